Context: an optimization exercise on an open-source flow, tuned for small area and a short achievable clock period. The choices shown serve that exercise and are no tape-out recipe.
Where RTL was checked, it was by simulation tests only, not by an equivalence proof against the original.
Runs are listed by start time; runs that overlapped did not see each other's results, and the first one shown may already differ from the original design.
The series may have gaps, and a smaller design here may also do less where the tests do not look.
Only the layout flow was run in runs 4 and 5; the RTL was not checked for function there.
Power figures rest on the tool's default switching activity, not on a simulated workload.

**design/flow/design.v**
```verilog
module processor ( 
		  input         CLK, RESET,
                  output [31:0] PCcurrent, 
                  input  [31:0] instruction, 
                  output        WEmem, 
                  output [31:0] Adres_mem, 
                  output [31:0] WriteData, 
                  input  [31:0] ReadData 
                );
	wire [3:0]  ALUControl; 
   	wire       Destination   ;
   	wire       AluIMMe    ;
    	wire       WEreg;
    	wire       PCSrcJal ;
    	wire       PCSrcJr   ;
	wire	   PCSrcBQ;
	wire MemToReg;
    controller controller_inst (
			instruction,
			ALUControl,
			Destination, 
			AluIMMe, 
			WEmem, 
			MemToReg, 
			WEreg,
			PCSrcJal, 
			PCSrcJr,
			PCSrcBQ
    );
	datapath compliting_instr (
			instruction,
			CLK,
			RESET,
			ReadData,
			ALUControl,
			Destination, 
			AluIMMe, 
			WEmem, 
			MemToReg, 
			WEreg,
			PCSrcJal, 
			PCSrcJr,
			PCSrcBQ,
			PCcurrent,
			Adres_mem,
			WriteData
    );
endmodule
module datapath (
	input [31:0]instruction,
	input CLK,
	input RESET,
	input [31:0]ReadData,
	input [3:0]ALUControl,
	input Destination, 
	input AluIMMe, 
	input WEmem, 
	input MemToReg, 
	input WEreg,
	input PCSrcJal, 
	input PCSrcJr,
	input PCSrcBQ,
	output [31:0]PCcurrent,
	output [31:0]Adres_mem,
	output [31:0]WriteData
);
wire [31:0] PCnext;
wire [31:0] PCjal;
wire [31:0] extimm;
wire [31:0] PCbeq;
wire [31:0] SrcA;
wire [31:0] SrcBtoAlu;
wire [31:0] PCSrcPC;
wire [31:0] ReadDataToReg;
wire [31:0] toWriteReg;
wire [4:0] CurrentRegD;
wire [4:0] defiRegD;
wire Zero;
wire PCSrcBeq;
PCAdder incCouter ( PCcurrent, PCnext);
jaladresmaker makeJaladres ( PCnext, instruction[25:0], PCjal);
signext extention ( instruction[15:0], extimm );
PCbranc makeBQadr ( extimm, PCnext, CLK, PCbeq );
mux2x1_5_dest choose_dest ( instruction[20:16], instruction[15:11], Destination, defiRegD );
mux2x1_JALdest Jal_dest (defiRegD, PCSrcJal, CurrentRegD);
mux2x1_32_ALUBSrc choose_ALUsrc( WriteData, extimm, AluIMMe, SrcBtoAlu); 
Registers redfile( instruction[25:21], instruction[20:16], CurrentRegD, ReadDataToReg, WEreg, CLK, SrcA, WriteData );
ALU32Bit Alu( ALUControl, SrcA, SrcBtoAlu, Adres_mem, Zero );
andbeq detectedBEQflag( Zero, PCSrcBeq);
mux_4to1_32toPC choose_new_PC( PCnext, PCjal, SrcA, PCbeq, PCSrcBeq, PCSrcBQ, PCSrcJr, PCSrcJal, PCSrcPC);
programcounter PC( PCSrcPC, RESET, CLK, PCcurrent );
mux2x1_32tomem choose_SRC_to_reg( Adres_mem, ReadData, MemToReg, toWriteReg);
mux_2x1_32jalwrite choose_normaly_or_JAL_reg( toWriteReg, PCnext, PCSrcJal, ReadDataToReg);
endmodule
module controller(
	input  [31:0] instruction,
	output  [3:0]  ALUControl, 
	output  Destination,
	output  AluIMMe,
	output  WEmem,
	output  MemToReg,
	output  WEreg,
	output  PCSrcJal,
	output  PCSrcJr,
	output  PCSrcBQ
);
decoder decod_inst (
			instruction,
			Destination, 
			AluIMMe, 
			WEmem, 
			MemToReg, 
			WEreg,
			PCSrcJal, 
			PCSrcJr,
			PCSrcBQ
    );
alu_dec alu_comand(
			instruction,
			ALUControl
   );	
endmodule
module alu_dec (
	input  [31:0] instruction     ,
	output reg [ 3:0] ALUControl
);
	always @(*) begin
		casex ({instruction[31:26], instruction[10:0]})
			17'b00000000000100000  : ALUControl = 4'b0010;
			17'b00000000000100010  : ALUControl = 4'b0110;
			17'b00000000000100100  : ALUControl = 4'b0000;
			17'b00000000000100101  : ALUControl = 4'b0001;
			17'b00000000000101010  : ALUControl = 4'b0111;
			17'b001000xxxxxxxxxxx  : ALUControl = 4'b0010; 
			17'b100011xxxxxxxxxxx  : ALUControl = 4'b0010; 
			17'b101011xxxxxxxxxxx  : ALUControl = 4'b0010; 
			17'b000100xxxxxxxxxxx  : ALUControl = 4'b0110;
			17'b01111100000010000  : ALUControl = 4'b1000;
			17'b01111100100010000  : ALUControl = 4'b1001;
			17'b000000xxxxx000100  : ALUControl = 4'b1010;
			17'b00000000000000110  : ALUControl = 4'b1011;
			17'b00000000000000111  : ALUControl = 4'b1100;
			default          : ALUControl = 4'b0010;
		endcase
	end
endmodule
module decoder(
	input  [31:0] instruction, 
	output  Destination,
	output  AluIMMe,
	output  WEmem,
	output  MemToReg,
	output  WEreg,
	output  PCSrcJal,
	output  PCSrcJr,
	output  PCSrcBQ
);
	wire [5:0] opcode;
	assign opcode = instruction[31:26];
	wire [5:0] func;
	assign func = instruction[5:0];
	wire [4:0] sramt;
	assign sramt = instruction[10:6];
	wire is_add = ((opcode == 6'h00) & (func == 6'h20));
	wire is_sub = ((opcode == 6'h00) & (func == 6'h22));
	wire is_and = ((opcode == 6'h00) & (func == 6'h24));
	wire is_or  = ((opcode == 6'h00) & (func == 6'h25));
	wire is_slt = ((opcode == 6'h00) & (func == 6'h2A));
	wire is_sllv = ((opcode == 6'h00) & (func == 6'h04));
	wire is_srlv = ((opcode == 6'h00) & (func == 6'h06));
	wire is_srav = ((opcode == 6'h00) & (func == 6'h07));
	wire is_addu_s = (( opcode == 6'h1f ) & (sramt == 5'h04));			
	wire is_addu = (( opcode == 6'h1f ) & (sramt == 5'h00));
	wire is_lw = (opcode == 6'h23);
	wire is_sw = (opcode == 6'h2B);
	wire is_beq  = (opcode == 6'h04);
	wire is_addi = (opcode == 6'h08);
	wire is_jr    = ( opcode == 6'h07 );
	wire is_jal   = ( opcode == 6'h03 );
	assign PCSrcBQ    = is_beq;
	assign PCSrcJr    = is_jr;
	assign PCSrcJal   = is_jal;
	assign MemToReg = is_lw;
	assign WEmem  = is_sw ;
	assign Destination    = is_add | is_sub | is_and | is_or | is_slt | is_sllv | is_srlv | is_srav | is_addu_s | is_addu;
	assign WEreg  = is_add | is_sub | is_and | is_or | is_slt | is_sllv | is_srlv | is_srav | is_addu_s | is_addu | is_lw  | is_addi | is_jal;
	assign AluIMMe    = is_addi | is_lw | is_sw;
endmodule	
module ALU32Bit(
	input   [3:0]   ALUControl,   
	input   [31:0]  SrcA, SrcB,	    
	output  reg [31:0]  ALUResult,	
	output  reg     Zero
	);	   
    always @(*)	
    begin
		case (ALUControl)
			4'b0000:  
				ALUResult = SrcA & SrcB;				
			4'b0001:  
				ALUResult = SrcA | SrcB;
			4'b0010:  
				begin					
					ALUResult = SrcA + SrcB;
				end
			4'b0011:  
				ALUResult = SrcA ^ SrcB;
			4'b0110:  
					begin
						ALUResult = SrcA - SrcB;
					end
			4'b0111:   
				begin 
						if (SrcA < SrcB)
						begin
							ALUResult = 1 ;
						end
						else
						begin
							ALUResult = 0 ;
						end
				end
			4'b1000:  
				begin
					ALUResult[7:0] = SrcA[6:0] + SrcB[6:0];
					ALUResult[7] = ALUResult[7] ^  (SrcA[7] ^ SrcB[7]);
					ALUResult[15:8] = SrcA[14:8] + SrcB[14:8];
					ALUResult[15] = ALUResult[15] ^  (SrcA[15] ^ SrcB[15]);
					ALUResult[23:16] = SrcA[22:16] + SrcB[22:16];
					ALUResult[23] = ALUResult[23] ^  (SrcA[23] ^ SrcB[23]);
					ALUResult[31:24] = SrcA[30:24] + SrcB[30:24];
					ALUResult[31] = ALUResult[31] ^  (SrcA[31] ^ SrcB[31]);			
				end
			4'b1001: 
				begin
					ALUResult[7:0] = SrcA[6:0] + SrcB[6:0];
					ALUResult[7] = ALUResult[7] ^  (SrcA[7] ^ SrcB[7]);
						if (SrcB[7:0] > ALUResult[7:0] || SrcA[7:0] > ALUResult[7:0])
						begin
						ALUResult[7:0]=8'hff;
						end
					ALUResult[15:8] = SrcA[14:8] + SrcB[14:8];
					ALUResult[15] = ALUResult[15] ^  (SrcA[15] ^ SrcB[15]);
						if (SrcB[15:8] > ALUResult[15:8] || SrcA[15:8] > ALUResult[15:8])
						begin
						ALUResult[15:8]=8'hff;
						end
					ALUResult[23:16] = SrcA[22:16] + SrcB[22:16];
					ALUResult[23] = ALUResult[23] ^  (SrcA[23] ^ SrcB[23]);
						if (SrcB[23:16] > ALUResult[23:16] || SrcA[23:16] > ALUResult[23:16])
						begin
						ALUResult[23:16]=8'hff;
						end
					ALUResult[31:24] = SrcA[30:24] + SrcB[30:24];
					ALUResult[31] = ALUResult[31] ^  (SrcA[31] ^ SrcB[31]);		
						if (SrcB[31:24] > ALUResult[31:24] || SrcA[31:24] > ALUResult[31:24])
						begin
						ALUResult[31:24]=8'hff;
						end
				end
			4'b1010:  
				begin
					ALUResult = SrcB << (SrcA[4:0]);
				end
			4'b1011:  
				begin
					ALUResult = SrcB >> (SrcA[4:0]);
				end
			4'b1100:  
				begin
					case (SrcA[4:0])
					5'b00000: ALUResult = SrcB;
					5'b00001: ALUResult =  { SrcB[31] , SrcB[31:1] };
					5'b00010: ALUResult =  { {2{SrcB[31]}} , SrcB[31:2] };
					5'b00011: ALUResult =  { {3{SrcB[31]}} , SrcB[31:3] };
					5'b00100: ALUResult =  { {4{SrcB[31]}} , SrcB[31:4] };
					5'b00101: ALUResult =  { {5{SrcB[31]}} , SrcB[31:5] };
					5'b00110: ALUResult =  { {6{SrcB[31]}} , SrcB[31:6] };
					5'b00111: ALUResult =  { {7{SrcB[31]}} , SrcB[31:7] };
					5'b01000: ALUResult =  { {8{SrcB[31]}} , SrcB[31:8] };
					5'b01001: ALUResult =  { {9{SrcB[31]}} , SrcB[31:9] };
					5'b01010: ALUResult =  { {10{SrcB[31]}} , SrcB[31:10] };
					5'b01011: ALUResult =  { {11{SrcB[31]}} , SrcB[31:11] };
					5'b01100: ALUResult =  { {12{SrcB[31]}} , SrcB[31:12] };
					5'b01101: ALUResult =  { {13{SrcB[31]}} , SrcB[31:13] };
					5'b01110: ALUResult =  { {14{SrcB[31]}} , SrcB[31:14] };
					5'b01111: ALUResult =  { {15{SrcB[31]}} , SrcB[31:15] };
					5'b10000: ALUResult =  { {16{SrcB[31]}} , SrcB[31:16] };
					5'b10001: ALUResult =  { {17{SrcB[31]}} , SrcB[31:17] };
					5'b10010: ALUResult =  { {18{SrcB[31]}} , SrcB[31:18] };
					5'b10011: ALUResult =  { {19{SrcB[31]}} , SrcB[31:19] };
					5'b10100: ALUResult =  { {20{SrcB[31]}} , SrcB[31:20] };
					5'b10101: ALUResult =  { {21{SrcB[31]}} , SrcB[31:21] };
					5'b10110: ALUResult =  { {22{SrcB[31]}} , SrcB[31:22] };
					5'b10111: ALUResult =  { {23{SrcB[31]}} , SrcB[31:23] };
					5'b11000: ALUResult =  { {24{SrcB[31]}} , SrcB[31:24] };
					5'b11001: ALUResult =  { {25{SrcB[31]}} , SrcB[31:25] };
					5'b11010: ALUResult =  { {26{SrcB[31]}} , SrcB[31:26] };
					5'b11011: ALUResult =  { {27{SrcB[31]}} , SrcB[31:27] };
					5'b11100: ALUResult =  { {28{SrcB[31]}} , SrcB[31:28] };
					5'b11101: ALUResult =  { {29{SrcB[31]}} , SrcB[31:29] };
					5'b11110: ALUResult =  { {30{SrcB[31]}} , SrcB[31:30] };
					5'b11111: ALUResult =  { {31{SrcB[31]}} , SrcB[31] };
					endcase
				end
			default:
				ALUResult = 32'h00000000;
			endcase
	end
        always @(ALUResult) 
		begin
		if (ALUResult == 0 )  
		begin
			Zero = 1;
		end else 
		begin
			Zero = 0;
		end
		end
endmodule
module andbeq(
    input   Zero,
    output reg PCSrcBeq
	); 
always@ ( Zero)
	begin
	PCSrcBeq = Zero & 1'b1;
	end
endmodule
module jaladresmaker (
	input [31:0] PCnext,
	input [25:0] JalAdres,
	output reg [31:0] PCjal
	);
always @(JalAdres,PCnext)
	begin	
	PCjal = {PCnext[31:28], JalAdres[25:0], 2'b00 };
	end
endmodule
module mux2x1_32tomem(
    input   [31:0] ALUResult,
    input   [31:0] RD,
    input          MemToReg,
    output reg [31:0] toWriteReg
	);
	 always@(ALUResult,RD,MemToReg)
	 begin
  		  if (MemToReg == 1)
	 		begin
	  		toWriteReg = RD;
			end
	 	  else 
			begin
     			toWriteReg = ALUResult;
	 	        end
	 end
endmodule
module mux2x1_5_dest(
    input   [4:0] regT,
    input   [4:0] regD,
    input          Destination,
    output reg [4:0] defiRegD
	);
	 always@(regT,regD,Destination)
	 begin
  		  if (Destination == 1)
	 		begin
	  		defiRegD = regD;
			end
	 	  else 
			begin
     			defiRegD = regT;
	 	        end
	 end
endmodule
module mux2x1_32_ALUBSrc(
    input   [31:0] SrcB,
    input   [31:0] extimm,
    input          AlluIMMe,
    output reg [31:0] SrcBtoAlu
	);
	 always@(SrcB,extimm,AlluIMMe)
	 begin
  		  if (AlluIMMe == 1)
	 		begin
	  		SrcBtoAlu = extimm;
			end
	 	  else 
			begin
     			SrcBtoAlu = SrcB;
	 	        end
	 end
endmodule
module mux_4to1_32toPC(
    input   [31:0] PCnext, PCjal, PCjr, PCbeq,
    input    PCSrcBeq, PCSrcBQ, PCSrcJr, PCSrcJal,
    output reg [31:0] PCcurrent
	); 
reg [2:0] key;
	 always@(*)
	 begin
	key=0;
	if(PCSrcBeq == 1 && PCSrcBQ == 1)
			begin	
			key = 1;
			end	
	else if ( PCSrcJr == 1 )
			begin	
			key = 2;
			end        
	else if (PCSrcJal == 1)
			begin
			key = 3;
			end	
		case (key) 
			0:
				PCcurrent = PCnext;
			1:
				PCcurrent = PCbeq;
			2:
				PCcurrent = PCjr;
			3:
				PCcurrent = PCjal;
			default:
				PCcurrent = PCnext;
		endcase
	 end
endmodule
module mux2x1_JALdest(
    input   [4:0] regD,
    input          PCSrcJal,
    output reg [4:0] CurrentRegD
	);
	 always@(regD,PCSrcJal)
	 begin
  		  if (PCSrcJal == 1)
	 		begin
	  		CurrentRegD = 5'b11111;
			end
	 	  else 
			begin
     			CurrentRegD = regD;
	 	        end
	 end
endmodule
module mux_2x1_32jalwrite(
    input   [31:0] toWriteReg, PCnext,
    input          PCSrcJal,
    output reg [31:0] WD3
	);
	 always@(PCnext,PCSrcJal,toWriteReg)
	 begin
  		  if (PCSrcJal == 1)
	 		begin
	  		WD3 = PCnext;
			end
	 	  else 
			begin
     			WD3 = toWriteReg;
	 	        end
	 end
endmodule
module programcounter(
	input       [31:0]  PCNext,
	input               RESET, CLK,
	output reg  [31:0]  PCcurrent
);
    always @(posedge CLK)
    begin
    	PCcurrent = PCNext;
	if (RESET == 1)
	    	begin
    		PCcurrent = 32'h00000000;
		end
    end
endmodule
module PCAdder(
    input   [31:0]  PCcurrent,
    output reg [31:0]  PCnext
);
    always @(PCcurrent)
    begin
    	PCnext = PCcurrent + 32'h00000004;
    end
endmodule
module PCbranc(
input [31:0] extimm, PCnext, 
input CLK,
output reg [31:0] PCbeq
		);
wire [31:0] temp;
assign temp = extimm<<2;
always@(*)
	 begin
	PCbeq = temp + PCnext;
	end
endmodule
module Registers(
	input [4:0] A1, A2, A3,
	input [31:0] WD3,
	input WEreg,CLK,
	output reg [31:0] SrcA,SrcB );
	reg [31:0] Registersmem [0:31];
	always  @(*)
		begin
	SrcA = (A1 == 5'd0) ? 32'h00000000 : Registersmem[A1];
	SrcB = (A2 == 5'd0) ? 32'h00000000 : Registersmem[A2];
		end
	always @(posedge CLK)
	begin
		if (WEreg == 1) 
		begin
			Registersmem[A3] = WD3;
		end
	end
endmodule
module signext(
      input   [15:0] imm,
      output reg [31:0] extimm
		);
        always@(imm)
	 begin
			extimm = {{16{imm[15]}}, imm};
	end
endmodule
```
**design/flow/config.mk**
```make
export PLATFORM = sky130hd
export DESIGN_NAME = processor
export DESIGN_NICKNAME = processor
export VERILOG_FILES = /design/flow/design.v
export SDC_FILE = /design/flow/constraint.sdc
export NUM_CORES = 4
export LEC_CHECK = 0
export CAP_MARGIN = 20
export CORE_MARGIN = 2
export CORE_UTILIZATION = 30
export SLEW_MARGIN = 20
```
**design/flow/constraint.sdc**
```tcl
create_clock -name core_clock -period 11.0 [get_ports {CLK}]
set_input_delay 2.2000 -clock core_clock [delete_from_list [all_inputs] [get_ports {CLK}]]
set_output_delay 2.2000 -clock core_clock [all_outputs]
set_load 0.01 [all_outputs]
```
**design/flow/run.sh**
```bash
#!/bin/bash
# synth_recipe.tcl (not shown) runs the flow's synth.tcl, then flattens the netlist and writes it again
# the make line also repeats each setting of config.mk as NAME=value (left out here)
make -C /OpenROAD-flow-scripts/flow DESIGN_CONFIG=/design/flow/config.mk WORK_HOME=/design/flow/orfs CLKGATE_MAP_FILE= SYNTH_SCRIPT=/design/flow/synth_recipe.tcl finish
```
==> notes.md, run 1 <==
* Outcome: finished clean
* Clock sinks at 1,056
* Hold buffer count at cts at 0
* Post-synth EDFFs at 1,024
* Post-layout min period at 10.84 ns
* Die height at 482 um
* Syn avg cell area at 12.0 um^2
* Syn Nets at 5,966
* Mapped Cells at 5,709
* Yosys cell types at 118
* Final instance area at 85,300 um^2
* Max-slew violations at 0
* Number of synthesis warnings at 15
* Crit path capture type: output port
* Skew-Pair Late Insertion Delay at 0.78 ns
* VDD IR max at 137 uV
* Final ANT Viol Nets at 0
* DP HPWL at 262 mm
* Cell Chain, Critical Path: clkdlybuf4s50_1 > buf_12 > nand3b_1 > buf_4 > buf_4 > o22ai_1 > a21o_1 > o41ai_2 > buf_4 > inv_1 > ha_1 > or3_1 > o41ai_2 > buf_4 > a221oi_2 > o31ai_2 > nand2_1 > a221oi_1 > a21oi_1 > nor4b_4 > buf_4 > inv_1 > clkdlybuf4s50_1
* Yosys reg bits at 1,056
* Final GP Congestion at 1.09
* Layout cell share with drive strength beyond 1 at 28.8%
* Pwr/cell area at 169 nW/um^2
* Worst-path clk slew at 0.07 ns
* Area grow syn2layout at 24.3%
* Global-route wire length before repair at 486 mm
* Worst setup SP type: input port
* Synthesized area at 68,700 um^2
* Most frequent cells in the layout: edfxtp_1 (1,024), buf_4 (952), mux2i_1 (444)
* Critical path fanouts, max at 14
* CTS H-tree depth at 3
* Final setup fails at 0
* Slew HR at 25.6%
* DRC viols at 0
* Top Ports at 163
* Internal at 9.17 mW
* Die area at 233,000 um^2
* Area after DPL at 80,700 um^2
* Layout net count at 6,812
* Vias in the first global route at 58,400
* Drt pass-1 iters at 9
* Final hold violations at 0
* Hold WS at 0.582 ns
* Pin count of the biggest net entering global routing at 112
* Sw Share at 36.4%
* Worst Tran Pin Value at 1.12 ns
* Number of port buffers at 162
* DRT iter0 DRCs at 10,200
* Clk pwr share at 27.3%
* Critical path's slowest cell: o41ai_2
* Setup TNS at 0 ns
* Max Fclk at 92.2 MHz
* Synth area leader: edfxtp_1
* Max cap viols at 0
* Leakage at 30.8 nW
* Most common cell after layout, fill and taps aside: edfxtp_1
* Sw Pwr at 5.25 mW
* Sequential element share of the synthesized area at 45.7%
* Fill cell count at 21,900
* CP arrival at 8.64 ns
* CTS Root Buffer Type: clkbuf_16
* Detailed Route WL at 360 mm
* CTS tree: done
* Combinational share of power at 38.4%
* Required time of the critical path at 8.80 ns
* Row cnt at 175
* Seq pwr share at 34.3%
* Post-synth top flop: edfxtp_1
* Post-synth top area share at 44.8%
* Initial antenna violation count at 15
* Initial Utilization at 30.2%
* Routed vias/inst at 6.39
* Post-synth ARST share at 0%
* Global route overflow at 0
* Final Cycle Share at 98.6%
* Die W at 482 um
* Clock Skew at 0.0559 ns
* Dominant cells by area after synthesis: edfxtp_1 (45%), mux4_2 (13%), mux2i_1 (6.5%)
* Worst Hold Class: reg2reg
* WL per Instance at 37.2 um
* Clock buffer count from CTS at 110
* Setup CP Type: in2out
* GRT Util Overall at 29.9%
* Max stage delay on crit path at 0.63 ns
* Core area at 227,000 um^2
* Clock Tree Buf Depth at 3
* Most used cell, CP: buf_4
* Vias at 61,700
* Tot Pwr at 14.4 mW
==> through the flow <==
step	utilization, %	std cells	setup slack [ns]
floorplan	-	5709	-0.0567
CTS	37.2	9636	0.000436
global placement	35.4	9425	-1.04
global route	37.5	9658	-0.0592
detailed placement	35.5	9427	-0.946
finish	37.5	9664	0.155
==> layer usage <==
metal | up-vias | share of wire [%] | wire length, um | GRT usage (%)
li1 | 24700 | - | - | -
met5 | - | 0.020 | 73 | 0
met1 | 31300 | 38 | 136000 | 39.0
met3 | 1090 | 12 | 42000 | 7.75
met2 | 4589 | 42 | 152000 | 43.5
met4 | 12 | 8.2 | 29500 | 20.1
==> state kept, by name, indices dropped and copies added (netlist names) <==
| signal | count |
|---|---|
| compliting_instr.PC.PCcurrent | 32 |
| compliting_instr.redfile.Registersmem | 1024 |
==> cell usage after synthesis, types with 40 or more instances <==
cell type / number
a221oi_1: 48
nand2b_1: 40
mux2_2: 47
edfxtp_1: 1024
buf_2: 100
a21oi_1: 346
a21o_1: 44
a31oi_1: 77
o21ai_0: 135
o221ai_1: 40
clkbuf_1: 234
ha_1: 185
buf_1: 50
nand2_1: 370
xnor2_1: 67
a211oi_1: 63
nand3_1: 141
nor3_1: 116
o22ai_1: 102
nand4_1: 58
mux2i_1: 444
inv_1: 128
o211ai_1: 70
mux4_2: 401
nor2_1: 377
a22oi_1: 178
==> cell families (layout without fill, tap and decap cells) <==
| group | after synthesis | after routing | synth area share, % |
|---|---|---|---|
| compound gates | 1524 | 1524 | 15.5 |
| xor+xnor | 93 | 93 | 1.19 |
| fa+ha+maj | 192 | 192 | 3.56 |
| buf+inv | 603 | 1543 | 4.17 |
| flops | 1056 | 1056 | 45.7 |
| mux | 893 | 893 | 20.4 |
| other cells | 0 | 6 | 0 |
| simple gates | 1348 | 1348 | 9.42 |
==> final timing paths <==
path	start	endpoint	slack, ns	cells after the start
max	instruction[20]	Adres_mem[25]	0.16	23
min	compliting_instr.PC.PCcurrent[0]	compliting_instr.PC.PCcurrent[0]	0.58	2
max reg2reg	compliting_instr.redfile.Registersmem[22][0]	compliting_instr.PC.PCcurrent[31]	2.95	32
min reg2reg	compliting_instr.PC.PCcurrent[0]	compliting_instr.PC.PCcurrent[0]	0.58	2
==> power by group through the flow <==
stage	registers, mW	logic (mW)	clock network, mW
floorplan	5.04	2.37	0
global placement	5.02	5.22	0
detailed placement	5.02	5.23	0
CTS	4.94	5.27	3.98
global route	4.94	5.70	4.13
finish	4.94	5.54	3.94
==> final cells by class <==
class                      instances  area [um^2]  area share, %
inverter                         142          547          0.641
antenna                            6         15.0         0.0176
clock buffer                     128         2820           3.30
tap                             3009         3760           4.41
multi-input combinational       4050        35400           41.5
clock inverter                    78          976           1.14
sequential                      1056        31400           36.8
timing repair buffer            1195        10400           12.2
==> critical path: cells and delay by family <==
kind	cells	cell delay, ns
AOI/OAI and AO/OA	8	2.23
adders and majority gates	1	0.42
and+or+nand+nor	4	1.24
buffers and inverters	10	2.52
==> timing repair <==
item,CTS,global route
buffers inserted,2,18
pin swaps,3,13
resized for setup,30,93
cloned,1,3
setup endpoints to repair,18,23
==> run 2: changes to the inputs <==
==> design/flow/design.v (replaced) <==
module processor (
    input         CLK, RESET,
    output [31:0] PCcurrent,
    input  [31:0] instruction,
    output        WEmem,
    output [31:0] Adres_mem,
    output [31:0] WriteData,
    input  [31:0] ReadData
);
    wire [5:0]  op  = instruction[31:26];
    wire [4:0]  rs  = instruction[25:21];
    wire [4:0]  rt  = instruction[20:16];
    wire [4:0]  rd  = instruction[15:11];
    wire [5:0]  fn  = instruction[5:0];
    wire [15:0] imm = instruction[15:0];
    wire is_r    = ~op[5] & ~op[3] & ~op[2] & ~op[1];    
    wire is_qb   = op[4];                                
    wire is_imm  = op[5] | (op[3] & ~op[4]);             
    wire is_lw   = op[5] & ~op[3];                       
    wire is_beq  = op[2] & ~op[1];                       
    wire is_jr   = op[2] & op[1] & ~op[4];               
    wire is_jal  = op[1] & op[0] & ~op[5] & ~op[2];      
    wire is_rd   = is_r | is_qb;
    wire we      = op[5] ? ~op[3] : ~(op[2] & ~op[4]);
    assign WEmem = (op == 6'h2B);
    wire f_shift = ~fn[5];
    wire f_logic = fn[2];
    wire f_slt   = fn[3];
    wire sub     = is_r & fn[1];
    wire sat     = is_qb & instruction[8];
    reg  [31:0] regs [1:31];
    wire [4:0]  wa = is_jal ? 5'd31 : (is_rd ? rd : rt);
    wire [31:0] wd;
    integer k;
    wire [31:0] a, b;
    wire [31:1] sel_a, sel_b;
    wire [32*31-1:0] rflat;
    genvar gi;
    generate for (gi = 1; gi < 32; gi = gi + 1) begin : rdec
        assign sel_a[gi] = (rs == gi);
        assign sel_b[gi] = (rt == gi);
        assign rflat[(gi-1)*32 +: 32] = regs[gi];
    end endgenerate
    rdmux rd_a (.sel(sel_a), .d(rflat), .y(a));
    rdmux rd_b (.sel(sel_b), .d(rflat), .y(b));
    always @(posedge CLK) begin
        if (we && wa != 5'd0)
            regs[wa] <= wd;
    end
    wire [31:0] bx = is_imm ? {{16{imm[15]}}, imm} : (b ^ {32{sub}});
    wire        ps = ~is_qb;    
    wire [34:0] a35 = {a[31:24], ps, a[23:16], ps, a[15:8], ps, a[7:0]};
    wire [34:0] b35 = {bx[31:24], 1'b0, bx[23:16], 1'b0, bx[15:8], 1'b0, bx[7:0]};
    wire [35:0] s36 = {1'b0, a35} + {1'b0, b35} + {35'd0, sub};
    wire [31:0] sum = {s36[34:27], s36[25:18], s36[16:9], s36[7:0]};
    wire [3:0]  bc  = {s36[35], s36[26], s36[17], s36[8]};
    wire [31:0] sum_sat = sum | {{8{sat & bc[3]}}, {8{sat & bc[2]}}, {8{sat & bc[1]}}, {8{sat & bc[0]}}};
    wire        ltu = ~s36[35];
    assign Adres_mem = sum;
    assign WriteData = b;
    wire        left = ~fn[1];
    wire        fill = fn[0] & b[31];
    reg  [31:0] brev, srev;
    always @(*) begin
        for (k = 0; k < 32; k = k + 1) brev[k] = b[31 - k];
    end
    wire [31:0] sx = left ? brev : b;
    wire [31:0] sh1 = a[0] ? {fill, sx[31:1]}          : sx;
    wire [31:0] sh2 = a[1] ? {{2{fill}}, sh1[31:2]}    : sh1;
    wire [31:0] sh4 = a[2] ? {{4{fill}}, sh2[31:4]}    : sh2;
    wire [31:0] sh8 = a[3] ? {{8{fill}}, sh4[31:8]}    : sh4;
    wire [31:0] sr  = a[4] ? {{16{fill}}, sh8[31:16]}  : sh8;
    always @(*) begin
        for (k = 0; k < 32; k = k + 1) srev[k] = sr[31 - k];
    end
    wire [31:0] shres = left ? srev : sr;
    wire [31:0] logic_r = fn[0] ? (a | b) : (a & b);
    wire [31:0] alu = ~is_r      ? sum_sat :
                      f_shift    ? shres :
                      f_logic    ? logic_r :
                      f_slt      ? {31'd0, ltu} : sum;
    wire [31:0] pc4 = {PCcurrent[31:2] + 30'd1, PCcurrent[1:0]};
    assign wd = is_lw ? ReadData : (is_jal ? pc4 : alu);
    reg  [31:0] pc;
    assign PCcurrent = pc;
    wire [31:0] pcbr = {pc4[31:2] + {{14{imm[15]}}, imm}, pc[1:0]};
    wire [31:0] pcj  = {pc4[31:28], instruction[25:0], 2'b00};
    wire        eq   = (a == b);
    wire [31:0] npc  = is_jr ? a : is_jal ? pcj : (is_beq & eq) ? pcbr : pc4;
    always @(posedge CLK) begin
        if (RESET) pc <= 32'd0;
        else       pc <= npc;
    end
endmodule
module rdmux (
    input      [31:1]        sel,
    input      [32*31-1:0]   d,
    output reg [31:0]        y
);
    integer k;
    always @(*) begin
        y = 32'd0;
        for (k = 1; k < 32; k = k + 1)
            y = y | ({32{sel[k]}} & d[(k-1)*32 +: 32]);
    end
endmodule
--- a/design/flow/config.mk
+++ b/design/flow/config.mk
@@ -7,5 +7,7 @@
 export LEC_CHECK = 0
 export CAP_MARGIN = 20
 export CORE_MARGIN = 2
-export CORE_UTILIZATION = 30
+export CORE_UTILIZATION = 45
 export SLEW_MARGIN = 20
+export SYNTH_HIERARCHICAL = 1
+export SYNTH_MINIMUM_KEEP_SIZE = 0
==> run 2 against run 1 <==
Against the previous run:
- final cell count fell by 37%
- clock-buffer cell count is 4 higher
- routed wire length fell by 39%
- area after synthesis is 22% lower
- sequential power shrank 2%
- flip-flop and latch count is 32 lower
- register-to-register slack improved by 1.9 ns
- synthesized cell count is 24% lower
- clock power fell by 6.3%
- worst setup slack improved by 0.029 ns
- via count down 30%
==> notes.md, run 2 <==
* Outcome: finished clean (unchanged)
* Post-synth top area share at 55.8% (was 44.8%)
* Post-synth top flop: edfxtp_1 (unchanged)
* Initial Utilization at 45.3% (was 30.2%)
* Setup CP Type: in2out (unchanged)
* Post-layout min period at 10.82 ns (was 10.84 ns)
* Dominant cells by area after synthesis: edfxtp_1 (56%), a22oi_1 (11%), ha_1 (2.9%) (was edfxtp_1 (45%), mux4_2 (13%), mux2i_1 (6.5%))
* Crit path from: instruction[24] (was instruction[20])
* Slew HR at 21.2% (was 25.6%)
* CTS Root Buffer Type: clkbuf_16 (unchanged)
* Synthesized area at 53,400 um^2 (was 68,700 um^2)
* Final Cycle Share at 98.3% (was 98.6%)
* Synth area leader: edfxtp_1 (unchanged)
* Max cap viols at 0 (unchanged)
* Required time of the critical path at 8.80 ns (about the same)
* Clock Tree Buf Depth at 3 (unchanged)
* Final ANT Viol Nets at 0 (unchanged)
* CTS H-tree depth at 3 (unchanged)
* Global route overflow at 0 (unchanged)
* R2R Path Start: regs[2][0] (was compliting_instr.redfile.Registersmem[22][0])
* Hold Startpoint: pc[1] (was compliting_instr.PC.PCcurrent[0])
* Clock sinks at 1,024 (was 1,056)
* Final setup fails at 0 (unchanged)
* Register Area at 30,400 um^2 (was 31,400 um^2)
* DRC viols at 0 (unchanged)
* Crit path capture type: output port (unchanged)
* Row cnt at 126 (was 175)
* CTS tree: done (unchanged)
* Detailed Route WL at 220 mm (was 360 mm)
* Clk pwr share at 32.3% (was 27.3%)
* Count leader, synth: edfxtp_1 (unchanged)
* Area grow syn2layout at 15.6% (was 24.3%)
* Skew-Pair Late Insertion Delay at 0.74 ns (was 0.78 ns)
* Post-synth ARST share at 0% (unchanged)
* Most common cell after layout, fill and taps aside: edfxtp_1 (unchanged)
* Number of port buffers at 162 (unchanged)
* Die height at 349 um (was 482 um)
* Global-route wire length before repair at 305 mm (was 486 mm)
* DRT iter0 DRCs at 7,169 (was 10,200)
* Sw Share at 31.4% (was 36.4%)
* Worst-path clk slew at 0.05 ns (was 0.07 ns)
* Footprint of the multi-input gates at 21,800 um^2 (was 35,400 um^2)
* Worst Tran Pin Value at 1.17 ns (was 1.12 ns)
* Sequential element share of the synthesized area at 57.0% (was 45.7%)
* Fill cell count at 9,978 (was 21,900)
* Core area at 118,000 um^2 (was 227,000 um^2)
* Most frequent cells in the layout: edfxtp_1 (992), a22oi_1 (777), buf_4 (227) (was edfxtp_1 (1,024), buf_4 (952), mux2i_1 (444))
* Die W at 349 um (was 482 um)
* Clock buffer count from CTS at 107 (was 110)
* Hold buffer count at cts at 0 (unchanged)
* Post-synth EDFFs at 992 (was 1,024)
* Clock Skew at 0.0358 ns (was 0.0559 ns)
* Max Fclk at 92.5 MHz (was 92.2 MHz)
* Worst Hold Class: reg2reg (unchanged)
* Combinational share of power at 25.2% (was 38.4%)
* Max FFs per register at 992 (was 1,024)
* Number of synthesis warnings at 8 (was 15)
* Syn Nets at 4,514 (was 5,966)
* Yosys reg bits at 1,024 (was 1,056)
* Drt pass-1 iters at 9 (unchanged)
* Tot Pwr at 11.4 mW (was 14.4 mW)
* Setup TNS at 0 ns (unchanged)
* Routed vias/inst at 7.12 (was 6.39)
* RSZ-0062 raised after global routing: no
* Pwr/cell area at 185 nW/um^2 (was 169 nW/um^2)
* Layout cell share with drive strength beyond 1 at 14.6% (was 28.8%)
* Final GP Congestion at 1.01 (was 1.09)
* Internal at 7.82 mW (was 9.17 mW)
* Leakage at 20.6 nW (was 30.8 nW)
* Vias at 43,500 (was 61,700)
* Fin worst setup slack at 0.184 ns (was 0.155 ns)
* GRT Util Overall at 35.3% (was 29.9%)
* Worst setup SP type: input port (unchanged)
* Pin count of the biggest net entering global routing at 77 (was 112)
* Vias in the first global route at 40,600 (was 58,400)
* Max-slew violations at 0 (unchanged)
* WL per Instance at 36.0 um (was 37.2 um)
* Layout net count at 4,683 (was 6,812)
* Seq pwr share at 42.5% (was 34.3%)
* Critical path fanouts, max at 31 (was 14)
* Initial antenna violation count at 17 (was 15)
* Setup WS pre-CTS at 0.0641 ns (was -0.946 ns)
* DP HPWL at 149 mm (was 262 mm)
* Syn avg cell area at 12.4 um^2 (was 12.0 um^2)
* VDD IR max at 157 uV (was 137 uV)
* Mapped Cells at 4,320 (was 5,709)
* Top Ports at 163 (unchanged)
* Final hold violations at 0 (unchanged)
* Die area at 121,000 um^2 (was 233,000 um^2)
* Most frequent cells after synthesis: edfxtp_1 (992), a22oi_1 (777), clkbuf_1 (277) (was edfxtp_1 (1,024), mux2i_1 (444), mux4_2 (401))
* CP arrival at 8.62 ns (was 8.64 ns)
* Sw Pwr at 3.58 mW (was 5.25 mW)
* Yosys cell types at 82 (was 118)
==> run 2: cell types whose count changed after synthesis, moves of 83 or more <==
cell     change
o22ai_1     -87
mux4_2     -345
buf_2       -83
mux2i_1    -380
a22oi_1    +599
nor2_1     -130
nand2_1    -213
a21oi_1    -168
==> run 2: power by group through the flow <==
stage / Combinational (mW) / Clock, mW / Sequential [mW]
global placement: 2.75 / 0 / 4.92
floorplan: 1.43 / 0 / 4.93
CTS: 2.78 / 3.71 / 4.84
detailed placement: 2.77 / 0 / 4.93
finish: 2.87 / 3.69 / 4.85
global route: 2.99 / 3.86 / 4.85
==> run 2: what timing repair did <==
action / 4_1_cts / 5_1_grt
resized for setup: 0 / 8
setup endpoints to repair: 0 / 6
setup buffers: 0 / 1
==> run 2: layer usage <==
layer  global-route usage (%)  up-vias  part of all wire [%]
li1                         -    18100                     -
met1                     47.0    21600                    38
met2                     52.4     3281                    43
met3                     10.7      527                    14
met4                     17.5        8                   5.7
met5                        0        -                 0.024
==> run 2: worst max-delay path, cell delays in order <==
cell	delay (ns)
clkdlybuf4s50_1	0.90
nand2b_1	0.28
buf_4	0.22
nor3_2	0.09
buf_4	0.41
a22oi_1	0.25
nand4_1	0.46
or4_1	0.80
ha_1	0.50
nand2_1	0.09
o31ai_1	0.26
a21oi_1	0.08
buf_4	0.16
nor3_1	0.19
o21ai_1	0.17
o21ai_1	0.26
nor4b_1	0.09
a311oi_1	0.54
clkdlybuf4s50_1	0.66
==> run 2: area by class of cell <==
class                           count  share of cell area [%]
Clock inverter                     62                    1.15
Clock buffer                      132                    4.56
Tap cell                         1536                    3.11
Antenna cell                        6                  0.0243
Inverter                          123                   0.748
Multi-Input combinational cell   2835                    35.4
Sequential cell                  1024                    49.3
Timing Repair Buffer              398                    5.72
==> run 2: per-module statistics from Yosys, one instance, submodules excluded <==
| module | flip-flops and latches | copies in the design | cells inside | cell area (um^2) |
|---|---|---|---|---|
| rdmux | 0 | 2 | 733 | 5340 |
| processor | 1024 | 1 | 2854 | 42700 |
==> run 2: path summary, 6_finish.rpt <==
path / slack (ns) / end / cells after the start
setup / recovery: 0.18 / Adres_mem[31] / 19
hold / removal: 0.55 / pc[1] / 2
setup reg to reg: 4.86 / regs[5][18] / 20
hold reg to reg: 0.55 / pc[1] / 2
==> run 2: cells by family after synthesis <==
logic type | Yosys count | share of synthesized area [%]
xor+xnor | 113 | 1.85
buf+inv | 461 | 3.61
simple gates | 930 | 8.76
flops | 1024 | 57.0
mux | 150 | 4.34
compound gates | 1514 | 21.4
fa+ha+maj | 128 | 3.04
==> run 2: per-stage QoR <==
stage	util [%]	area, um^2	instances	hold slack, ns
after floorplan	-	53400	4320	0.556
after global placement	49.2	58000	5910	0.534
after detailed placement	49.3	58200	5915	0.526
after CTS	52.3	61700	6109	0.542
after global routing	52.3	61700	6110	0.558
final	52.3	61700	6116	0.547
==> run 3: changes to the inputs <==
--- a/design/flow/config.mk
+++ b/design/flow/config.mk
@@ -8,6 +8,7 @@
 export CAP_MARGIN = 20
 export CORE_MARGIN = 2
 export CORE_UTILIZATION = 45
+export SETUP_SLACK_MARGIN = 3.0
 export SLEW_MARGIN = 20
 export SYNTH_HIERARCHICAL = 1
 export SYNTH_MINIMUM_KEEP_SIZE = 0
==> run 3 against run 2 <==
Against the previous run:
- routed wire length increased by 0.82%
- design area increased by 4.8%
- first-iteration DRC count increased by 0.93%
- largest power group unchanged
- worst setup slack improved by 1.8 ns
- hold slack improved by 0.0054 ns
- via count increased by 2.4%
- largest cell class unchanged
- register-to-register slack improved by 0.30 ns
==> notes.md, run 3 <==
* Pwr/cell area at 181 nW/um^2 (was 185 nW/um^2)
* Layout cell share with drive strength beyond 1 at 22.5% (was 14.6%)
* Vias in the first global route at 41,700 (was 40,600)
* Mapped Cells at 4,320 (unchanged)
* CP delay by family, top: simple AND/OR/NAND/NOR gates (was buffers and inverters)
* DRT iter0 DRCs at 7,236 (was 7,169)
* Hold Crit Depth at 2 (unchanged)
* Global route overflow at 0 (unchanged)
* Core area at 118,000 um^2 (unchanged)
* DP HPWL at 149 mm (about the same)
* CTS tree: done (unchanged)
* Post-synth top flop: edfxtp_1 (unchanged)
* WHS Endpoint: pc[1] (unchanged)
* Clock sinks at 1,024 (unchanged)
* Max-slew violations at 0 (unchanged)
* Die height at 349 um (unchanged)
* RSZ-0062 raised after global routing: yes (was no)
* GRT Util Overall at 35.5% (was 35.3%)
* Synth area leader: edfxtp_1 (unchanged)
* Outcome: finished clean (unchanged)
* Post-synth EDFFs at 992 (unchanged)
* Post-layout min period at 9.05 ns (was 10.82 ns)
* Post-synth ARST share at 0% (unchanged)
* Row cnt at 126 (unchanged)
* Layout net count at 4,840 (was 4,683)
* WL per Instance at 35.4 um (was 36.0 um)
* Syn avg cell area at 12.4 um^2 (unchanged)
* Most frequent cells in the layout: edfxtp_1 (992), a22oi_1 (766), buf_4 (328) (was edfxtp_1 (992), a22oi_1 (777), buf_4 (227))
* Worst setup SP type: input port (unchanged)
* Fin worst setup slack at 1.95 ns (was 0.184 ns)
* Die W at 349 um (unchanged)
* Cell Chain, Critical Path: buf_12 > buf_8 > nand3b_1 > buf_4 > buf_6 > nor2_4 > a22oi_2 > nand4_1 > or4_4 > xnor2_2 > a21oi_2 > fa_2 > fa_2 > a21o_1 > a221o_1 > a21oi_4 > nor3_2 > o21ai_1 > buf_4 > o21ai_4 > nor4b_4 > a311oi_4 > buf_2 (was clkdlybuf4s50_1 > nand2b_1 > buf_4 > nor3_2 > buf_4 > a22oi_1 > nand4_1 > or4_1 > ha_1 > nand2_1 > o31ai_1 > a21oi_1 > buf_4 > nor3_1 > o21ai_1 > o21ai_1 > nor4b_1 > a311oi_1 > clkdlybuf4s50_1)
* Detailed Route WL at 222 mm (was 220 mm)
* Yosys reg bits at 1,024 (unchanged)
* Number of synthesis warnings at 8 (unchanged)
* Reg2Reg Setup Slack at 5.16 ns (was 4.86 ns)
* R2r worst-path depth at 17 (was 20)
* CTS H-tree depth at 3 (unchanged)
* CP arrival at 6.85 ns (was 8.62 ns)
* Setup WS pre-CTS at 0.212 ns (was 0.0641 ns)
* Crit path capture type: output port (unchanged)
* R2R Path Start: regs[2][0] (unchanged)
* Synthesized area at 53,400 um^2 (unchanged)
* Initial antenna violation count at 8 (was 17)
* Hold Startpoint: pc[1] (unchanged)
* Pin count of the biggest net entering global routing at 68 (was 77)
* Initial Utilization at 45.3% (unchanged)
* Final design utilization at 54.9% (was 52.3%)
* Setup TNS at 0 ns (unchanged)
* Final Cycle Share at 82.3% (was 98.3%)
* Sequential element share of the synthesized area at 57.0% (unchanged)
* Max stage delay on crit path at 0.63 ns (was 0.90 ns)
* Required time of the critical path at 8.80 ns (about the same)
* Worst Tran Pin Value at 1.30 ns (was 1.17 ns)
* Final setup fails at 0 (unchanged)
* Yosys cell types at 82 (unchanged)
* Setup CP Type: in2out (unchanged)
* Top Ports at 163 (unchanged)
* Slew HR at 12.8% (was 21.2%)
* Fill cell count at 9,779 (was 9,978)
* Most frequent cells after synthesis: edfxtp_1 (992), a22oi_1 (777), clkbuf_1 (277) (unchanged)
* Routed vias/inst at 7.10 (was 7.12)
* Final ANT Viol Nets at 0 (unchanged)
* Final hold violations at 0 (unchanged)
* Die area at 121,000 um^2 (unchanged)
* Max FFs per register at 992 (unchanged)
* Dominant cells by area after synthesis: edfxtp_1 (56%), a22oi_1 (11%), ha_1 (2.9%) (unchanged)
* Max Fclk at 110 MHz (was 92.5 MHz)
* Leakage at 22.0 nW (was 20.6 nW)
* Clock buffer count from CTS at 107 (unchanged)
* Global-route wire length before repair at 310 mm (was 305 mm)
* R2R Path End: regs[20][18] (was regs[5][18])
* Final GP Congestion at 1.02 (was 1.01)
* Hold WS at 0.552 ns (was 0.547 ns)
* Clock Skew at 0.0628 ns (was 0.0358 ns)
* Critical path's slowest cell: or4_4 (was clkdlybuf4s50_1)
* Tot Pwr at 11.7 mW (was 11.4 mW)
* Syn Nets at 4,514 (unchanged)
* Worst Hold Class: reg2reg (unchanged)
* DRC viols at 0 (unchanged)
* VDD IR max at 127 uV (was 157 uV)
* Most common cell after layout, fill and taps aside: edfxtp_1 (unchanged)
* CTS Root Buffer Type: clkbuf_16 (unchanged)
* Count leader, synth: edfxtp_1 (unchanged)
* Buf+Inv Stages, Crit Path at 6 (was 5)
* Clock Tree Buf Depth at 3 (unchanged)
* Drt pass-1 iters at 9 (unchanged)
* Number of port buffers at 162 (unchanged)
* Area grow syn2layout at 21.2% (was 15.6%)
* Max cap viols at 0 (unchanged)
* Skew-Pair Late Insertion Delay at 0.74 ns (about the same)
* Post-synth top area share at 55.8% (unchanged)
* Critical path fanouts, max at 7 (was 31)
* Vias at 44,600 (was 43,500)
* Worst-path clk slew at 0.06 ns (was 0.05 ns)
run 3: timing repair:
action                      CTS  global route
cloned                        7             2
setup buffers               112            34
setup endpoints to repair  1069           152
resized for setup           361           107
pin swaps                   117            74
hold buffers                  0             0
run 3: per-module statistics from Yosys (local to each module, per instance):
module,cells,cell area [um^2]
processor,2854,42700
rdmux,733,5340
run 3: per-layer routing:
metal | GRT usage (%) | routed length (um) | up-vias
met5 | 0 | 43 | -
met4 | 18.4 | 13800 | 6
met3 | 9.27 | 29200 | 571
met2 | 54.2 | 97500 | 3554
met1 | 46.8 | 81700 | 22000
li1 | - | - | 18400
run 3: logic make-up (layout without fill, tap and decap cells):
logic type,Yosys count,count (layout),share of synthesized area (%)
compound gates,1514,1514,21.4
other cells,0,3,0
mux,150,150,4.34
fa+ha+maj,128,128,3.04
xor+xnor,113,113,1.85
flops,1024,1024,57.0
buf+inv,461,873,3.61
simple gates,930,932,8.76
run 3: cell type report:
type | count | area, um^2 | area share (%)
Antenna cell | 3 | 7.51 | 0.0116
Clock buffer | 127 | 2800 | 4.32
Clock inverter | 70 | 674 | 1.04
Inverter | 123 | 462 | 0.713
Multi-Input combinational cell | 2837 | 23300 | 36.0
Sequential cell | 1024 | 30400 | 47.0
Tap cell | 1536 | 1920 | 2.97
Timing Repair Buffer | 553 | 5120 | 7.92
run 3: metrics by stage:
step / instance area, um^2 / cells
finish: 64700 / 6273
global placement: 58400 / 5918
CTS: 64000 / 6234
global route: 64700 / 6270
detailed placement: 58400 / 5918
floorplan: 53900 / 4320
run 3: worst max-delay path by stage:
stage                          from            end  depth (start not counted)
floorplan           instruction[16]  Adres_mem[31]                         18
global placement    instruction[25]  Adres_mem[29]                         20
detailed placement  instruction[19]  Adres_mem[29]                         20
CTS                 instruction[20]  Adres_mem[22]                         21
global route        instruction[20]  Adres_mem[26]                         26
finish              instruction[20]  Adres_mem[31]                         23
run 3: power by group:
part	internal (mW)	total, mW	leakage [nW]	switching (mW)
Clock	2.05	3.63	1.70	1.58
Sequential	4.80	4.85	9.19	0.0504
Combinational	1.13	3.20	11.1	2.08
run 3: worst reg2reg max path: cells and delay by family, from the launching register on:
kind	cells	cell delay [ns]
buffers and inverters	3	0.81
flip-flops	1	0.41
multiplexers	1	0.37
AND/OR/NAND/NOR	5	1.14
AO/OA/AOI/OAI	8	2.77
==> run 4: changes to the inputs <==
--- a/design/flow/design.v
+++ b/design/flow/design.v
@@ -26,7 +26,7 @@
     wire f_shift = ~fn[5];
     wire f_logic = fn[2];
     wire f_slt   = fn[3];
-    wire sub     = is_r & fn[1];
+    wire sub     = (is_r & fn[1]) | is_beq;    
     wire sat     = is_qb & instruction[8];
     reg  [31:0] regs [1:31];
     wire [4:0]  wa = is_jal ? 5'd31 : (is_rd ? rd : rt);
@@ -51,12 +51,13 @@
     wire        ps = ~is_qb;    
     wire [34:0] a35 = {a[31:24], ps, a[23:16], ps, a[15:8], ps, a[7:0]};
     wire [34:0] b35 = {bx[31:24], 1'b0, bx[23:16], 1'b0, bx[15:8], 1'b0, bx[7:0]};
-    wire [35:0] s36 = {1'b0, a35} + {1'b0, b35} + {35'd0, sub};
+    wire [36:0] s37 = {1'b0, a35, 1'b1} + {1'b0, b35, sub};
+    wire [35:0] s36 = s37[36:1];
     wire [31:0] sum = {s36[34:27], s36[25:18], s36[16:9], s36[7:0]};
     wire [3:0]  bc  = {s36[35], s36[26], s36[17], s36[8]};
     wire [31:0] sum_sat = sum | {{8{sat & bc[3]}}, {8{sat & bc[2]}}, {8{sat & bc[1]}}, {8{sat & bc[0]}}};
     wire        ltu = ~s36[35];
-    assign Adres_mem = sum;
+    assign Adres_mem = a + {{16{imm[15]}}, imm};
     assign WriteData = b;
     wire        left = ~fn[1];
     wire        fill = fn[0] & b[31];
@@ -85,7 +86,7 @@
     assign PCcurrent = pc;
     wire [31:0] pcbr = {pc4[31:2] + {{14{imm[15]}}, imm}, pc[1:0]};
     wire [31:0] pcj  = {pc4[31:28], instruction[25:0], 2'b00};
-    wire        eq   = (a == b);
+    wire        eq   = &(a ^ bx);    
     wire [31:0] npc  = is_jr ? a : is_jal ? pcj : (is_beq & eq) ? pcbr : pc4;
     always @(posedge CLK) begin
         if (RESET) pc <= 32'd0;
--- a/design/flow/config.mk
+++ b/design/flow/config.mk
@@ -7,8 +7,9 @@
 export LEC_CHECK = 0
 export CAP_MARGIN = 20
 export CORE_MARGIN = 2
-export CORE_UTILIZATION = 45
-export SETUP_SLACK_MARGIN = 3.0
+export CORE_UTILIZATION = 55
+export CTS_BUF_LIST = sky130_fd_sc_hd__clkbuf_8 sky130_fd_sc_hd__clkbuf_4
+export SETUP_SLACK_MARGIN = 3.5
 export SLEW_MARGIN = 20
 export SYNTH_HIERARCHICAL = 1
 export SYNTH_MINIMUM_KEEP_SIZE = 0
==> run 4 against run 3 <==
Against the previous run:
- global-route usage rose by 7.5 points
- critical endpoint is now Adres_mem[28]
- clock skew decreased by 0.0057 ns
- still clean on timing, DRC and antenna
- power down 2.5%
==> notes.md, run 4 <==
* Synthesized area at 53,200 um^2 (was 53,400 um^2)
* Most frequent cells after synthesis: edfxtp_1 (992), a22oi_1 (785), clkbuf_1 (244) (was edfxtp_1 (992), a22oi_1 (777), clkbuf_1 (277))
* Worst-path clk slew at 0.06 ns (about the same)
* Hold buffer count at cts at 0 (unchanged)
* Clock sinks at 1,024 (unchanged)
* Layout cell share with drive strength beyond 1 at 23.8% (was 22.5%)
* DRT iter0 DRCs at 7,921 (was 7,236)
* Initial antenna violation count at 9 (was 8)
* Post-synth top area share at 56.0% (was 55.8%)
* CP arrival at 6.54 ns (was 6.85 ns)
* CTS H-tree depth at 4 (was 3)
* Die height at 315 um (was 349 um)
* Pin count of the biggest net entering global routing at 52 (was 68)
* Core area at 96,300 um^2 (was 118,000 um^2)
* Count leader, synth: edfxtp_1 (unchanged)
* Clock Tree Buf Depth at 3 (unchanged)
* Layout net count at 4,860 (was 4,840)
* Leakage at 21.5 nW (was 22.0 nW)
* Cell Chain, Critical Path: buf_12 > buf_8 > nand3b_1 > nor3_4 > buf_12 > buf_6 > a22oi_2 > nand4_1 > or4_4 > inv_2 > fa_2 > nor2b_1 > o21a_1 > o21a_1 > o211a_4 > o31ai_2 > buf_4 > a311oi_4 > o31ai_2 > buf_4 > o21bai_1 > a21oi_1 > xnor2_1 > buf_2 (was buf_12 > buf_8 > nand3b_1 > buf_4 > buf_6 > nor2_4 > a22oi_2 > nand4_1 > or4_4 > xnor2_2 > a21oi_2 > fa_2 > fa_2 > a21o_1 > a221o_1 > a21oi_4 > nor3_2 > o21ai_1 > buf_4 > o21ai_4 > nor4b_4 > a311oi_4 > buf_2)
* Skew-Pair Late Insertion Delay at 0.88 ns (was 0.74 ns)
* Syn avg cell area at 12.4 um^2 (about the same)
* Post-layout min period at 8.74 ns (was 9.05 ns)
* Top Ports at 163 (unchanged)
* Outcome: finished clean (unchanged)
* Global route overflow at 0 (unchanged)
* Post-Synth Adder-Cell Area at 2.86% (was 3.04%)
* Post-synth top flop: edfxtp_1 (unchanged)
* Hold WS at 0.486 ns (was 0.552 ns)
* Final Cycle Share at 79.4% (was 82.3%)
* Largest family of logic cells by synthesized area: compound AO/OA/AOI/OAI gates (unchanged)
* Post-synth EDFFs at 992 (unchanged)
* Clock Skew at 0.0571 ns (was 0.0628 ns)
* CTS tree: done (unchanged)
* Vias at 45,400 (was 44,600)
* Max layer used: met5 (unchanged)
* Yosys reg bits at 1,024 (unchanged)
* Most common cell after layout, fill and taps aside: edfxtp_1 (unchanged)
* Routed vias/inst at 7.43 (was 7.10)
* Worst setup SP type: input port (unchanged)
* Buf+Inv Stages, Crit Path at 8 (was 6)
* VDD IR max at 154 uV (was 127 uV)
* Vias in the first global route at 42,500 (was 41,700)
* Initial Utilization at 55.3% (was 45.3%)
* Dominant cells by area after synthesis: edfxtp_1 (56%), a22oi_1 (11%), mux4_2 (2.3%) (was edfxtp_1 (56%), a22oi_1 (11%), ha_1 (2.9%))
* RSZ-0062 raised after global routing: yes (unchanged)
* Simple-gate area share of the yosys netlist at 9.14% (was 8.76%)
* Mapped Cells at 4,300 (was 4,320)
* Routed length on met3 at 32.9 mm (was 29.2 mm)
* Max cap viols at 0 (unchanged)
* Worst Tran Pin Value at 1.27 ns (was 1.30 ns)
* Worst Hold Class: reg2reg (unchanged)
* Yosys cell types at 84 (was 82)
* Drt pass-1 iters at 10 (was 9)
* Clock buffer count from CTS at 168 (was 107)
* CP delay by family, top: compound AO/OA/AOI/OAI gates (was simple AND/OR/NAND/NOR gates)
* Met2 WL at 94.4 mm (was 97.5 mm)
* Final hold violations at 0 (unchanged)
* Die W at 315 um (was 349 um)
* GRT Util Overall at 43.1% (was 35.5%)
* Max stage delay on crit path at 0.69 ns (was 0.63 ns)
* Critical path's slowest cell: or4_4 (unchanged)
* WL per Instance at 35.9 um (was 35.4 um)
* Most frequent cells in the layout: edfxtp_1 (992), a22oi_1 (770), buf_4 (298) (was edfxtp_1 (992), a22oi_1 (766), buf_4 (328))
* CTS Root Buffer Type: clkbuf_8 (was clkbuf_16)
* Compound-cell area share of the yosys netlist at 22.2% (was 21.4%)
* Number of port buffers at 162 (unchanged)
* Final setup fails at 0 (unchanged)
* Detailed Route WL at 220 mm (was 222 mm)
* Max Fclk at 114 MHz (was 110 MHz)
* Syn Nets at 4,462 (was 4,514)
* Post-synth ARST share at 0% (unchanged)
* Row cnt at 114 (was 126)
* Synth area leader: edfxtp_1 (unchanged)
* Global-route wire length before repair at 304 mm (was 310 mm)
* Crit path capture type: output port (unchanged)
* Final ANT Viol Nets at 0 (unchanged)
* Sequential element share of the synthesized area at 57.2% (was 57.0%)
* DP HPWL at 144 mm (was 149 mm)
* Setup CP Type: in2out (unchanged)
* Pwr/cell area at 178 nW/um^2 (was 181 nW/um^2)
* Required time of the critical path at 8.80 ns (about the same)
* Die area at 99,300 um^2 (was 121,000 um^2)
* Area grow syn2layout at 20.3% (was 21.2%)
* DRC viols at 0 (unchanged)
* Final GP Congestion at 1.00 (was 1.02)
* Setup TNS at 0 ns (unchanged)
* Max FFs per register at 992 (unchanged)
* Met1 WL at 78.1 mm (was 81.7 mm)
* Multiplexer share of the synthesized area at 3.56% (was 4.34%)
* Max-slew violations at 0 (unchanged)
* Number of synthesis warnings at 8 (unchanged)
* Critical path fanouts, max at 7 (unchanged)
* XOR/XNOR Fraction of Synth Area at 2.19% (was 1.85%)
* Slew HR at 14.9% (was 12.8%)
## run 4: logic make-up (layout without fill, tap and decap cells)
kind of cell | after synthesis | count (layout)
muxes | 119 | 119
and+or+nand+nor | 970 | 971
buffers and inverters | 359 | 888
AOI/OAI and AO/OA | 1569 | 1569
xor gates and xnor gates | 133 | 133
other | 0 | 6
DFF | 1024 | 1024
adders and majority gates | 126 | 126
## run 4: worst register-to-register path, stage by stage, from the launching register on
cell and delay, ns:
edfxtp_1 0.40, a22oi_2 0.21, nand4_1 0.31, or4_4 0.69, inv_2 0.10, buf_4 0.11, buf_4 0.10, buf_4 0.09
buf_4 0.09, buf_4 0.09, buf_4 0.11, buf_4 0.10, buf_4 0.10, buf_4 0.10, buf_4 0.09, buf_4 0.10
buf_4 0.26, mux2i_1 0.28, a21oi_1 0.16, mux2i_1 0.20, nand2b_1 0.14, a311oi_1 1.07, a21oi_1 0.06, o21ai_0 0.15
o21ai_2 0.07, buf_4 0.26
## run 4: path summary, 6_finish.rpt
kind,startpoint,end,slack [ns],cells after the start
worst max-delay path,instruction[22],Adres_mem[28],2.26,24
worst min-delay path,pc[0],pc[0],0.49,2
worst max register to register,regs[3][1],regs[16][23],5.21,25
worst min register to register,pc[0],pc[0],0.49,2
## run 4: per-layer routing
layer / vias up / global-route usage, %
met3: 737 / 15.9
met5: - / 0
met2: 3756 / 62.6
li1: 18600 / -
met1: 22200 / 55.6
met4: 10 / 24.6
## run 4: through the flow
stage | utilization [%] | cell area [um^2] | power (mW) | instances | setup slack [ns]
after floorplan | - | 53500 | 6.46 | 4300 | 2.61
after global placement | 59.7 | 57500 | 7.67 | 5627 | 0.400
after detailed placement | 59.8 | 57500 | 7.68 | 5627 | 0.337
after CTS | 65.8 | 63300 | 11.2 | 6063 | 2.35
after global routing | 66.5 | 64000 | 11.7 | 6107 | 2.18
final | 66.5 | 64000 | 11.4 | 6112 | 2.26
## run 4: repair_timing
action / 4_1_cts / 5_1_grt
buffers inserted: 128 / 42
setup endpoints to repair: 1081 / 916
pin swaps: 97 / 69
gates cloned: 6 / 1
resized for setup: 430 / 92
## run 4: final cells by class
class / instances / area [um^2]
Clock buffer: 217 / 2710
Sequential cell: 1024 / 30400
Antenna cell: 6 / 15.0
Timing Repair Buffer: 542 / 5130
Inverter: 44 / 165
Fill cell: 7106 / 32200
Tap cell: 1276 / 1600
Multi-Input combinational cell: 2918 / 23300
Clock inverter: 85 / 647
## run 4: report_power, final
group / switching, mW / internal [mW]
clock network: 1.55 / 1.84
registers: 0.0517 / 4.81
logic: 2.08 / 1.06
## run 4: modules after synthesis, one instance, submodules excluded
module	times used	area, um^2
processor	1	42500
rdmux	2	5340
==> run 5: changes to the inputs <==
--- a/design/flow/config.mk
+++ b/design/flow/config.mk
@@ -7,8 +7,7 @@
 export LEC_CHECK = 0
 export CAP_MARGIN = 20
 export CORE_MARGIN = 2
-export CORE_UTILIZATION = 55
-export CTS_BUF_LIST = sky130_fd_sc_hd__clkbuf_8 sky130_fd_sc_hd__clkbuf_4
+export CORE_UTILIZATION = 45
 export SETUP_SLACK_MARGIN = 3.5
 export SLEW_MARGIN = 20
 export SYNTH_HIERARCHICAL = 1
==> run 5 against run 4 <==
Against the previous run:
- still clean on timing, DRC and antenna
- design area grew 0.75%
- utilization shrank 12 points
- clock-buffer cell count shrank 96
- critical path depth is the same
- routed wire length grew 1.1%
==> notes.md, run 5 <==
* Yosys cell types at 84 (unchanged)
* Worst-path clk slew at 0.07 ns (was 0.06 ns)
* Global-route wire length before repair at 308 mm (was 304 mm)
* CTS tree: done (unchanged)
* Final hold violations at 0 (unchanged)
* Post-synth ARST share at 0% (unchanged)
* Syn Nets at 4,462 (unchanged)
* Slew HR at 23.5% (was 14.9%)
* Most common cell after layout, fill and taps aside: edfxtp_1 (unchanged)
* Dominant cells by area after synthesis: edfxtp_1 (56%), a22oi_1 (11%), mux4_2 (2.3%) (unchanged)
* Critical path fanouts, max at 8 (was 7)
* Area grow syn2layout at 21.2% (was 20.3%)
* Synth area leader: edfxtp_1 (unchanged)
* Routed vias/inst at 7.16 (was 7.43)
* Count leader, synth: edfxtp_1 (unchanged)
* Syn avg cell area at 12.4 um^2 (unchanged)
* Outcome: finished clean (unchanged)
* WL per Instance at 35.3 um (was 35.9 um)
* Clock buffer count from CTS at 105 (was 168)
* Synthesized area at 53,200 um^2 (unchanged)
* Pwr/cell area at 178 nW/um^2 (about the same)
* Vias at 45,100 (was 45,400)
* Hold buffer count at cts at 0 (unchanged)
* Sequential element share of the synthesized area at 57.2% (unchanged)
* Post-synth top flop: edfxtp_1 (unchanged)
* Drt pass-1 iters at 14 (was 10)
* Number of synthesis warnings at 8 (unchanged)
* Final setup fails at 0 (unchanged)
* Clock Skew at 0.0433 ns (was 0.0571 ns)
* Post-synth EDFFs at 992 (unchanged)
* DRC viols at 0 (unchanged)
* Tot Pwr at 11.5 mW (was 11.4 mW)
* RSZ-0062 raised after global routing: yes (unchanged)
* Post-synth top area share at 56.0% (unchanged)
* Number of port buffers at 162 (unchanged)
* Most used cell, CP: buf_4
* DRT iter0 DRCs at 7,893 (was 7,921)
* Skew-Pair Late Insertion Delay at 0.73 ns (was 0.88 ns)
* Detailed Route WL at 222 mm (was 220 mm)
* Crit path capture type: output port (unchanged)
* Layout cell share with drive strength beyond 1 at 22.8% (was 23.8%)
* Vias in the first global route at 42,200 (was 42,500)
* Post-layout min period at 8.94 ns (was 8.74 ns)
* Leakage at 21.6 nW (was 21.5 nW)
* Worst Tran Pin Value at 1.14 ns (was 1.27 ns)
* Initial Utilization at 45.3% (was 55.3%)
* Row cnt at 126 (was 114)
* Yosys reg bits at 1,024 (unchanged)
* Die height at 348 um (was 315 um)
* Final ANT Viol Nets at 0 (unchanged)
* Fill cell count at 9,635 (was 7,106)
* Die W at 348 um (was 315 um)
* Mapped Cells at 4,300 (unchanged)
* Core area at 118,000 um^2 (was 96,300 um^2)
* Most frequent cells after synthesis: edfxtp_1 (992), a22oi_1 (785), clkbuf_1 (244) (unchanged)
* Max Fclk at 112 MHz (was 114 MHz)
* Pin count of the biggest net entering global routing at 52 (unchanged)
* Clock Tree Buf Depth at 3 (unchanged)
* Clock sinks at 1,024 (unchanged)
* Most frequent cells in the layout: edfxtp_1 (992), a22oi_1 (762), buf_4 (339) (was edfxtp_1 (992), a22oi_1 (770), buf_4 (298))
* Die area at 121,000 um^2 (was 99,300 um^2)
* CTS H-tree depth at 3 (was 4)
* Worst setup SP type: input port (unchanged)
* Max-slew violations at 0 (unchanged)
* CTS Root Buffer Type: clkbuf_16 (was clkbuf_8)
* Max stage delay on crit path at 0.60 ns (was 0.69 ns)
* Cell Chain, Critical Path: buf_12 > buf_8 > nand3b_1 > buf_4 > nor2_4 > buf_12 > buf_4 > a22oi_2 > nand4_1 > or4_4 > ha_4 > and3_4 > nand3_2 > nor2_1 > o211a_1 > o31ai_2 > buf_4 > a311oi_4 > o31ai_4 > buf_4 > o21bai_1 > a21oi_2 > xnor2_1 > buf_2 (was buf_12 > buf_8 > nand3b_1 > nor3_4 > buf_12 > buf_6 > a22oi_2 > nand4_1 > or4_4 > inv_2 > fa_2 > nor2b_1 > o21a_1 > o21a_1 > o211a_4 > o31ai_2 > buf_4 > a311oi_4 > o31ai_2 > buf_4 > o21bai_1 > a21oi_1 > xnor2_1 > buf_2)
* Final GP Congestion at 1.04 (was 1.00)
* Required time of the critical path at 8.80 ns (about the same)
* Final Cycle Share at 81.3% (was 79.4%)
* Layout net count at 4,836 (was 4,860)
* Setup TNS at 0 ns (unchanged)
* GRT Util Overall at 35.2% (was 43.1%)
* Critical path's slowest cell: or4_4 (unchanged)
* Initial antenna violation count at 9 (unchanged)
* Worst Hold Class: reg2reg (unchanged)
* VDD IR max at 120 uV (was 154 uV)
* Top Ports at 163 (unchanged)
* CP arrival at 6.74 ns (was 6.54 ns)
* Setup CP Type: in2out (unchanged)
* Max FFs per register at 992 (unchanged)
* Max cap viols at 0 (unchanged)
* DP HPWL at 145 mm (was 144 mm)
* Global route overflow at 0 (unchanged)
run 5: per-module statistics from Yosys (local to each module, per instance):
| module | cell area, um^2 | cells |
|---|---|---|
| processor | 42500 | 2834 |
| rdmux | 5340 | 733 |
run 5: timing repair:
action	in CTS	in global routing
pin swaps	102	118
resized for setup	339	155
setup endpoints to repair	1086	850
buffers inserted	161	42
hold endpoints to repair	0	0
gates cloned	9	5
run 5: worst max-delay path, delay by kind of cell:
family                     cells  cell delay, ns
buffers and inverters          8            1.19
xor gates and xnor gates       1            0.16
AOI/OAI and AO/OA              7            1.25
and+or+nand+nor                7            1.59
adders and majority gates      1            0.31
run 5: final cells by class:
| cell class | count | area [um^2] | area share (%) |
|---|---|---|---|
| Tap cell | 1536 | 1920 | 2.98 |
| Multi-Input combinational cell | 2922 | 23300 | 36.2 |
| Clock inverter | 69 | 631 | 0.978 |
| Timing Repair Buffer | 577 | 5320 | 8.24 |
| Clock buffer | 121 | 2710 | 4.20 |
| Inverter | 44 | 168 | 0.260 |
| Sequential cell | 1024 | 30400 | 47.2 |
| Antenna cell | 3 | 7.51 | 0.0116 |
run 5: metrics by stage:
step | hold WS (ns) | instances | utilization, % | setup slack, ns | cell area [um^2]
after floorplan | 0.505 | 4300 | - | 2.61 | 53500
after global placement | 0.495 | 5886 | 49.1 | 0.424 | 57800
after detailed placement | 0.506 | 5886 | 49.1 | 0.287 | 57800
after CTS | 0.515 | 6246 | 54.0 | 2.17 | 63600
after global routing | 0.550 | 6293 | 54.8 | 2.00 | 64500
final | 0.517 | 6296 | 54.9 | 2.06 | 64500
run 5: cell families (layout without fill, tap and decap cells):
| family | Yosys count | count (layout) | share of synthesized area [%] |
|---|---|---|---|
| compound gates | 1569 | 1569 | 22.2 |
| xor+xnor | 133 | 133 | 2.19 |
| fa+ha+maj | 126 | 126 | 2.86 |
| buf+inv | 359 | 811 | 2.90 |
| flops | 1024 | 1024 | 57.2 |
| mux | 119 | 119 | 3.56 |
| other cells | 0 | 3 | 0 |
| simple gates | 970 | 975 | 9.14 |
run 5: report_power, final:
part           switching (mW)  internal [mW]  leakage [nW]
Combinational            2.06           1.04          10.8
Clock                    1.55           1.97          1.61
Sequential             0.0525           4.81          9.20
Total                    3.66           7.82          21.6
run 5: per-layer routing:
metal  routed length, um  vias to the layer above  GRT usage, %
met5                 115                        -             0
met4               14200                       16          19.6
met3               28800                      609          9.80
met2               97200                     3523          53.0
met1               81700                    22300          46.0
li1                    -                    18600             -
run 5: worst paths after layout:
check,startpoint,slack (ns),endpoint,cells after the start
max,instruction[21],2.06,Adres_mem[28],24
min,pc[0],0.52,pc[0],2
max reg2reg,regs[2][0],5.33,regs[31][21],19
min reg2reg,pc[0],0.52,pc[0],2
==> run 6: changes to the inputs <==
==> design/flow/design.v (replaced) <==
module processor (
    input         CLK, RESET,
    output [31:0] PCcurrent,
    input  [31:0] instruction,
    output        WEmem,
    output [31:0] Adres_mem,
    output [31:0] WriteData,
    input  [31:0] ReadData
);
    wire [5:0]  op  = instruction[31:26];
    wire [4:0]  rs  = instruction[25:21];
    wire [4:0]  rt  = instruction[20:16];
    wire [4:0]  rd  = instruction[15:11];
    wire [5:0]  fn  = instruction[5:0];
    wire [15:0] imm = instruction[15:0];
    wire [31:0] simm = {{16{imm[15]}}, imm};
    wire is_r    = ~op[5] & ~op[3] & ~op[2] & ~op[1];    
    wire is_qb   = op[4];                                
    wire is_imm  = op[5] | (op[3] & ~op[4]);             
    wire is_lw   = op[5] & ~op[3];                       
    wire is_beq  = op[2] & ~op[1];                       
    wire is_jr   = op[2] & op[1] & ~op[4];               
    wire is_jal  = op[1] & op[0] & ~op[5] & ~op[2];      
    wire is_rd   = is_r | is_qb;
    wire we      = op[5] ? ~op[3] : ~(op[2] & ~op[4]);
    assign WEmem = (op == 6'h2B);
    wire sub     = (is_r & fn[1]) | is_beq;    
    wire sat     = is_qb & instruction[8];     
    reg  [31:0] regs [1:31];
    wire [4:0]  wa = is_jal ? 5'd31 : (is_rd ? rd : rt);
    wire [31:0] wd;
    always @(posedge CLK) begin
        if (we && wa != 5'd0)
            regs[wa] <= wd;
    end
    wire [32*32-1:0] rflat;
    wire [7:0] a_lo, b_lo;
    wire [3:0] a_hi, b_hi;
    assign rflat[31:0] = 32'd0;
    genvar gi;
    generate
        for (gi = 1; gi < 32; gi = gi + 1) begin : rdat
            assign rflat[gi*32 +: 32] = regs[gi];
        end
        for (gi = 0; gi < 8; gi = gi + 1) begin : rdlo
            assign a_lo[gi] = (rs[2:0] == gi);
            assign b_lo[gi] = (rt[2:0] == gi);
        end
        for (gi = 0; gi < 4; gi = gi + 1) begin : rdhi
            assign a_hi[gi] = (rs[4:3] == gi);
            assign b_hi[gi] = (rt[4:3] == gi);
        end
    endgenerate
    wire [31:0] a, b;
    rdmux rd_a (.lo(a_lo), .hi(a_hi), .d(rflat), .y(a));
    rdmux rd_b (.lo(b_lo), .hi(b_hi), .d(rflat), .y(b));
    assign WriteData = b;
    ksadd32 addr_add (.a(a), .b(simm), .s(Adres_mem));
    wire [31:0] bx = is_imm ? simm : (b ^ {32{sub}});
    wire        ps = ~is_qb;    
    wire [34:0] a35 = {a[31:24], ps, a[23:16], ps, a[15:8], ps, a[7:0]};
    wire [34:0] b35 = {bx[31:24], 1'b0, bx[23:16], 1'b0, bx[15:8], 1'b0, bx[7:0]};
    wire [36:0] s37 = {1'b0, a35, 1'b1} + {1'b0, b35, sub};
    wire [35:0] s36 = s37[36:1];
    wire [31:0] sum = {s36[34:27], s36[25:18], s36[16:9], s36[7:0]};
    wire [3:0]  bc  = {s36[35], s36[26], s36[17], s36[8]};
    wire [31:0] sum_sat = sum | {{8{sat & bc[3]}}, {8{sat & bc[2]}}, {8{sat & bc[1]}}, {8{sat & bc[0]}}};
    wire        ltu = ~s36[35];
    integer k;
    wire        left = ~fn[1];
    wire        fill = fn[0] & b[31];
    reg  [31:0] brev, srev;
    always @(*) begin
        for (k = 0; k < 32; k = k + 1) brev[k] = b[31 - k];
    end
    wire [31:0] sx  = left ? brev : b;
    wire [31:0] sh1 = a[0] ? {fill, sx[31:1]}          : sx;
    wire [31:0] sh2 = a[1] ? {{2{fill}}, sh1[31:2]}    : sh1;
    wire [31:0] sh4 = a[2] ? {{4{fill}}, sh2[31:4]}    : sh2;
    wire [31:0] sh8 = a[3] ? {{8{fill}}, sh4[31:8]}    : sh4;
    wire [31:0] sr  = a[4] ? {{16{fill}}, sh8[31:16]}  : sh8;
    always @(*) begin
        for (k = 0; k < 32; k = k + 1) srev[k] = sr[31 - k];
    end
    wire [31:0] shres = left ? srev : sr;
    wire [31:0] pc4 = {PCcurrent[31:2] + 30'd1, PCcurrent[1:0]};
    wire r_alu   = is_r & fn[5];
    wire w_sum   = ~is_r ? ~(is_lw | is_jal) : (r_alu & ~fn[2] & ~fn[3]);
    wire w_shift = is_r & ~fn[5];
    wire w_and   = r_alu & fn[2] & ~fn[0];
    wire w_or    = r_alu & fn[2] & fn[0];
    wire w_slt   = r_alu & ~fn[2] & fn[3];
    assign wd = ({32{w_sum}}   & sum_sat)
              | ({32{w_shift}} & shres)
              | ({32{w_and}}   & (a & b))
              | ({32{w_or}}    & (a | b))
              | {31'd0, w_slt & ltu}
              | ({32{is_lw}}   & ReadData)
              | ({32{is_jal}}  & pc4);
    reg  [31:0] pc;
    assign PCcurrent = pc;
    wire [31:0] pcbr = {pc4[31:2] + simm[29:0], pc[1:0]};
    wire [31:0] pcj  = {pc4[31:28], instruction[25:0], 2'b00};
    wire        eq   = &(a ^ bx);    
    wire [31:0] npc  = is_jr ? a : is_jal ? pcj : (is_beq & eq) ? pcbr : pc4;
    always @(posedge CLK) begin
        if (RESET) pc <= 32'd0;
        else       pc <= npc;
    end
endmodule
module rdmux (
    input      [7:0]         lo,
    input      [3:0]         hi,
    input      [32*32-1:0]   d,
    output reg [31:0]        y
);
    integer g, l;
    reg [31:0] t;
    always @(*) begin
        y = 32'd0;
        for (g = 0; g < 4; g = g + 1) begin
            t = 32'd0;
            for (l = 0; l < 8; l = l + 1)
                if (g * 8 + l != 0)
                    t = t | ({32{lo[l]}} & d[(g * 8 + l) * 32 +: 32]);
            y = y | ({32{hi[g]}} & t);
        end
    end
endmodule
module ksadd32 (
    input  [31:0] a, b,
    output [31:0] s
);
    wire [31:0] g0 = a & b, p0 = a ^ b;
    wire [31:0] g1, p1, g2, p2, g3, p3, g4, p4, g5, p5;
    kslevel #(1)  l1 (.gi(g0), .pi(p0), .go(g1), .po(p1));
    kslevel #(2)  l2 (.gi(g1), .pi(p1), .go(g2), .po(p2));
    kslevel #(4)  l3 (.gi(g2), .pi(p2), .go(g3), .po(p3));
    kslevel #(8)  l4 (.gi(g3), .pi(p3), .go(g4), .po(p4));
    kslevel #(16) l5 (.gi(g4), .pi(p4), .go(g5), .po(p5));
    assign s = p0 ^ {g5[30:0], 1'b0};
endmodule
module kslevel #(parameter D = 1) (
    input  [31:0] gi, pi,
    output [31:0] go, po
);
    assign go = gi | (pi & {gi[31-D:0], {D{1'b0}}});
    assign po = pi & {pi[31-D:0], {D{1'b1}}};
endmodule
--- a/design/flow/config.mk
+++ b/design/flow/config.mk
@@ -7,8 +7,9 @@
 export LEC_CHECK = 0
 export CAP_MARGIN = 20
 export CORE_MARGIN = 2
-export CORE_UTILIZATION = 45
-export SETUP_SLACK_MARGIN = 3.5
+export CORE_UTILIZATION = 55
+export CTS_BUF_LIST = sky130_fd_sc_hd__clkbuf_8 sky130_fd_sc_hd__clkbuf_4
+export SETUP_SLACK_MARGIN = 4.0
 export SLEW_MARGIN = 20
 export SYNTH_HIERARCHICAL = 1
 export SYNTH_MINIMUM_KEEP_SIZE = 0
==> run 6 against run 5 <==
Against the previous run:
- clock-buffer cell count is 95 higher
- synthesized cell count is 0.88% lower
- utilization is 12 points higher
- hold slack better by 0.00066 ns
- first-iteration DRC count is 31% higher
- clock skew is 0.026 ns higher
- final cell count is 3.8% lower
- worst setup slack better by 0.99 ns
- critical path type unchanged
==> notes.md, run 6 <==
* Number of port buffers at 162 (unchanged)
* Setup TNS at 0 ns (unchanged)
* Fill cell count at 7,136 (was 9,635)
* Layout cell share with drive strength beyond 1 at 23.1% (was 22.8%)
* Clk pwr share at 29.4% (was 30.7%)
* Synthesized area at 54,000 um^2 (was 53,200 um^2)
* DRT iter0 DRCs at 10,400 (was 7,893)
* Sw Pwr at 3.59 mW (was 3.66 mW)
* Worst-path clk slew at 0.06 ns (was 0.07 ns)
* Die height at 317 um (was 348 um)
* Max cap viols at 0 (unchanged)
* Required time of the critical path at 8.80 ns (about the same)
* CTS tree: done (unchanged)
* Max FFs per register at 992 (unchanged)
* Leakage at 22.1 nW (was 21.6 nW)
* Worst Tran Pin Value at 1.08 ns (was 1.14 ns)
* Detailed Route WL at 249 mm (was 222 mm)
* Max Fclk at 126 MHz (was 112 MHz)
* Critical path fanouts, max at 47 (was 8)
* Routed vias/inst at 7.94 (was 7.16)
* Vias in the first global route at 44,600 (was 42,200)
* Worst Hold Class: reg2reg (unchanged)
* RSZ-0062 raised after global routing: yes (unchanged)
* Reg2Reg Setup Slack at 5.73 ns (was 5.33 ns)
* Layout net count at 4,789 (was 4,836)
* Final GP Congestion at 1.00 (was 1.04)
* Sw Share at 32.6% (was 31.9%)
* Pin count of the biggest net entering global routing at 60 (was 52)
* Final design utilization at 67.1% (was 54.9%)
* R2R Path Start: regs[18][0] (was regs[2][0])
* CTS H-tree depth at 4 (was 3)
* Drt pass-1 iters at 14 (unchanged)
* Syn Nets at 4,424 (was 4,462)
* Most common cell after layout, fill and taps aside: edfxtp_1 (unchanged)
* Initial Utilization at 55.6% (was 45.3%)
* Mapped Cells at 4,262 (was 4,300)
* DRC viols at 0 (unchanged)
* Clock Tree Buf Depth at 3 (unchanged)
* Top Ports at 163 (unchanged)
* Crit path capture type: output port (unchanged)
* Hold Startpoint: pc[1] (was pc[0])
* Most frequent cells in the layout: edfxtp_1 (992), a22oi_1 (845), buf_4 (259) (was edfxtp_1 (992), a22oi_1 (762), buf_4 (339))
* Outcome: finished clean (unchanged)
* Clock Skew at 0.0693 ns (was 0.0433 ns)
* Final Cycle Share at 72.2% (was 81.3%)
* Hold buffer count at cts at 0 (unchanged)
* GRT Util Overall at 48.2% (was 35.2%)
* Die area at 101,000 um^2 (was 121,000 um^2)
* Final setup fails at 0 (unchanged)
* CP arrival at 5.75 ns (was 6.74 ns)
* Setup CP Type: in2out (unchanged)
* Seq pwr share at 43.7% (was 42.3%)
* WL per Instance at 41.2 um (was 35.3 um)
* Register Area at 30,400 um^2 (unchanged)
* Final ANT Viol Nets at 0 (unchanged)
* Area grow syn2layout at 20.6% (was 21.2%)
* Vias at 48,100 (was 45,100)
* CTS Root Buffer Type: clkbuf_8 (was clkbuf_16)
* Global route overflow at 0 (unchanged)
* Initial antenna violation count at 18 (was 9)
* Clock buffer count from CTS at 169 (was 105)
* Post-layout min period at 7.95 ns (was 8.94 ns)
* Pwr/cell area at 169 nW/um^2 (was 178 nW/um^2)
* Internal at 7.42 mW (was 7.82 mW)
* Final hold violations at 0 (unchanged)
* Clock sinks at 1,024 (unchanged)
* Footprint of the multi-input gates at 23,300 um^2 (about the same)
* Combinational share of power at 27.0% (about the same)
* DP HPWL at 133 mm (was 145 mm)
* Core area at 97,000 um^2 (was 118,000 um^2)
* VDD IR max at 126 uV (was 120 uV)
* Number of synthesis warnings at 8 (unchanged)
* Max-slew violations at 0 (unchanged)
* Slew HR at 27.9% (was 23.5%)
* Skew-Pair Late Insertion Delay at 0.89 ns (was 0.73 ns)
* Syn avg cell area at 12.7 um^2 (was 12.4 um^2)
* Crit path from: instruction[21] (unchanged)
* Row cnt at 114 (was 126)
* Die W at 317 um (was 348 um)
* Worst setup SP type: input port (unchanged)
* Global-route wire length before repair at 337 mm (was 308 mm)
==> run 6: path summary, 6_finish.rpt <==
| kind | end | depth (start not counted) |
|---|---|---|
| setup / recovery | Adres_mem[31] | 16 |
| setup reg to reg | regs[14][16] | 15 |
| hold / removal | pc[1] | 2 |
| hold reg to reg | pc[1] | 2 |
==> run 6: through the flow <==
step                      power, mW  setup slack [ns]  instance area [um^2]  std cells  hold slack (ns)
after floorplan                6.40              3.84                 54900       4262            0.504
after global placement         7.46              1.46                 57900       5491            0.497
after detailed placement       7.47              1.49                 57900       5492            0.511
after CTS                      10.8              3.12                 64100       5990            0.524
after global routing           11.2              3.04                 65000       6038            0.555
final                          11.0              3.05                 65100       6057            0.518
==> run 6: critical path: stages <==
cell	delay [ns]
buf_16	0.12
buf_12	0.13
nor3b_4	0.31
buf_16	0.31
buf_6	0.32
a22oi_1	0.14
a41oi_1	0.41
a2111o_2	0.25
ha_4	0.24
and2_1	0.15
and2_1	0.17
a21o_1	0.20
a21o_1	0.16
a21o_1	0.20
xor2_2	0.15
buf_2	0.14
==> run 6: power groups by stage <==
| stage | clock (mW) | sequential [mW] | combinational [mW] |
|---|---|---|---|
| after floorplan | 0 | 4.89 | 1.51 |
| after global placement | 0 | 4.88 | 2.58 |
| after detailed placement | 0 | 4.89 | 2.59 |
| after CTS | 3.21 | 4.80 | 2.76 |
| after global routing | 3.39 | 4.81 | 3.05 |
| final | 3.24 | 4.81 | 2.97 |
==> run 6: area by class of cell <==
type,count,share of cell area [%]
Tap cell,1276,2.45
Timing Repair Buffer,563,9.85
Timing Repair inverter,1,0.00961
Clock buffer,216,4.16
Clock inverter,86,0.648
Antenna cell,23,0.0884
Sequential cell,1024,46.7
Inverter,38,0.292
Multi-Input combinational cell,2830,35.7
==> run 6: layer usage <==
layer  wire length (um)  share of wire [%]  global-route usage [%]
met5                199              0.080                       0
met4              20300                8.1                    33.6
met3              41700                 17                    18.2
met1              83800                 34                    61.3
met2             103000                 41                    68.1
==> run 6: repair_timing <==
item / CTS / global route
resized for setup: 379 / 108
pin swaps: 162 / 101
buffers inserted: 159 / 38
gates cloned: 37 / 5
endpoints found under the setup margin: 1086 / 497
==> run 7: changes to the inputs <==
--- a/design/flow/design.v
+++ b/design/flow/design.v
@@ -34,28 +34,18 @@
             regs[wa] <= wd;
     end
     wire [32*32-1:0] rflat;
-    wire [7:0] a_lo, b_lo;
-    wire [3:0] a_hi, b_hi;
     assign rflat[31:0] = 32'd0;
     genvar gi;
     generate
         for (gi = 1; gi < 32; gi = gi + 1) begin : rdat
             assign rflat[gi*32 +: 32] = regs[gi];
         end
-        for (gi = 0; gi < 8; gi = gi + 1) begin : rdlo
-            assign a_lo[gi] = (rs[2:0] == gi);
-            assign b_lo[gi] = (rt[2:0] == gi);
-        end
-        for (gi = 0; gi < 4; gi = gi + 1) begin : rdhi
-            assign a_hi[gi] = (rs[4:3] == gi);
-            assign b_hi[gi] = (rt[4:3] == gi);
-        end
     endgenerate
     wire [31:0] a, b;
-    rdmux rd_a (.lo(a_lo), .hi(a_hi), .d(rflat), .y(a));
-    rdmux rd_b (.lo(b_lo), .hi(b_hi), .d(rflat), .y(b));
+    rdport rd_a (.r(rs), .d(rflat), .y(a));
+    rdport rd_b (.r(rt), .d(rflat), .y(b));
     assign WriteData = b;
-    ksadd32 addr_add (.a(a), .b(simm), .s(Adres_mem));
+    ksadd #(.W(32)) addr_add (.a(a), .b(simm), .s(Adres_mem));
     wire [31:0] bx = is_imm ? simm : (b ^ {32{sub}});
     wire        ps = ~is_qb;    
     wire [34:0] a35 = {a[31:24], ps, a[23:16], ps, a[15:8], ps, a[7:0]};
@@ -108,42 +98,82 @@
         else       pc <= npc;
     end
 endmodule
-module rdmux (
-    input      [7:0]         lo,
-    input      [3:0]         hi,
-    input      [32*32-1:0]   d,
-    output reg [31:0]        y
+module rdport (
+    input  [4:0]         r,
+    input  [32*32-1:0]   d,
+    output [31:0]        y
+);
+    genvar s, g;
+    generate
+        for (s = 0; s < 4; s = s + 1) begin : sl
+            wire [7:0]    lo;
+            wire [3:0]    hi;
+            wire [32*8-1:0] ds;
+            for (g = 0; g < 32; g = g + 1) begin : reg8
+                assign ds[g*8 +: 8] = d[g*32 + s*8 +: 8];
+            end
+            rdec  dec (.r(r), .lo(lo), .hi(hi));
+            rmux8 mux (.lo(lo), .hi(hi), .d(ds), .y(y[s*8 +: 8]));
+        end
+    endgenerate
+endmodule
+module rdec (
+    input      [4:0] r,
+    output reg [7:0] lo,
+    output reg [3:0] hi
+);
+    integer i;
+    always @(*) begin
+        for (i = 0; i < 8; i = i + 1) lo[i] = (r[2:0] == i);
+        for (i = 0; i < 4; i = i + 1) hi[i] = (r[4:3] == i);
+    end
+endmodule
+module rmux8 (
+    input      [7:0]        lo,
+    input      [3:0]        hi,
+    input      [32*8-1:0]   d,
+    output reg [7:0]        y
 );
     integer g, l;
-    reg [31:0] t;
+    reg [7:0] t;
     always @(*) begin
-        y = 32'd0;
+        y = 8'd0;
         for (g = 0; g < 4; g = g + 1) begin
-            t = 32'd0;
+            t = 8'd0;
             for (l = 0; l < 8; l = l + 1)
                 if (g * 8 + l != 0)
-                    t = t | ({32{lo[l]}} & d[(g * 8 + l) * 32 +: 32]);
-            y = y | ({32{hi[g]}} & t);
+                    t = t | ({8{lo[l]}} & d[(g * 8 + l) * 8 +: 8]);
+            y = y | ({8{hi[g]}} & t);
         end
     end
 endmodule
-module ksadd32 (
-    input  [31:0] a, b,
-    output [31:0] s
+module ksadd #(parameter W = 32) (
+    input  [W-1:0] a, b,
+    output [W-1:0] s
 );
-    wire [31:0] g0 = a & b, p0 = a ^ b;
-    wire [31:0] g1, p1, g2, p2, g3, p3, g4, p4, g5, p5;
-    kslevel #(1)  l1 (.gi(g0), .pi(p0), .go(g1), .po(p1));
-    kslevel #(2)  l2 (.gi(g1), .pi(p1), .go(g2), .po(p2));
-    kslevel #(4)  l3 (.gi(g2), .pi(p2), .go(g3), .po(p3));
-    kslevel #(8)  l4 (.gi(g3), .pi(p3), .go(g4), .po(p4));
-    kslevel #(16) l5 (.gi(g4), .pi(p4), .go(g5), .po(p5));
-    assign s = p0 ^ {g5[30:0], 1'b0};
+    localparam L = (W > 32) ? 6 : 5;            
+    wire [W-1:0] g [0:L];
+    wire [W-1:0] p [0:L];
+    assign g[0] = a & b;
+    assign p[0] = a ^ b;
+    genvar i;
+    generate
+        for (i = 0; i < L; i = i + 1) begin : lev
+            kslevel #(.W(W), .D(1 << i), .INV(i % 2), .LAST(i == L - 1))
+                l (.gi(g[i]), .pi(p[i]), .go(g[i+1]), .po(p[i+1]));
+        end
+    endgenerate
+    wire [W-1:0] c = (L % 2) ? ~g[L] : g[L];
+    assign s = p[0] ^ {c[W-2:0], 1'b0};
 endmodule
-module kslevel #(parameter D = 1) (
-    input  [31:0] gi, pi,
-    output [31:0] go, po
+module kslevel #(parameter W = 32, parameter D = 1, parameter INV = 0, parameter LAST = 0) (
+    input  [W-1:0] gi, pi,
+    output [W-1:0] go, po
 );
-    assign go = gi | (pi & {gi[31-D:0], {D{1'b0}}});
-    assign po = pi & {pi[31-D:0], {D{1'b1}}};
+    wire [W-1:0] gt = INV ? ~gi : gi;
+    wire [W-1:0] pt = INV ? ~pi : pi;
+    wire [W-1:0] gn = gt | (pt & {gt[W-1-D:0], {D{1'b0}}});
+    wire [W-1:0] pn = pt & {pt[W-1-D:0], {D{1'b1}}};
+    assign go = INV ? gn : ~gn;
+    assign po = LAST ? {W{1'b0}} : (INV ? pn : ~pn);
 endmodule
--- a/design/flow/config.mk
+++ b/design/flow/config.mk
@@ -7,8 +7,7 @@
 export LEC_CHECK = 0
 export CAP_MARGIN = 20
 export CORE_MARGIN = 2
-export CORE_UTILIZATION = 55
-export CTS_BUF_LIST = sky130_fd_sc_hd__clkbuf_8 sky130_fd_sc_hd__clkbuf_4
+export CORE_UTILIZATION = 45
 export SETUP_SLACK_MARGIN = 4.0
 export SLEW_MARGIN = 20
 export SYNTH_HIERARCHICAL = 1
==> run 7 against run 6 <==
Against the previous run:
- the layout now fails its checks (slew limit)
- utilization is 12 points lower
- combinational power is 5% higher
- area after synthesis is 1.2% lower
- largest power group unchanged
==> notes.md, run 7 <==
* Skew-Pair Late Insertion Delay at 0.74 ns (was 0.89 ns)
* Number of port buffers at 162 (unchanged)
* DRC viols at 0 (unchanged)
* Fill cell count at 9,735 (was 7,136)
* RSZ-0062 raised after global routing: yes (unchanged)
* Outcome: finished with violations (was finished clean)
* Worst-path clk slew at 0.05 ns (was 0.06 ns)
* Syn Nets at 4,462 (was 4,424)
* Required time of the critical path at 8.80 ns (about the same)
* DRT iter0 DRCs at 9,522 (was 10,400)
* Die area at 121,000 um^2 (was 101,000 um^2)
* Worst Tran Pin Value at 1.67 ns (was 1.08 ns)
* Top Ports at 163 (unchanged)
* Area grow syn2layout at 21.8% (was 20.6%)
* Most frequent cells in the layout: edfxtp_1 (992), a22oi_1 (897), buf_4 (219) (was edfxtp_1 (992), a22oi_1 (845), buf_4 (259))
* Initial antenna violation count at 13 (was 18)
* Hold WS at 0.767 ns (was 0.518 ns)
* Sw Pwr at 3.72 mW (was 3.59 mW)
* Die W at 348 um (was 317 um)
* Worst setup SP type: input port (unchanged)
* Max Fclk at 130 MHz (was 126 MHz)
* CTS Root Buffer Type: clkbuf_16 (was clkbuf_8)
* Drt pass-1 iters at 15 (was 14)
* Slew HR at -11.3% (was 27.9%)
* GRT Util Overall at 39.8% (was 48.2%)
* Worst Hold Class: reg2reg (unchanged)
* Crit path from: instruction[23] (was instruction[21])
* Synthesized area at 53,300 um^2 (was 54,000 um^2)
* Routed vias/inst at 7.59 (was 7.94)
* Vias at 47,400 (was 48,100)
* Clock Skew at 0.0434 ns (was 0.0693 ns)
* CP arrival at 5.51 ns (was 5.75 ns)
* Max-slew violations at 2 (was 0)
* Final hold violations at 0 (unchanged)
* WL per Instance at 40.8 um (was 41.2 um)
* Hold Crit Depth at 2 (unchanged)
* Crit path capture type: output port (unchanged)
* Pin count of the biggest net entering global routing at 71 (was 60)
* Layout Check Fails: slew limit
* R2r worst-path depth at 14 (was 15)
* R2R Path Start: regs[3][2] (was regs[18][0])
* Number of synthesis warnings at 10 (was 8)
* Syn avg cell area at 12.4 um^2 (was 12.7 um^2)
* Setup CP Type: in2out (unchanged)
* Clock Tree Buf Depth at 3 (unchanged)
* Setup WS pre-CTS at 1.60 ns (was 1.49 ns)
* Global route overflow at 0 (unchanged)
* Vias in the first global route at 43,500 (was 44,600)
* Setup TNS at 0 ns (unchanged)
* Post-layout min period at 7.71 ns (was 7.95 ns)
* Hold Startpoint: pc[1] (unchanged)
* DP HPWL at 148 mm (was 133 mm)
* Placed insts at 5,868 (was 5,492)
* Final design utilization at 55.1% (was 67.1%)
* Pwr/cell area at 177 nW/um^2 (was 169 nW/um^2)
* Post-route insts no fill at 6,238 (was 6,057)
* Layout cell share with drive strength beyond 1 at 22.4% (was 23.1%)
* Mapped Cells at 4,300 (was 4,262)
* CTS H-tree depth at 3 (was 4)
* Row cnt at 126 (was 114)
* Combinational share of power at 27.0% (about the same)
* Tot Pwr at 11.5 mW (was 11.0 mW)
* Initial Utilization at 45.3% (was 55.6%)
* Sw Share at 32.4% (was 32.6%)
* Final instance area at 64,900 um^2 (was 65,100 um^2)
* Final Cycle Share at 70.1% (was 72.2%)
* Max FFs per register at 992 (unchanged)
* Critical path fanouts, max at 16 (was 47)
* Detailed Route WL at 255 mm (was 249 mm)
* VDD IR max at 151 uV (was 126 uV)
* Global-route wire length before repair at 340 mm (was 337 mm)
* Seq pwr share at 41.9% (was 43.7%)
* Layout net count at 4,768 (was 4,789)
* CTS tree: done (unchanged)
* Clock buffer count from CTS at 106 (was 169)
* Die height at 348 um (was 317 um)
* Area after DPL at 57,300 um^2 (was 57,900 um^2)
* Leakage at 20.6 nW (was 22.1 nW)
* Most common cell after layout, fill and taps aside: edfxtp_1 (unchanged)
* Final setup fails at 0 (unchanged)
* Core area at 118,000 um^2 (was 97,000 um^2)
* Final GP Congestion at 1.06 (was 1.00)
* Clock sinks at 1,024 (unchanged)
* Clk pwr share at 31.1% (was 29.4%)
* Final ANT Viol Nets at 0 (unchanged)
* Fin worst setup slack at 3.29 ns (was 3.05 ns)
* Internal at 7.77 mW (was 7.42 mW)
* Max cap viols at 0 (unchanged)
-- run 7: worst max-delay path, cell delays in order --
cell and delay [ns]:
bufbuf_16 0.29, buf_4 0.17, and3_4 0.27, a222oi_1 0.28
a31oi_1 0.16, a2111o_1 0.39, buf_4 0.21, ha_2 0.41
nand2_1 0.13, nor2_2 0.16, nand2_1 0.12, o21ai_1 0.19
a21oi_2 0.06, xnor2_2 0.24, buf_2 0.19
-- run 7: final timing paths --
| check | end | slack (ns) |
|---|---|---|
| worst max-delay path | Adres_mem[31] | 3.29 |
| worst min-delay path | pc[1] | 0.77 |
| worst max register to register | regs[13][14] | 5.81 |
| worst min register to register | pc[1] | 0.77 |
-- run 7: layer usage --
layer	part of all wire, %	vias up	GRT usage (%)	wire, um
met1	37	23300	54.4	94400
met5	0.032	-	0.640	81
li1	-	18700	-	-
met2	41	4453	55.7	103000
met3	16	908	13.1	39800
met4	6.6	10	21.5	16800
-- run 7: repair_timing --
item,4_1_cts,5_1_grt
setup endpoints to repair,1086,809
pin swaps,145,109
hold buffers,0,0
buffers inserted,85,36
resized for setup,588,196
endpoints found under the hold margin,0,0
gates cloned,28,17
-- run 7: power by group through the flow --
stage / registers (mW) / logic, mW / clock network (mW)
after global placement: 4.90 / 2.47 / 0
after CTS: 4.82 / 2.78 / 3.58
after global routing: 4.82 / 3.19 / 3.73
after detailed placement: 4.90 / 2.48 / 0
after floorplan: 4.90 / 1.37 / 0
final: 4.82 / 3.11 / 3.57
-- run 7: cell type report --
class	count	area [um^2]	area share (%)
sequential	1024	30400	46.9
clock inverter	75	637	0.981
inverter	79	332	0.511
timing repair buffer	453	4590	7.07
antenna	4	10.0	0.0154
multi-input combinational	2942	24300	37.3
tap	1536	1920	2.96
clock buffer	125	2770	4.26
==> run 8: changes to the inputs <==
--- a/design/flow/config.mk
+++ b/design/flow/config.mk
@@ -7,8 +7,10 @@
 export LEC_CHECK = 0
 export CAP_MARGIN = 20
 export CORE_MARGIN = 2
-export CORE_UTILIZATION = 45
+export CORE_UTILIZATION = 50
+export CTS_BUF_LIST = sky130_fd_sc_hd__clkbuf_8 sky130_fd_sc_hd__clkbuf_4
 export SETUP_SLACK_MARGIN = 4.0
-export SLEW_MARGIN = 20
+export SLEW_MARGIN = 30
 export SYNTH_HIERARCHICAL = 1
 export SYNTH_MINIMUM_KEEP_SIZE = 0
+export TNS_END_PERCENT = 10
==> run 8 against run 7 <==
Against the previous run:
- the run now finishes clean
- design area is 0.64% lower
- fmax increased by 0.71%
- power down 2.3%
- sequential power barely moved
- non-clock buffer count down 3
- register-to-register slack got worse by 0.28 ns
- die area fell by 9.9%
- hold slack got worse by 0.088 ns
- synthesized cell count is the same
- via count grew 0.63%
- global-route usage increased by 4.6 points
- critical path type unchanged
- critical endpoint is now Adres_mem[13]
==> notes.md, run 8 <==
* WL per Instance at 40.1 um (was 40.8 um)
* Die height at 331 um (was 348 um)
* Synthesized area at 53,300 um^2 (unchanged)
* Core area at 106,000 um^2 (was 118,000 um^2)
* Setup TNS at 0 ns (unchanged)
* Leakage at 20.7 nW (was 20.6 nW)
* Initial Utilization at 50.5% (was 45.3%)
* R2R Path Start: pc[4] (was regs[3][2])
* Final design utilization at 61.1% (was 55.1%)
* Clock Tree Buf Depth at 3 (unchanged)
* Top Ports at 163 (unchanged)
* Pwr/cell area at 174 nW/um^2 (was 177 nW/um^2)
* Area grow syn2layout at 21.1% (was 21.8%)
* Drt pass-1 iters at 11 (was 15)
* Max-slew violations at 0 (was 2)
* Hold WS at 0.679 ns (was 0.767 ns)
* Routed vias/inst at 7.68 (was 7.59)
* Initial antenna violation count at 8 (was 13)
* Number of port buffers at 162 (unchanged)
* Worst setup SP type: input port (unchanged)
* Layout cell share with drive strength beyond 1 at 23.2% (was 22.4%)
* Hold Startpoint: pc[0] (was pc[1])
* CP arrival at 5.46 ns (was 5.51 ns)
* Most frequent cells in the layout: edfxtp_1 (992), a22oi_1 (875), buf_4 (214) (was edfxtp_1 (992), a22oi_1 (897), buf_4 (219))
* Pin count of the biggest net entering global routing at 69 (was 71)
* Syn Nets at 4,462 (unchanged)
* R2R Path End: pc[28] (was regs[13][14])
* VDD IR max at 175 uV (was 151 uV)
* Crit path capture type: output port (unchanged)
* Global-route wire length before repair at 339 mm (was 340 mm)
* Max cap viols at 0 (unchanged)
* Setup WS pre-CTS at 1.79 ns (was 1.60 ns)
* Clock sinks at 1,024 (unchanged)
* Final setup fails at 0 (unchanged)
* DRT iter0 DRCs at 8,626 (was 9,522)
* Final hold violations at 0 (unchanged)
* Critical path fanouts, max at 8 (was 16)
* Worst Tran Pin Value at 1.06 ns (was 1.67 ns)
* Slew HR at 29.3% (was -11.3%)
* Post-route insts no fill at 6,203 (was 6,238)
* Row cnt at 119 (was 126)
* DP HPWL at 143 mm (was 148 mm)
* Outcome: finished clean (was finished with violations)
* Area after DPL at 57,200 um^2 (was 57,300 um^2)
* CTS tree: done (unchanged)
* Required time of the critical path at 8.80 ns (about the same)
* Setup CP Type: in2out (unchanged)
* Global route overflow at 0 (unchanged)
* Syn avg cell area at 12.4 um^2 (unchanged)
* RSZ-0062 raised after global routing: yes (unchanged)
* Clock Skew at 0.0787 ns (was 0.0434 ns)
* Post-layout min period at 7.66 ns (was 7.71 ns)
* Most common cell after layout, fill and taps aside: edfxtp_1 (unchanged)
* Final Cycle Share at 69.6% (was 70.1%)
* Worst Hold Class: reg2reg (unchanged)
* Tot Pwr at 11.2 mW (was 11.5 mW)
* Max Fclk at 131 MHz (was 130 MHz)
* WHS Endpoint: pc[0] (was pc[1])
* GRT Util Overall at 44.3% (was 39.8%)
* CTS Root Buffer Type: clkbuf_8 (was clkbuf_16)
* Final instance area at 64,500 um^2 (was 64,900 um^2)
* Worst-path clk slew at 0.06 ns (was 0.05 ns)
* Final GP Congestion at 1.03 (was 1.06)
* Mapped Cells at 4,300 (unchanged)
* Fill cell count at 8,436 (was 9,735)
* Internal at 7.62 mW (was 7.77 mW)
* Die area at 109,000 um^2 (was 121,000 um^2)
* Vias in the first global route at 45,100 (was 43,500)
* DRC viols at 0 (unchanged)
* Vias at 47,700 (was 47,400)
* Sw Pwr at 3.60 mW (was 3.72 mW)
* Seq pwr share at 43.0% (was 41.9%)
* Placed insts at 5,719 (was 5,868)
* Max FFs per register at 992 (unchanged)
* Fin worst setup slack at 3.34 ns (was 3.29 ns)
* Clk pwr share at 31.6% (was 31.1%)
* Final ANT Viol Nets at 0 (unchanged)
* Sw Share at 32.1% (was 32.4%)
* Hold buffer count at cts at 0 (unchanged)
* R2r worst-path depth at 15 (was 14)
* Number of synthesis warnings at 10 (unchanged)
* Skew-Pair Late Insertion Delay at 0.93 ns (was 0.74 ns)
* Reg2Reg Setup Slack at 5.53 ns (was 5.81 ns)
* CTS H-tree depth at 4 (was 3)
* Detailed Route WL at 249 mm (was 255 mm)
* Combinational share of power at 25.5% (was 27.0%)
* Hold Crit Depth at 2 (unchanged)
* Clock buffer count from CTS at 171 (was 106)
* Die W at 331 um (was 348 um)
* Layout net count at 4,834 (was 4,768)
## run 8: power groups by stage
stage / Sequential [mW] / Combinational [mW] / Clock [mW]
after floorplan: 4.90 / 1.37 / 0
after global placement: 4.90 / 2.40 / 0
after detailed placement: 4.90 / 2.42 / 0
after CTS: 4.82 / 2.66 / 3.55
after global routing: 4.83 / 2.96 / 3.72
final: 4.82 / 2.86 / 3.54
## run 8: how the worst max path moves through the flow
stage                               start       endpoint  slack [ns]  depth (start not counted)
after floorplan           instruction[22]   regs[10][19]        3.87                         20
after detailed placement  instruction[16]   regs[16][29]        1.79                         19
after global routing      instruction[23]  Adres_mem[29]        3.35                         16
after CTS                 instruction[22]  Adres_mem[27]        3.48                         15
after global placement    instruction[25]  Adres_mem[31]        1.74                         13
final                     instruction[23]  Adres_mem[13]        3.34                         16
## run 8: layer usage
layer | vias to the layer above | wire length (um) | share of wire, % | global-route usage (%)
li1 | 18900 | - | - | -
met1 | 23400 | 88700 | 36 | 58.3
met2 | 4333 | 104000 | 42 | 63.7
met3 | 1031 | 35800 | 14 | 12.3
met4 | 8 | 20000 | 8.0 | 30.6
met5 | - | 56 | 0.022 | 0
## run 8: layout make-up
class	count	area, um^2	area share [%]
Tap cell	1391	1740	2.70
Timing Repair Buffer	450	4550	7.05
Clock inverter	78	686	1.06
Clock buffer	229	2810	4.36
Inverter	79	329	0.510
Multi-Input combinational cell	2946	24000	37.1
Antenna cell	6	15.0	0.0233
Sequential cell	1024	30400	47.2
## run 8: repair_timing
item                        CTS  global route
pin swaps                   132            62
cloned                       41             6
resized for setup           529           130
setup endpoints to repair  1081           882
setup buffers               107            12
## run 8: worst max-delay path, stage by stage
cell and delay, ns:
buf_16 0.13, nor3b_4 0.16, buf_12 0.14, buf_12 0.12, buf_16 0.14, a222oi_1 0.38
a31oi_1 0.15, a2111o_2 0.52, ha_4 0.37, nand2_2 0.13, o21ai_4 0.21, a21oi_2 0.07
o21ai_2 0.24, inv_2 0.08, xnor2_2 0.21, buf_2 0.16
==> run 9: changes to the inputs <==
--- a/design/flow/config.mk
+++ b/design/flow/config.mk
@@ -8,7 +8,9 @@
 export CAP_MARGIN = 20
 export CORE_MARGIN = 2
 export CORE_UTILIZATION = 50
-export CTS_BUF_LIST = sky130_fd_sc_hd__clkbuf_8 sky130_fd_sc_hd__clkbuf_4
+export CTS_BUF_LIST = sky130_fd_sc_hd__clkbuf_16 sky130_fd_sc_hd__clkbuf_8
+export CTS_CLUSTER_DIAMETER = 80
+export CTS_CLUSTER_SIZE = 30
 export SETUP_SLACK_MARGIN = 4.0
 export SLEW_MARGIN = 30
 export SYNTH_HIERARCHICAL = 1
==> run 9 against run 8 <==
Against the previous run:
- fmax decreased by 0.75%
- largest cell class unchanged
- power shrank 9.6%
- critical path type unchanged
- still clean on timing, DRC and antenna
- synthesized cell count unchanged
==> notes.md, run 9 <==
* Syn Nets at 4,462 (unchanged)
* Setup TNS at 0 ns (unchanged)
* Number of port buffers at 162 (unchanged)
* Global-route wire length before repair at 338 mm (was 339 mm)
* Max cap viols at 0 (unchanged)
* Final GP Congestion at 1.03 (unchanged)
* Area after DPL at 57,200 um^2 (unchanged)
* WL per Instance at 41.4 um (was 40.1 um)
* Number of synthesis warnings at 10 (unchanged)
* Final ANT Viol Nets at 0 (unchanged)
* Clock Tree Buf Depth at 3 (unchanged)
* DRC viols at 0 (unchanged)
* Pin count of the biggest net entering global routing at 69 (unchanged)
* Max Fclk at 130 MHz (was 131 MHz)
* Post-layout min period at 7.72 ns (was 7.66 ns)
* Drt pass-1 iters at 8 (was 11)
* Critical path fanouts, max at 14 (was 8)
* Clock Skew at 0.0690 ns (was 0.0787 ns)
* R2R Path End: pc[28] (unchanged)
* Initial antenna violation count at 5 (was 8)
* Required time of the critical path at 8.80 ns (about the same)
* Final hold violations at 0 (unchanged)
* Tot Pwr at 10.1 mW (was 11.2 mW)
* RSZ-0062 raised after global routing: yes (unchanged)
* Cell Chain, Critical Path: buf_16 > nor3b_4 > clkbuf_16 > buf_12 > a22oi_2 > a41oi_2 > a2111o_2 > ha_4 > a21oi_4 > buf_6 > o21ai_4 > a21oi_2 > o21ai_4 > buf_4 > inv_2 > xnor2_2 > buf_2 (was buf_16 > nor3b_4 > buf_12 > buf_12 > buf_16 > a222oi_1 > a31oi_1 > a2111o_2 > ha_4 > nand2_2 > o21ai_4 > a21oi_2 > o21ai_2 > inv_2 > xnor2_2 > buf_2)
* Die area at 109,000 um^2 (unchanged)
* Final setup fails at 0 (unchanged)
* Area grow syn2layout at 20.2% (was 21.1%)
* CP arrival at 5.52 ns (was 5.46 ns)
* Clock sinks at 1,024 (unchanged)
* Die height at 331 um (unchanged)
* Vias at 47,500 (was 47,700)
* Core area at 106,000 um^2 (unchanged)
* VDD IR max at 183 uV (was 175 uV)
* Worst Setup EP: Adres_mem[15] (was Adres_mem[13])
* Vias in the first global route at 44,200 (was 45,100)
* Leakage at 20.3 nW (was 20.7 nW)
* Initial Utilization at 50.5% (unchanged)
* Reg2Reg Setup Slack at 5.64 ns (was 5.53 ns)
* Hold Crit Depth at 2 (unchanged)
* Routed vias/inst at 7.85 (was 7.68)
* Mapped Cells at 4,300 (unchanged)
* Final design utilization at 60.7% (was 61.1%)
* Setup CP Type: in2out (unchanged)
* DP HPWL at 143 mm (unchanged)
* Skew-Pair Late Insertion Delay at 0.73 ns (was 0.93 ns)
* Row cnt at 119 (unchanged)
* Most used cell, CP: o21ai_4
* Worst-path clk slew at 0.11 ns (was 0.06 ns)
* Top Ports at 163 (unchanged)
* Die W at 331 um (unchanged)
* CTS H-tree depth at 2 (was 4)
* Final Cycle Share at 70.1% (was 69.6%)
* Most frequent cells in the layout: edfxtp_1 (992), a22oi_1 (868), buf_4 (257) (was edfxtp_1 (992), a22oi_1 (875), buf_4 (214))
* Layout net count at 4,788 (was 4,834)
* Worst setup SP type: input port (unchanged)
* Crit path capture type: output port (unchanged)
* Final instance area at 64,000 um^2 (was 64,500 um^2)
* Max FFs per register at 992 (unchanged)
* Critical path's slowest cell: nor3b_4 (was a2111o_2)
* Max-slew violations at 0 (unchanged)
* Fin worst setup slack at 3.28 ns (was 3.34 ns)
* Clock buffer count from CTS at 49 (was 171)
* GRT Util Overall at 44.3% (about the same)
* Max stage delay on crit path at 0.52 ns (about the same)
* CTS Root Buffer Type: clkbuf_16 (was clkbuf_8)
* Layout cell share with drive strength beyond 1 at 22.6% (was 23.2%)
* Setup WS pre-CTS at 1.79 ns (unchanged)
* R2r worst-path depth at 15 (unchanged)
* Outcome: finished clean (unchanged)
* Pwr/cell area at 158 nW/um^2 (was 174 nW/um^2)
* Worst Tran Pin Value at 1.25 ns (was 1.06 ns)
* Worst Hold Class: reg2reg (unchanged)
* Detailed Route WL at 251 mm (was 249 mm)
* Syn avg cell area at 12.4 um^2 (unchanged)
* Slew HR at 16.9% (was 29.3%)
* Synthesized area at 53,300 um^2 (unchanged)
* R2R Path Start: pc[4] (unchanged)
* Crit path from: instruction[22] (was instruction[23])
* Global route overflow at 0 (unchanged)
* Hold buffer count at cts at 0 (unchanged)
* Most common cell after layout, fill and taps aside: edfxtp_1 (unchanged)
* DRT iter0 DRCs at 9,047 (was 8,626)
* Fill cell count at 8,398 (was 8,436)
* CTS tree: done (unchanged)
==> run 9: cell count changes in the layout (fill, tap and decap cells not counted), moves of 9 or more <==
cell and change:
clkbuf_4 -54, clkinv_2 -10, buf_6 +13, buf_12 +20, clkinv_1 -40, buf_4 +43, clkbuf_16 +49, nand2_1 -14
clkbuf_8 -175, o21ai_4 +9
==> run 9: area by class of cell <==
class | count | area, um^2 | share of cell area (%)
sequential | 1024 | 30400 | 47.5
multi-input combinational | 2945 | 24300 | 38.0
timing repair buffer | 527 | 5490 | 8.57
tap | 1391 | 1740 | 2.72
clock buffer | 51 | 1280 | 1.99
clock inverter | 33 | 442 | 0.690
inverter | 79 | 325 | 0.508
antenna | 7 | 17.5 | 0.0273
==> run 9: power breakdown <==
group / internal (mW) / switching, mW
clock: 0.956 / 1.37
combinational: 1.03 / 1.98
sequential: 4.76 / 0.0530
total: 6.74 / 3.41
==> run 9: how the worst min path moves through the flow <==
stage | start | to
2_1_floorplan | pc[0] | pc[0]
3_3_place_gp | pc[0] | pc[0]
3_5_place_dp | pc[0] | pc[0]
4_1_cts | pc[0] | pc[0]
5_1_grt | pc[1] | pc[1]
6_report | pc[1] | pc[1]
==> run 9: layer usage <==
metal / track usage, % / wire length (um)
met1: 58.4 / 89200
met2: 64.2 / 106000
met4: 28.1 / 18800
met5: 0 / 23
met3: 12.8 / 36400
==> run 9: stage by stage <==
stage	hold WS, ns	std cells
after floorplan	0.551	4300
after global placement	0.656	5711
after detailed placement	0.649	5719
after CTS	0.669	5982
after global routing	0.712	6051
final	0.696	6057
==> run 9: critical path: cells and delay by family <==
family / cells / cell delay (ns)
and+or+nand+nor: 1 / 0.52
AOI/OAI and AO/OA: 7 / 1.27
buffers and inverters: 7 / 1.06
adders and majority gates: 1 / 0.30
xor gates and xnor gates: 1 / 0.12
==> run 9: timing repair <==
item                                    4_1_cts  5_1_grt
cloned                                       42        7
setup buffers                               137       57
resized for setup                           669      109
endpoints found under the setup margin     1126     1088
pin swaps                                   197       69
==> run 10: changes to the inputs <==
--- a/design/flow/design.v
+++ b/design/flow/design.v
@@ -154,8 +154,8 @@
     localparam L = (W > 32) ? 6 : 5;            
     wire [W-1:0] g [0:L];
     wire [W-1:0] p [0:L];
-    assign g[0] = a & b;
-    assign p[0] = a ^ b;
+    bitand #(.W(W)) ug (.a(a), .b(b), .y(g[0]));
+    bitxor #(.W(W)) up (.a(a), .b(b), .y(p[0]));
     genvar i;
     generate
         for (i = 0; i < L; i = i + 1) begin : lev
@@ -177,3 +177,9 @@
     assign go = INV ? gn : ~gn;
     assign po = LAST ? {W{1'b0}} : (INV ? pn : ~pn);
 endmodule
+module bitand #(parameter W = 32) (input [W-1:0] a, b, output [W-1:0] y);
+    assign y = a & b;
+endmodule
+module bitxor #(parameter W = 32) (input [W-1:0] a, b, output [W-1:0] y);
+    assign y = a ^ b;
+endmodule
--- a/design/flow/config.mk
+++ b/design/flow/config.mk
@@ -8,9 +8,7 @@
 export CAP_MARGIN = 20
 export CORE_MARGIN = 2
 export CORE_UTILIZATION = 50
-export CTS_BUF_LIST = sky130_fd_sc_hd__clkbuf_16 sky130_fd_sc_hd__clkbuf_8
-export CTS_CLUSTER_DIAMETER = 80
-export CTS_CLUSTER_SIZE = 30
+export CTS_BUF_LIST = sky130_fd_sc_hd__clkbuf_8 sky130_fd_sc_hd__clkbuf_4
 export SETUP_SLACK_MARGIN = 4.0
 export SLEW_MARGIN = 30
 export SYNTH_HIERARCHICAL = 1
==> run 10 against run 9 <==
Against the previous run:
- die area increased by 0.12%
- critical path depth shrank 2
- worst setup slack lost 0.039 ns
- critical path type unchanged
==> notes.md, run 10 <==
* Outcome: finished clean (unchanged)
* Syn avg cell area at 12.3 um^2 (was 12.4 um^2)
* Most frequent cells in the layout: edfxtp_1 (992), a22oi_1 (872), buf_4 (250) (was edfxtp_1 (992), a22oi_1 (868), buf_4 (257))
* Cell Chain, Critical Path: buf_16 > buf_4 > and3b_4 > a222oi_1 > a31oi_1 > a2111o_2 > and2_1 > a21oi_2 > o21ai_2 > a21oi_2 > o21ai_2 > buf_4 > a21oi_4 > xnor2_1 > buf_2 (was buf_16 > nor3b_4 > clkbuf_16 > buf_12 > a22oi_2 > a41oi_2 > a2111o_2 > ha_4 > a21oi_4 > buf_6 > o21ai_4 > a21oi_2 > o21ai_4 > buf_4 > inv_2 > xnor2_2 > buf_2)
* Required time of the critical path at 8.80 ns (about the same)
* CTS Root Buffer Type: clkbuf_8 (was clkbuf_16)
* CP arrival at 5.55 ns (was 5.52 ns)
* Initial Utilization at 50.6% (was 50.5%)
* Post-layout min period at 7.75 ns (was 7.72 ns)
* Routed vias/inst at 7.64 (was 7.85)
* WHS Endpoint: pc[1] (unchanged)
* CTS H-tree depth at 4 (was 2)
* CTS tree: done (unchanged)
* Area grow syn2layout at 22.8% (was 20.2%)
* Slew HR at 30.5% (was 16.9%)
* Drt pass-1 iters at 10 (was 8)
* Vias at 48,000 (was 47,500)
* Syn Nets at 4,460 (was 4,462)
* Die W at 331 um (about the same)
* Final ANT Viol Nets at 0 (unchanged)
* Max stage delay on crit path at 0.60 ns (was 0.52 ns)
* Synthesized area at 53,400 um^2 (was 53,300 um^2)
* VDD IR max at 122 uV (was 183 uV)
* Mapped Cells at 4,330 (was 4,300)
* Initial antenna violation count at 5 (unchanged)
* Die height at 331 um (about the same)
* GRT Util Overall at 43.9% (was 44.3%)
* Skew-Pair Late Insertion Delay at 0.89 ns (was 0.73 ns)
* Hold Crit Depth at 2 (unchanged)
* Layout cell share with drive strength beyond 1 at 25.7% (was 22.6%)
* Reg2Reg Setup Slack at 5.45 ns (was 5.64 ns)
* DP HPWL at 145 mm (was 143 mm)
* Post-route insts no fill at 6,282 (was 6,057)
* Clock sinks at 1,024 (unchanged)
* Clock Tree Buf Depth at 3 (unchanged)
* Max cap viols at 0 (unchanged)
* Layout net count at 4,883 (was 4,788)
* Final hold violations at 0 (unchanged)
* Max-slew violations at 0 (unchanged)
* Detailed Route WL at 248 mm (was 251 mm)
* Hold Startpoint: pc[1] (unchanged)
* Crit path capture type: output port (unchanged)
* Setup TNS at 0 ns (unchanged)
* Setup CP Type: in2out (unchanged)
* Worst setup SP type: input port (unchanged)
* Placed insts at 5,754 (was 5,719)
* Leakage at 21.1 nW (was 20.3 nW)
* Global-route wire length before repair at 337 mm (was 338 mm)
* Max Fclk at 129 MHz (was 130 MHz)
* Global route overflow at 0 (unchanged)
* Max FFs per register at 992 (unchanged)
* Vias in the first global route at 44,900 (was 44,200)
* Row cnt at 119 (unchanged)
* Clock buffer count from CTS at 171 (was 49)
* Worst Tran Pin Value at 1.04 ns (was 1.25 ns)
* R2R Path Start: regs[3][3] (was pc[4])
* Pin count of the biggest net entering global routing at 71 (was 69)
* Final instance area at 65,500 um^2 (was 64,000 um^2)
* DRC viols at 0 (unchanged)
* WL per Instance at 39.5 um (was 41.4 um)
* Worst Hold Class: reg2reg (unchanged)
* Hold buffer count at cts at 0 (unchanged)
* DRT iter0 DRCs at 9,040 (was 9,047)
* RSZ-0062 raised after global routing: yes (unchanged)
* Number of synthesis warnings at 10 (unchanged)
* Die area at 109,000 um^2 (about the same)
* Final setup fails at 0 (unchanged)
* Most common cell after layout, fill and taps aside: edfxtp_1 (unchanged)
* Final Cycle Share at 70.5% (was 70.1%)
* Critical path's slowest cell: a2111o_2 (was nor3b_4)
* Number of port buffers at 162 (unchanged)
* Final design utilization at 62.1% (was 60.7%)
* Area after DPL at 57,200 um^2 (about the same)
* R2R Path End: regs[26][25] (was pc[28])
* Critical path fanouts, max at 16 (was 14)
* Tot Pwr at 11.2 mW (was 10.1 mW)
* R2r worst-path depth at 16 (was 15)
* Pwr/cell area at 171 nW/um^2 (was 158 nW/um^2)
* Core area at 106,000 um^2 (unchanged)
* Worst-path clk slew at 0.06 ns (was 0.11 ns)
* Clock Skew at 0.0429 ns (was 0.0690 ns)
* Final GP Congestion at 1.06 (was 1.03)
* Top Ports at 163 (unchanged)
[run 10: layer usage]
layer / vias to the layer above / part of all wire, % / GRT usage, %
li1: 19000 / - / -
met1: 23500 / 35 / 55.5
met2: 4373 / 42 / 63.5
met3: 1051 / 15 / 15.5
met4: 6 / 8.2 / 29.8
met5: - / 0.020 / 0
[run 10: worst max-delay path by stage]
stage / from / end / slack (ns) / cells after the start
4_1_cts: instruction[21] / Adres_mem[30] / 3.40 / 17
3_3_place_gp: instruction[23] / Adres_mem[19] / 1.75 / 15
5_1_grt: instruction[21] / Adres_mem[30] / 3.23 / 18
3_5_place_dp: instruction[23] / Adres_mem[19] / 1.71 / 15
2_1_floorplan: instruction[22] / regs[10][19] / 3.85 / 20
6_report: instruction[21] / Adres_mem[30] / 3.25 / 15
[run 10: cell type report]
type,count,area (um^2)
Timing Repair Buffer,505,5070
Tap cell,1391,1740
Inverter,79,325
Multi-Input combinational cell,2972,24600
Antenna cell,4,10.0
Clock buffer,227,2790
Clock inverter,80,542
Fill cell,8334,40000
Sequential cell,1024,30400
[run 10: critical path, delay by kind of cell]
| kind | cells | cell delay [ns] |
|---|---|---|
| AND/OR/NAND/NOR | 2 | 0.57 |
| buffers and inverters | 4 | 0.64 |
| XOR/XNOR | 1 | 0.13 |
| AO/OA/AOI/OAI | 8 | 1.99 |
[run 10: where the power goes]
group | switching, mW | leakage, nW | internal, mW | total, mW
Clock | 1.59 | 1.78 | 1.78 | 3.37
Sequential | 0.0518 | 9.23 | 4.77 | 4.82
Combinational | 2.02 | 10.1 | 0.999 | 3.02
Total | 3.66 | 21.1 | 7.54 | 11.2
[run 10: metrics by stage]
step | worst slack (ns) | hold WS (ns)
floorplan | 3.85 | 0.551
global placement | 1.75 | 0.647
detailed placement | 1.71 | 0.639
CTS | 3.40 | 0.658
global route | 3.23 | 0.678
finish | 3.25 | 0.674
[run 10: timing repair]
| action | in CTS | in global routing |
|---|---|---|
| endpoints found under the setup margin | 1080 | 1087 |
| hold endpoints to repair | 0 | 0 |
| buffers inserted | 129 | 38 |
| pin swaps | 150 | 101 |
| resized for setup | 680 | 152 |
| cloned | 40 | 7 |
==> run 11: changes to the inputs <==
--- a/design/flow/config.mk
+++ b/design/flow/config.mk
@@ -8,7 +8,9 @@
 export CAP_MARGIN = 20
 export CORE_MARGIN = 2
 export CORE_UTILIZATION = 50
-export CTS_BUF_LIST = sky130_fd_sc_hd__clkbuf_8 sky130_fd_sc_hd__clkbuf_4
+export CTS_BUF_LIST = sky130_fd_sc_hd__clkbuf_16 sky130_fd_sc_hd__clkbuf_8
+export CTS_CLUSTER_DIAMETER = 60
+export CTS_CLUSTER_SIZE = 20
 export SETUP_SLACK_MARGIN = 4.0
 export SLEW_MARGIN = 30
 export SYNTH_HIERARCHICAL = 1
==> run 11 against run 10 <==
Against the previous run:
- still clean
- clock-buffer cell count down 142
- critical path depth up 2
- via count down 0.25%
- flip-flop and latch count unchanged
- sequential power about the same
- critical path type unchanged
==> notes.md, run 11 <==
* Final Cycle Share at 69.9% (was 70.5%)
* Pwr/cell area at 168 nW/um^2 (was 171 nW/um^2)
* Slew HR at 29.4% (was 30.5%)
* Worst Hold Class: reg2reg (unchanged)
* Max Fclk at 130 MHz (was 129 MHz)
* Layout cell share with drive strength beyond 1 at 24.6% (was 25.7%)
* CP delay by family, top: compound AO/OA/AOI/OAI gates (unchanged)
* Synthesized area at 53,400 um^2 (unchanged)
* Vias at 47,800 (was 48,000)
* Hold buffer count at cts at 0 (unchanged)
* Worst-path clk slew at 0.07 ns (was 0.06 ns)
* Pin count of the biggest net entering global routing at 71 (unchanged)
* VDD IR max at 150 uV (was 122 uV)
* Initial Utilization at 50.6% (unchanged)
* DP HPWL at 145 mm (unchanged)
* Post-layout min period at 7.69 ns (was 7.75 ns)
* Required time of the critical path at 8.80 ns (about the same)
* Final setup fails at 0 (unchanged)
* Die height at 331 um (unchanged)
* Die W at 331 um (unchanged)
* Initial antenna violation count at 7 (was 5)
* Setup TNS at 0 ns (unchanged)
* WHS Endpoint: pc[1] (unchanged)
* Final hold violations at 0 (unchanged)
* Global-route wire length before repair at 339 mm (was 337 mm)
* Hold WS at 0.697 ns (was 0.674 ns)
* Clock buffer count from CTS at 83 (was 171)
* Layout net count at 4,836 (was 4,883)
* CTS tree: done (unchanged)
* Most frequent cells in the layout: edfxtp_1 (992), a22oi_1 (869), buf_4 (262) (was edfxtp_1 (992), a22oi_1 (872), buf_4 (250))
* Syn avg cell area at 12.3 um^2 (unchanged)
* Routed vias/inst at 7.76 (was 7.64)
* R2R Path Start: regs[9][6] (was regs[3][3])
* Post-route insts no fill at 6,166 (was 6,282)
* CTS H-tree depth at 3 (was 4)
* Syn Nets at 4,460 (unchanged)
* Die area at 109,000 um^2 (unchanged)
* GRT Util Overall at 44.2% (was 43.9%)
* Max FFs per register at 992 (unchanged)
* Leakage at 21.1 nW (about the same)
* Clock sinks at 1,024 (unchanged)
* WL per Instance at 40.4 um (was 39.5 um)
* Vias in the first global route at 44,700 (was 44,900)
* Skew-Pair Late Insertion Delay at 0.72 ns (was 0.89 ns)
* Critical path's slowest cell: nor3_4 (was a2111o_2)
* R2r worst-path depth at 15 (was 16)
* Max cap viols at 0 (unchanged)
* Critical path fanouts, max at 6 (was 16)
* Max stage delay on crit path at 0.46 ns (was 0.60 ns)
* Max-slew violations at 0 (unchanged)
* Row cnt at 119 (unchanged)
* Setup CP Type: in2out (unchanged)
* Worst Tran Pin Value at 1.05 ns (was 1.04 ns)
* DRC viols at 0 (unchanged)
* RSZ-0062 raised after global routing: yes (unchanged)
* Hold Crit Depth at 2 (unchanged)
* Worst setup SP type: input port (unchanged)
* Outcome: finished clean (unchanged)
* Buf+Inv Stages, Crit Path at 6 (was 4)
* CTS Root Buffer Type: clkbuf_16 (was clkbuf_8)
* Reg2Reg Setup Slack at 5.64 ns (was 5.45 ns)
* Clock Skew at 0.0491 ns (was 0.0429 ns)
* CP arrival at 5.49 ns (was 5.55 ns)
* Number of synthesis warnings at 10 (unchanged)
* Cell Chain, Critical Path: clkbuf_16 > buf_4 > nor3_4 > clkbuf_16 > a22oi_1 > a41oi_2 > a2111o_2 > buf_6 > xor2_4 > buf_12 > a21oi_4 > o21ai_4 > a21oi_2 > o21ai_1 > a21oi_2 > xnor2_2 > buf_2 (was buf_16 > buf_4 > and3b_4 > a222oi_1 > a31oi_1 > a2111o_2 > and2_1 > a21oi_2 > o21ai_2 > a21oi_2 > o21ai_2 > buf_4 > a21oi_4 > xnor2_1 > buf_2)
* Detailed Route WL at 249 mm (was 248 mm)
* Mapped Cells at 4,330 (unchanged)
* Crit path capture type: output port (unchanged)
* Placed insts at 5,754 (unchanged)
* Hold Startpoint: pc[1] (unchanged)
* Global route overflow at 0 (unchanged)
* Drt pass-1 iters at 11 (was 10)
* Core area at 106,000 um^2 (unchanged)
* Top Ports at 163 (unchanged)
* R2R Path End: pc[24] (was regs[26][25])
* Most common cell after layout, fill and taps aside: edfxtp_1 (unchanged)
* Number of port buffers at 162 (unchanged)
* Area grow syn2layout at 23.0% (was 22.8%)
* Final GP Congestion at 1.06 (unchanged)
* Clock Tree Buf Depth at 3 (unchanged)
* DRT iter0 DRCs at 9,159 (was 9,040)
* Final ANT Viol Nets at 0 (unchanged)
==> run 11: tightest hold or removal path: stages, from the launching register on <==
cell and delay, ns:
dfxtp_1 0.40, a22oi_1 0.19, nor2_1 0.06
==> run 11: power by group <==
group / internal (mW) / total, mW / switching (mW)
logic: 1.04 / 3.07 / 2.03
clock network: 1.57 / 3.15 / 1.58
registers: 4.76 / 4.81 / 0.0517
==> run 11: timing repair <==
item,CTS,global route
endpoints found under the setup margin,1147,1262
cloned,50,6
endpoints found under the hold margin,0,0
buffers inserted,163,36
pin swaps,182,65
gates resized for setup,737,137
==> run 11: area by class of cell <==
type / instances / area [um^2]
Antenna cell: 3 / 7.51
Clock buffer: 85 / 2130
Clock inverter: 66 / 688
Fill cell: 8170 / 39900
Inverter: 79 / 327
Multi-Input combinational cell: 2975 / 24700
Sequential cell: 1024 / 30400
Tap cell: 1391 / 1740
Timing Repair Buffer: 543 / 5690
==> run 11: metrics by stage <==
stage	power, mW	util [%]	area (um^2)	setup slack, ns
after global placement	7.33	54.1	57100	1.75
after floorplan	6.27	-	53400	3.85
after detailed placement	7.35	54.2	57200	1.71
after CTS	10.8	61.2	64600	3.47
final	11.0	62.2	65700	3.32
after global routing	11.3	62.2	65700	3.29
==> run 11: worst max-delay path by stage <==
| stage | endpoint | depth (start not counted) | from | slack [ns] |
|---|---|---|---|---|
| detailed placement | Adres_mem[19] | 15 | instruction[23] | 1.71 |
| global route | Adres_mem[30] | 16 | instruction[21] | 3.29 |
| CTS | Adres_mem[19] | 18 | instruction[23] | 3.47 |
| floorplan | regs[10][19] | 20 | instruction[22] | 3.85 |
| finish | Adres_mem[19] | 17 | instruction[23] | 3.32 |
| global placement | Adres_mem[19] | 15 | instruction[23] | 1.75 |
==> run 11: metal layers <==
layer  track usage, %  vias up  share of wire (%)
met1             56.1    23500                 35
met2             63.8     4420                 42
li1                 -    18900                  -
met3             14.8     1010                 15
met5           0.0435        -              0.018
met4             30.6        6                8.2
==> run 12: changes to the inputs <==
--- a/design/flow/design.v
+++ b/design/flow/design.v
@@ -154,8 +154,8 @@
     localparam L = (W > 32) ? 6 : 5;            
     wire [W-1:0] g [0:L];
     wire [W-1:0] p [0:L];
-    bitand #(.W(W)) ug (.a(a), .b(b), .y(g[0]));
-    bitxor #(.W(W)) up (.a(a), .b(b), .y(p[0]));
+    assign g[0] = a & b;
+    assign p[0] = a ^ b;
     genvar i;
     generate
         for (i = 0; i < L; i = i + 1) begin : lev
@@ -177,9 +177,3 @@
     assign go = INV ? gn : ~gn;
     assign po = LAST ? {W{1'b0}} : (INV ? pn : ~pn);
 endmodule
-module bitand #(parameter W = 32) (input [W-1:0] a, b, output [W-1:0] y);
-    assign y = a & b;
-endmodule
-module bitxor #(parameter W = 32) (input [W-1:0] a, b, output [W-1:0] y);
-    assign y = a ^ b;
-endmodule
==> run 12 against run 11 <==
Against the previous run:
- clock-buffer cell count up 6
- hold slack better by 0.0035 ns
- sequential power about the same
- routed wire length up 1.6%
- final cell count down 1.1%
- highest routed layer unchanged
==> notes.md, run 12 <==
* Die area at 109,000 um^2 (about the same)
* Critical path's slowest cell: a2111o_2 (was nor3_4)
* Outcome: finished clean (unchanged)
* Worst Tran Pin Value at 1.09 ns (was 1.05 ns)
* Drt pass-1 iters at 12 (was 11)
* Reg2Reg Setup Slack at 5.62 ns (was 5.64 ns)
* Met1 WL at 89.0 mm (was 85.9 mm)
* Fin worst setup slack at 3.36 ns (was 3.32 ns)
* Combinational share of power at 26.6% (was 27.8%)
* Seq pwr share at 43.2% (was 43.6%)
* Most used cell, CP: a21oi_4
* Crit path capture type: output port (unchanged)
* Clock Tree Buf Depth at 3 (unchanged)
* RSZ-0062 raised after global routing: yes (unchanged)
* Clk pwr share at 30.2% (was 28.6%)
* Core area at 106,000 um^2 (unchanged)
* Slew HR at 27.2% (was 29.4%)
* Final GP Congestion at 1.03 (was 1.06)
* Max-slew violations at 0 (unchanged)
* WL per Instance at 41.4 um (was 40.4 um)
* Internal at 7.42 mW (was 7.37 mW)
* Pwr/cell area at 172 nW/um^2 (was 168 nW/um^2)
* Sw Pwr at 3.73 mW (was 3.66 mW)
* Post-layout min period at 7.64 ns (was 7.69 ns)
* Vias at 47,800 (about the same)
* Routed vias/inst at 7.83 (was 7.76)
* Most frequent cells in the layout: edfxtp_1 (992), a22oi_1 (876), buf_4 (243) (was edfxtp_1 (992), a22oi_1 (869), buf_4 (262))
* Worst Hold Class: reg2reg (unchanged)
* Mapped Cells at 4,300 (was 4,330)
* Final hold violations at 0 (unchanged)
* Placed insts at 5,719 (was 5,754)
* Max FFs per register at 992 (unchanged)
* Syn avg cell area at 12.4 um^2 (was 12.3 um^2)
* Setup CP Type: in2out (unchanged)
* Sw Share at 33.5% (was 33.2%)
* Number of synthesis warnings at 10 (unchanged)
* Leakage at 20.8 nW (was 21.1 nW)
* Final Cycle Share at 69.4% (was 69.9%)
* Row cnt at 119 (unchanged)
* Layout cell share with drive strength beyond 1 at 22.9% (was 24.6%)
* Final ANT Viol Nets at 0 (unchanged)
* Max layer used: met5 (unchanged)
* Final design utilization at 61.6% (was 62.2%)
* Detailed Route WL at 253 mm (was 249 mm)
* Die height at 331 um (about the same)
* Routed length on met3 at 37.7 mm (was 37.3 mm)
* Setup WS pre-CTS at 1.79 ns (was 1.71 ns)
* Syn Nets at 4,462 (was 4,460)
* Area grow syn2layout at 21.9% (was 23.0%)
* Final setup fails at 0 (unchanged)
* Setup TNS at 0 ns (unchanged)
* Max Fclk at 131 MHz (was 130 MHz)
* Clock Skew at 0.0431 ns (was 0.0491 ns)
* DP HPWL at 143 mm (was 145 mm)
* CTS Root Buffer Type: clkbuf_16 (unchanged)
* Hold WS at 0.700 ns (was 0.697 ns)
* Post-route insts no fill at 6,101 (was 6,166)
* Layout net count at 4,792 (was 4,836)
* Global-route wire length before repair at 343 mm (was 339 mm)
* Number of port buffers at 162 (unchanged)
* Top Ports at 163 (unchanged)
* Max stage delay on crit path at 0.63 ns (was 0.46 ns)
* Max cap viols at 0 (unchanged)
* CTS tree: done (unchanged)
* Critical path fanouts, max at 17 (was 6)
* Initial Utilization at 50.5% (was 50.6%)
* Worst setup SP type: input port (unchanged)
* CP arrival at 5.44 ns (was 5.49 ns)
* DRT iter0 DRCs at 9,416 (was 9,159)
* DRC viols at 0 (unchanged)
* Skew-Pair Late Insertion Delay at 0.73 ns (was 0.72 ns)
* Clock sinks at 1,024 (unchanged)
* Worst-path clk slew at 0.07 ns (about the same)
* Required time of the critical path at 8.80 ns (about the same)
* Most common cell after layout, fill and taps aside: edfxtp_1 (unchanged)
* Cell Chain, Critical Path: buf_4 > and2_1 > inv_1 > a41oi_1 > a2111o_2 > ha_4 > a21oi_4 > o21ai_4 > a21oi_4 > o21ai_2 > a21oi_2 > xnor2_1 > buf_2 (was clkbuf_16 > buf_4 > nor3_4 > clkbuf_16 > a22oi_1 > a41oi_2 > a2111o_2 > buf_6 > xor2_4 > buf_12 > a21oi_4 > o21ai_4 > a21oi_2 > o21ai_1 > a21oi_2 > xnor2_2 > buf_2)
* VDD IR max at 173 uV (was 150 uV)
* Global route overflow at 0 (unchanged)
* Met2 WL at 107 mm (was 105 mm)
* Die W at 331 um (about the same)
* Vias in the first global route at 44,700 (about the same)
* CTS H-tree depth at 3 (unchanged)
* Initial antenna violation count at 13 (was 7)
* Hold buffer count at cts at 0 (unchanged)
* Synthesized area at 53,300 um^2 (was 53,400 um^2)
* Clock buffer count from CTS at 88 (was 83)
* GRT Util Overall at 44.9% (was 44.2%)
* Pin count of the biggest net entering global routing at 69 (was 71)
[run 12: layout make-up]
class | count | area (um^2)
fillers | 8305 | 40600
diodes | 10 | 25.0
inverters | 79 | 324
well taps | 1391 | 1740
clock inverters | 69 | 793
clock buffers | 91 | 2280
flip-flops and latches | 1024 | 30400
repair buffers | 493 | 5180
multi-input cells | 2944 | 24200
[run 12: power by group through the flow]
stage          clock (mW)  sequential [mW]  combinational (mW)
3_5_place_dp            0             4.90                2.42
6_report             3.37             4.81                2.97
2_1_floorplan           0             4.90                1.37
5_1_grt              3.51             4.82                3.07
4_1_cts              3.35             4.81                2.79
3_3_place_gp            0             4.90                2.40
[run 12: stage by stage]
stage               total power, mW  area (um^2)
finish                         11.2        65000
CTS                            10.9        64300
floorplan                      6.27        53300
global placement               7.30        56900
detailed placement             7.32        57200
global route                   11.4        65000
[run 12: timing repair]
action	4_1_cts	5_1_grt
resized for setup	663	70
gates cloned	52	4
pin swaps	197	84
setup buffers	123	30
setup endpoints to repair	1132	866
[run 12: metal layers]
layer / track usage, % / vias up
li1: - / 18800
met1: 58.6 / 23400
met2: 64.5 / 4466
met3: 14.4 / 1043
met4: 29.4 / 20
met5: 0 / -
[run 12: worst paths after layout]
check / startpoint / endpoint / depth (start not counted)
setup / recovery: instruction[25] / Adres_mem[28] / 13
hold / removal: pc[1] / pc[1] / 2
setup reg to reg: pc[4] / pc[28] / 15
hold reg to reg: pc[1] / pc[1] / 2
[run 12: worst max-delay path: cells and delay by family]
kind | cells | cell delay (ns)
xor gates and xnor gates | 1 | 0.15
adders and majority gates | 1 | 0.34
buffers and inverters | 3 | 0.82
and+or+nand+nor | 1 | 0.22
AOI/OAI and AO/OA | 7 | 1.66

## port drivers added, routing unchanged
The results above use ideal ports. As a check the final layouts listed here were re-extracted and re-timed, cells and wires unchanged. Step 1 (the two cells are an assumption about what drives the block):
set clk [get_ports {CLK}]
set_driving_cell -lib_cell sky130_fd_sc_hd__clkbuf_16 $clk
set_driving_cell -lib_cell sky130_fd_sc_hd__buf_2 [delete_from_list [all_inputs] $clk]
Step 2, shift: input delay + t, output delay - t, t = (earliest + latest rising clock arrival at the registers) / 2. This alone moves slack from input paths to output paths. Slacks: ideal / step 1 / step 2; pairs: ideal / step 1.
run | shift t [ns] | setup slack, ns | worst setup path after step 2 | worst data-port slew with drivers (ns)
run 1 | 0.834 | 0.155 / 0.106 / 0.106 | input to output | 0.08
run 2 | 0.802 | 0.184 / 0.140 / 0.140 | input to output | 0.10
run 3 | 0.776 | 1.946 / 1.778 / 1.778 | input to output | 0.22
run 4 | 0.922 | 2.261 / 2.201 / 2.201 | input to output | 0.10
run 5 | 0.788 | 2.060 / 2.011 / 2.011 | input to output | 0.07
run 6 | 0.944 | 3.053 / 2.864 / 2.863 | input to register | 0.25
run 7 | 0.797 | 3.288 / 2.868 / 2.868 | input to output | 0.51
run 8 | 0.953 | 3.342 / 3.004 / 2.572 | input to register | 0.43
run 9 | 0.779 | 3.285 / 2.829 / 2.757 | input to register | 0.58
run 10 | 0.941 | 3.246 / 2.893 / 2.691 | input to register | 0.38
run 11 | 0.770 | 3.315 / 2.987 / 2.789 | input to register | 0.43
run 12 | 0.786 | 3.364 / 2.909 / 2.760 | input to register | 0.64
The setup slack of run 8, which loses most, moves by -0.338 ns with the drivers and by -0.770 ns with both steps.
